From an optimization exercise on the open Yosys and OpenROAD flow, aimed at small area; shortcuts taken in it are not production practice. In this exercise RTL edits were held to simulation tests only and were not proved equivalent to the original. The runs stand in the order in which they began. Some may have run side by side, so a run need not build on the results above it, and the first need not be the original design. The series may have gaps, and a smaller design here may also do less where the tests do not look. The clock cells of runs 2 to 9 come from the design's own scripts or RTL, not from TritonCTS. The flow treats the clock pin as an ideal source. Dropping or thinning the clock tree relies on that and would not hold on a real chip. No activity file was given, so power comes from the tool's default toggle rates.

[design/flow/design.v]
`timescale 1ns / 1ps
module Wlaz_kot(
input iCLK,
input iRST,
 output oSOUND
 );
 wire [30:0] mTIME [74:0];
 assign mTIME[0] = 6;
 assign mTIME[1] = 2;
 assign mTIME[2] = 6;
 assign mTIME[3] = 2;
 assign mTIME[4] = 6;
 assign mTIME[5] = 2;
 assign mTIME[6] = 6;
 assign mTIME[7] = 2;
 assign mTIME[8] = 6;
 assign mTIME[9] = 2;
 assign mTIME[10] = 6;
 assign mTIME[11] = 2;
 assign mTIME[12] = 6;
 assign mTIME[13] = 6;
 assign mTIME[14] = 2;
 assign mTIME[15] = 6;
 assign mTIME[16] = 2;
 assign mTIME[17] = 2;
 assign mTIME[18] = 6;
 assign mTIME[19] = 2;
 assign mTIME[20] = 6;
 assign mTIME[21] = 2;
 assign mTIME[22] = 6;
 assign mTIME[23] = 2;
 assign mTIME[24] = 6;
 assign mTIME[25] = 2;
 assign mTIME[26] = 6;
 assign mTIME[27] = 2;
 assign mTIME[28] = 6;
 assign mTIME[29] = 2;
 assign mTIME[30] = 6;
 assign mTIME[31] = 6;
 assign mTIME[32] = 2;
 assign mTIME[33] = 6;
 assign mTIME[34] = 2;
 assign mTIME[35] = 2;
 assign mTIME[36] = 2;
 assign mTIME[37] = 2;
 assign mTIME[38] = 2;
 assign mTIME[39] = 6;
 assign mTIME[40] = 2;
 assign mTIME[41] = 6;
 assign mTIME[42] = 2;
 assign mTIME[43] = 6;
 assign mTIME[44] = 2;
 assign mTIME[45] = 6;
 assign mTIME[46] = 2;
 assign mTIME[47] = 6;
 assign mTIME[48] = 2;
 assign mTIME[49] = 6;
 assign mTIME[50] = 2;
 assign mTIME[51] = 6;
 assign mTIME[52] = 6;
 assign mTIME[53] = 2;
 assign mTIME[54] = 6;
 assign mTIME[55] = 2;
 assign mTIME[56] = 2;
 assign mTIME[57] = 6;
 assign mTIME[58] = 2;
 assign mTIME[59] = 6;
 assign mTIME[60] = 2;
 assign mTIME[61] = 6;
 assign mTIME[62] = 2;
 assign mTIME[63] = 6;
 assign mTIME[64] = 2;
 assign mTIME[65] = 6;
 assign mTIME[66] = 2;
 assign mTIME[67] = 6;
 assign mTIME[68] = 2;
 assign mTIME[69] = 6;
 assign mTIME[70] = 6;
 assign mTIME[71] = 2;
 assign mTIME[72] = 6;
 assign mTIME[73] = 2;
 assign mTIME[74] = 2;
 wire [120:0] mFREQUENCY [74:0];
 assign mFREQUENCY[0] = 249;  
 assign mFREQUENCY[1] = 0;
 assign mFREQUENCY[2] = 296;  
 assign mFREQUENCY[3] = 0;
 assign mFREQUENCY[4] = 296;  
 assign mFREQUENCY[5] = 0;
 assign mFREQUENCY[6] = 280;  
 assign mFREQUENCY[7] = 0;
 assign mFREQUENCY[8] = 333;  
 assign mFREQUENCY[9] = 0;
 assign mFREQUENCY[10] = 333;  
 assign mFREQUENCY[11] = 0;
 assign mFREQUENCY[12] = 373;  
 assign mFREQUENCY[13] = 296;  
 assign mFREQUENCY[14] = 0;
 assign mFREQUENCY[15] = 249;  
 assign mFREQUENCY[16] = 0;
 assign mFREQUENCY[17] = 0;
 assign mFREQUENCY[18] = 249;  
 assign mFREQUENCY[19] = 0;
 assign mFREQUENCY[20] = 296;  
 assign mFREQUENCY[21] = 0;
 assign mFREQUENCY[22] = 296;  
 assign mFREQUENCY[23] = 0;
 assign mFREQUENCY[24] = 280;  
 assign mFREQUENCY[25] = 0;
 assign mFREQUENCY[26] = 333;  
 assign mFREQUENCY[27] = 0;
 assign mFREQUENCY[28] = 333;  
 assign mFREQUENCY[29] = 0;
 assign mFREQUENCY[30] = 373;  
 assign mFREQUENCY[31] = 296;  
 assign mFREQUENCY[32] = 0;
 assign mFREQUENCY[33] = 373;  
 assign mFREQUENCY[34] = 0;
 assign mFREQUENCY[35] = 0;
 assign mFREQUENCY[36] = 0;
 assign mFREQUENCY[37] = 0;
 assign mFREQUENCY[38] = 0;
 assign mFREQUENCY[39] = 373;  
 assign mFREQUENCY[40] = 0;
 assign mFREQUENCY[41] = 296;  
 assign mFREQUENCY[42] = 0;
 assign mFREQUENCY[43] = 296;  
 assign mFREQUENCY[44] = 0;
 assign mFREQUENCY[45] = 280;  
 assign mFREQUENCY[46] = 0;
 assign mFREQUENCY[47] = 333;  
 assign mFREQUENCY[48] = 0;
 assign mFREQUENCY[49] = 333;  
 assign mFREQUENCY[50] = 0;
 assign mFREQUENCY[51] = 373;  
 assign mFREQUENCY[52] = 296;  
 assign mFREQUENCY[53] = 0;
 assign mFREQUENCY[54] = 249;  
 assign mFREQUENCY[55] = 0;
 assign mFREQUENCY[56] = 0;
 assign mFREQUENCY[57] = 249;  
 assign mFREQUENCY[58] = 0;
 assign mFREQUENCY[59] = 296;  
 assign mFREQUENCY[60] = 0;
 assign mFREQUENCY[61] = 296;  
 assign mFREQUENCY[62] = 0;
 assign mFREQUENCY[63] = 280;  
 assign mFREQUENCY[64] = 0;
 assign mFREQUENCY[65] = 333;  
 assign mFREQUENCY[66] = 0;
 assign mFREQUENCY[67] = 333;  
 assign mFREQUENCY[68] = 0;
 assign mFREQUENCY[69] = 373;  
 assign mFREQUENCY[70] = 296;  
 assign mFREQUENCY[71] = 0;
 assign mFREQUENCY[72] = 373;  
 assign mFREQUENCY[73] = 0;
 assign mFREQUENCY[74] = 0;
reg rTYM;
reg [12:0] rCNT;
reg wTICK;
reg [12:0] wCNT;
always @(*) begin
wCNT = rCNT + 1;
wTICK = (wCNT == 6_250) && rTYM;
end
always @( posedge iCLK ) begin
if (iRST) begin
rCNT <= 0;
rTYM <= 0;
end else if (wCNT == 6_250) begin
rCNT <= 0;
rTYM <= !rTYM;
end else begin
rCNT <= wCNT;
end
end
reg [100:0] rNUMSTAN;
reg [100:0] rUCNT;
reg rSIG;
reg [100:0] vNUMSTAN;
reg [100:0] vUCNT;
reg vSIG;
always @(*) begin
vNUMSTAN = rNUMSTAN;
vUCNT = rUCNT;
vSIG = rSIG;
vUCNT = vUCNT + 1;
if (vUCNT >= mTIME[vNUMSTAN]) begin
vNUMSTAN=vNUMSTAN+1;
vUCNT=0;
vSIG=!vSIG;
if (vNUMSTAN>=74) vNUMSTAN=0;
end
end
always @( posedge iCLK ) begin
if (iRST) begin
rNUMSTAN <= 0;
rUCNT <= 2'b11;
rSIG <= 1;
end else if (wTICK) begin
rNUMSTAN <= vNUMSTAN;
rUCNT <= vUCNT;
rSIG <= vSIG;
end
end
reg [13:0] rCNT_S;
reg rSOUND;
reg [13:0] vCNT_S;
reg vSOUND;
always @(*) begin
vCNT_S = rCNT_S;
vSOUND = rSOUND;
if (rSIG==1) begin
vCNT_S=vCNT_S+1;
if (vCNT_S==mFREQUENCY[rNUMSTAN]) begin
vCNT_S=0;
vSOUND=!vSOUND;
end
end
if(rSIG == 0) begin
vSOUND = 0;
end
end
always @( posedge iCLK ) begin
if (iRST) begin
rCNT_S <= 0;
rSOUND <= 0;
end else begin
rCNT_S <= vCNT_S;
rSOUND <= vSOUND;
end
end
assign oSOUND=rSOUND;
endmodule
[design/flow/run.sh]
#!/bin/bash
# synth_recipe.tcl (not shown) runs the flow's synth.tcl, then flattens the netlist and writes it again
# the make line also repeats each setting of config.mk as NAME=value (left out here)
make -C /OpenROAD-flow-scripts/flow DESIGN_CONFIG=/design/flow/config.mk WORK_HOME=/design/flow/orfs CLKGATE_MAP_FILE= SYNTH_SCRIPT=/design/flow/synth_recipe.tcl finish
[design/flow/config.mk]
export PLATFORM = sky130hd
export DESIGN_NAME = Wlaz_kot
export DESIGN_NICKNAME = Wlaz_kot
export VERILOG_FILES = /design/flow/design.v
export SDC_FILE = /design/flow/constraint.sdc
export NUM_CORES = 4
export LEC_CHECK = 0
export CAP_MARGIN = 20
export CORE_MARGIN = 2
export CORE_UTILIZATION = 40
export PLACE_DENSITY = 0.6
export SLEW_MARGIN = 20
[design/flow/constraint.sdc]
create_clock -name core_clock -period 10.0 [get_ports {iCLK}]
set_input_delay 2.0000 -clock core_clock [delete_from_list [all_inputs] [get_ports {iCLK}]]
set_output_delay 2.0000 -clock core_clock [all_outputs]
set_load 0.01 [all_outputs]
==> reports/metrics.yaml, run 1 <==
synth-async-reset-ratio_pct: 0
n_antenna_cell: 0
cts_tree: "yes"
drive_above_1_share_pct: 5.20
min_period_over_period_pct: 51.3
cts_hold_buffers: 0
reg2reg_from: "rNUMSTAN[2]"
maxCapViolations: 0
post-cts-setup-buffers: 0
dieWidth_um: 185
tightest_slew_ns: 1.05
syn_to_final_growth_pct: 9.95
synthCells: 1611
core_area_um2: 32300
place_congestion: 0.885
synth.net_count: 1624
detail-route-antenna-nets: 0
dp_hpwl_mm: 22.4
ys_types: 73
rows: 66
outcome: "finished clean"
crit_start: "rNUMSTAN[2]"
arrival_ns: 5.56
path_max_fanout: 25
num_vias: 11382
endpoint_kind: "flip-flop"
grt_setup_unrepaired: "no"
tns_ns: 0
hold_path.class: "reg -> reg"
slew_violations: 0
fin_util_pct: 44.4
grt_use_total_pct: 18.9
drt_iter0_markers: 877
root_buffer: "clkbuf_16"
synthTopCellsByArea: "dfxtp_1 (36%), and2_1 (10%), xnor2_1 (5.4%), nand3_1 (4.1%), nand4_1 (3.8%)"
grt_pass1_vias: 10580
start_util_pct: 40.4
max_freq_ghz: 0.195
whs_ns: 0.483
cts-buffers-inserted: 27
setup_viol: 0
synth-main-ff-cell: "dfxtp_1"
cts_max_level: 1
finalClockSkew_ns: 0.0172
wl_per_cell_um: 15.7
clock_path_buffers: 3
cts_resized: 0
pin_count: 3
synth.yosys.warnings: 1
synth_top_area_cell: "dfxtp_1"
synth-edff-count: 0
required_ns: 10.43
slowest_delay_ns: 0.85
die_area_um2: 34100
maxSlewHeadroom_pct: 29.3
synth_seq_cells: 232
clock_insertion_delay_worst_skew_ns: 0.54
grt_max_degree: 99
period_minus_slack_ns: 5.13
firstDrtPassIters: 5
port_buffers: 2
grt_pass1_wl_mm: 54.0
path_cells: "nand3_1 > nor4_4 > nand4_1 > nor4_1 > xnor2_1 > a2111o_1 > nor4_1 > nand3_1 > nor4_4 > nand2b_1 > o31ai_1"
worst_setup_path_start_kind: "flip-flop"
synth.cell_area_um2: 13000
clkTransAtPathRegs_ns: 0.06
drc: 0
timing_worst_setup_path_type: "reg -> reg"
clock-sinks: 232
hold_violations: 0
vias_per_cell: 5.59
fp.dieH_um: 185
totalWireLength_mm: 32.1
antenna_found_initial: 0
avgSynthCellArea_um2: 8.10
yosys.area.top_type_share_pct: 35.6
min_from: "rCNT[0]"
nNetsFinal: 1590
overflow: 0
critical-path-top-delay-family: "simple AND/OR/NAND/NOR gates"
cp_slowest_cell: "dfxtp_1"
yosysSeqAreaShare_pct: 35.6
critPathBufInv: 0
==> area by class of cell <==
| cell class | count | area (um2) |
|---|---|---|
| clock inverter | 14 | 208 |
| timing repair buffer | 8 | 65.1 |
| multi-input combinational | 1279 | 8030 |
| inverter | 29 | 109 |
| tap | 442 | 553 |
| sequential | 232 | 4640 |
| fill | 3230 | 17900 |
| clock buffer | 33 | 738 |
==> worst register-to-register path, cell delays in order (launching register included) <==
cell,delay (ns)
dfxtp_1,0.85
nand3_1,0.47
nor4_4,0.54
nand4_1,0.61
nor4_1,0.51
xnor2_1,0.13
a2111o_1,0.36
nor4_1,0.26
nand3_1,0.18
nor4_4,0.57
nand2b_1,0.31
o31ai_1,0.24
==> layer usage <==
layer | vias up | track usage (%) | part of all wire (%)
li1 | 5768 | - | -
met1 | 5326 | 27.3 | 50
met2 | 246 | 29.5 | 44
met3 | 42 | 2.81 | 4.8
met4 | 0 | 4.48 | 1.5
met5 | - | 0 | 0
==> cells by family after synthesis <==
family                     after synthesis  synth area share [%]
AOI/OAI and AO/OA                      208                  10.9
muxes                                   11                 0.873
buffers and inverters                  100                  3.01
adders and majority gates               11                  1.05
xor gates and xnor gates               135                  9.06
and+or+nand+nor                        914                  39.5
DFF                                    232                  35.6
==> cells in the mapped netlist, types with 5 or more instances <==
master / count
dfxtp_1: 232
nand2_1: 119
xor2_1: 55
ha_1: 11
nand3_1: 108
a21oi_1: 39
o2111ai_1: 5
inv_1: 27
or4_1: 6
o31ai_1: 15
o21ai_0: 38
o211ai_1: 9
a31o_2: 5
nor2_1: 96
nand4_1: 80
or3_1: 20
and4_1: 17
a31oi_1: 24
and2_1: 210
mux2i_1: 8
or2_2: 11
nor4_1: 59
nor3_1: 74
o32ai_1: 8
nor3b_1: 8
clkbuf_1: 59
xnor2_1: 80
o31a_1: 7
a211oi_1: 11
nand2b_1: 21
and3_1: 49
nor2b_1: 7
buf_2: 7
==> registers in the layout (all words and copies together), names as in the netlist <==
name and flops:
rCNT 13, rCNT_S 14, rNUMSTAN 101, rSIG 1
rSOUND 1, rTYM 1, rUCNT 101
==> path summary, 6_finish.rpt <==
path                      end  slack, ns  cells past startpoint
setup / recovery  rNUMSTAN[0]       4.87                     11
hold / removal        rCNT[0]       0.48                      1
setup reg to reg  rNUMSTAN[0]       4.87                     11
hold reg to reg       rCNT[0]       0.48                      1
==> through the flow <==
step / instances / setup slack [ns] / cell area [um2]
floorplan: 1611 / 6.20 / 13000
global placement: 1990 / 4.90 / 13400
detailed placement: 1990 / 4.93 / 13400
CTS: 2037 / 4.88 / 14300
global route: 2037 / 4.32 / 14300
finish: 2037 / 4.87 / 14300
==> placed cells by master, fill, tap and decap left out, types with 15 or more instances in the layout <==
cell type | Yosys | routed
o31ai_1 | 15 | 15
o21ai_0 | 38 | 38
a31oi_1 | 24 | 24
clkbuf_16 | 0 | 27
xnor2_1 | 80 | 80
a21oi_1 | 39 | 38
nand4_1 | 80 | 80
nor3_1 | 74 | 74
nand2b_1 | 21 | 21
nand3_1 | 108 | 108
and4_1 | 17 | 17
dfxtp_1 | 232 | 232
or3_1 | 20 | 20
inv_1 | 27 | 27
and3_1 | 49 | 49
and2_1 | 210 | 210
nor2_1 | 96 | 96
nor4_1 | 59 | 59
nand2_1 | 119 | 119
xor2_1 | 55 | 55
Power of run 1 is not shown: the default activity estimate is doubtful for this run.
==> run 2: changes to the inputs <==
==> design/flow/design.v (replaced) <==
module Wlaz_kot(
  input iCLK,
  input iRST,
  output oSOUND
);
  reg [14:0] rT;
  wire dtick = (rT == 15'b010110101101000);
  wire fb = ~(rT[13] ^ rT[14]);
  always @(posedge iCLK)
    if (iRST) rT <= 15'b100001010010100;
    else if (dtick) rT <= 15'd0;
    else rT <= {~rT[13:0], fb};
  reg [1:0] ph;
  reg [3:0] g;
  reg [1:0] r;
  wire pend = g[3] & r[0] & ((ph == 2'd1) ? (g[0] & ~r[1]) : r[1]);
  always @(posedge iCLK)
    if (iRST) begin
      ph <= 0; g <= 0; r <= 2'd1;
    end else if (dtick) begin
      if (pend) begin
        ph <= ph + 2'd1; g <= 0; r <= 0;
      end else
        {g, r} <= {g, r} + 6'd1;
    end
  wire g_lt7 = ~g[3] & ~(g[2] & g[1] & g[0]);
  wire r3 = r[1] & r[0];
  wire r0 = ~r[1] & ~r[0];
  wire r2 = r[1] & ~r[0];
  wire en = ph[1] ? (g_lt7 ? r0 : ~r3)
                  : (g_lt7 ? ~r3 : (g[3] & g[0] ? r0 : r2));
  wire sA = ph[1] ? (g == 4'd8 & ~ph[0]) : (g == 4'd0);
  wire sB = ph[1] ? (g == 4'd7) : (g == 4'd1 | g == 4'd2);
  wire sC = ~ph[1] & (g == 4'd3);
  wire sD = ~ph[1] & (g == 4'd4 | g == 4'd5);
  wire sE = ph[1] ? (g == 4'd8 & ph[0]) : (g == 4'd6);
  wire sZ = ~(sA | sB | sC | sD | sE);
  reg [13:0] rC;
  reg rS;
  wire mA = rC[13:3] == 11'b00000011111;
  wire mB = ~rC[13] & ~rC[12] & rC[8] & rC[5] & rC[2] & rC[1] & rC[0];
  wire mC = rC == 14'd279;
  wire mD = rC[8] & rC[6] & rC[3] & rC[2];
  wire mE = rC[8] & rC[6] & rC[5] & rC[4] & rC[2];
  wire match = sA & mA | sB & mB | sC & mC | sD & mD | sE & mE | sZ & (&rC);
  always @(posedge iCLK)
    if (iRST) begin
      rC <= 0; rS <= 0;
    end else if (en) begin
      rC <= match ? 14'd0 : rC + 14'd1;
      rS <= rS ^ match;
    end else
      rS <= 0;
  assign oSOUND = rS;
endmodule
==> design/flow/flow/run.sh (new file) <==
#!/bin/bash
# Own flow: the standard layout (standard.sh's make command), with
#  - Yosys's ABC step given an area-oriented mapping script (flow/area.abc) in place of ORFS's,
#  - no separate half/full-adder mapping (ABC maps the adders with the rest of the logic),
#  - after clock tree synthesis, the tree replaced by ONEBUF_N clock buffers fed straight from
#    the clock port, each driving one cluster of flip-flops (flow/onebuf.tcl),
#  - port buffers of the smallest buffer cell.
# Each tool's output goes to the ORFS logs under orfs/logs; make's own output to flow.log.
set -euo pipefail
W=$(pwd)
export ONEBUF_CELL=sky130_fd_sc_hd__clkbuf_8
export ONEBUF_N=3
{
  head -n 1 synth_recipe.tcl
  echo "proc abc {args} { set i [lsearch -exact \$args -script]; if {\$i >= 0} { set args [lreplace \$args \$i [expr {\$i+1}] -script $W/flow/area.abc] }; yosys abc {*}\$args }"
  tail -n +2 synth_recipe.tcl
} > my_synth.tcl
sed -e "s|SYNTH_SCRIPT=[^ ]*|SYNTH_SCRIPT=$W/my_synth.tcl ADDER_MAP_FILE= 'CTS_ARGS=-sink_clustering_enable -repair_clock_nets -dont_use_dummy_load' POST_CTS_TCL=$W/flow/onebuf.tcl 'BUFFER_PORTS_ARGS=-buffer_cell sky130_fd_sc_hd__buf_1'|" standard.sh > my_standard.sh
bash my_standard.sh > flow.log 2>&1
==> design/flow/flow/area.abc (new file) <==
strash
&get -n
&deepsyn -T 20
&put
amap
topo
==> design/flow/flow/onebuf.tcl (new file) <==
# Replace the clock tree that CTS built with a single clock buffer driving every flip-flop.
# The clock port then drives only that buffer's input.
set cell $::env(ONEBUF_CELL)
set block [ord::get_db_block]
set db [ord::get_db]
set port [$block findBTerm iCLK]
set rootnet [$port getNet]
# the clock network: nets reached from the port through buffers
set bufs {}
set sinks {}
set todo [list $rootnet]
set nets {}
while {[llength $todo] > 0} {
  set n [lindex $todo 0]
  set todo [lrange $todo 1 end]
  lappend nets $n
  foreach it [$n getITerms] {
    if {![$it isInputSignal]} { continue }
    set inst [$it getInst]
    set m [[$inst getMaster] getName]
    if {[string match "*clkbuf*" $m] || [string match "*clkinv*" $m] || [string match "*_buf_*" $m]} {
      lappend bufs $inst
      foreach o [$inst getITerms] {
        if {[$o isOutputSignal] && [$o getNet] ne "NULL"} { lappend todo [$o getNet] }
      }
    } else {
      lappend sinks $it
    }
  }
}
puts "onebuf: [llength $bufs] clock buffers, [llength $sinks] sinks"
foreach it $sinks { $it disconnect }
foreach inst $bufs {
  foreach it [$inst getITerms] { if {[$it getNet] ne "NULL" && [$it getNet] ne $rootnet} { set nn [$it getNet]; $it disconnect; if {[llength [$nn getITerms]] == 0} { odb::dbNet_destroy $nn } } }
  odb::dbInst_destroy $inst
}
set master [$db findMaster $cell]
$rootnet setSigType CLOCK
# k-means on the sinks' positions, one buffer per cluster
set nclu $::env(ONEBUF_N)
set pts {}
foreach it $sinks { set bb [[$it getInst] getBBox]; lappend pts [list [expr {([$bb xMin] + [$bb xMax]) / 2.0}] [expr {([$bb yMin] + [$bb yMax]) / 2.0}]] }
set sorted [lsort -real -index 0 $pts]
set cent {}
for {set k 0} {$k < $nclu} {incr k} { lappend cent [lindex $sorted [expr {int(($k + 0.5) * [llength $sorted] / $nclu)}]] }
for {set iter 0} {$iter < 50} {incr iter} {
  set asg {}
  foreach p $pts {
    set best 0; set bd 1e30
    for {set k 0} {$k < $nclu} {incr k} {
      set c [lindex $cent $k]
      set d [expr {abs([lindex $p 0] - [lindex $c 0]) + abs([lindex $p 1] - [lindex $c 1])}]
      if {$d < $bd} { set bd $d; set best $k }
    }
    lappend asg $best
  }
  set nc {}
  for {set k 0} {$k < $nclu} {incr k} {
    set sx 0; set sy 0; set n 0
    foreach p $pts a $asg { if {$a == $k} { set sx [expr {$sx + [lindex $p 0]}]; set sy [expr {$sy + [lindex $p 1]}]; incr n } }
    if {$n > 0} { lappend nc [list [expr {$sx / $n}] [expr {$sy / $n}]] } else { lappend nc [lindex $cent $k] }
  }
  set cent $nc
}
for {set k 0} {$k < $nclu} {incr k} {
  set b [odb::dbInst_create $block $master clkbuf_leaf_$k]
  set cn [odb::dbNet_create $block clknet_leaf_$k]
  $cn setSigType CLOCK
  [$b findITerm A] connect $rootnet
  [$b findITerm X] connect $cn
  set n 0
  foreach it $sinks a $asg { if {$a == $k} { $it connect $cn; incr n } }
  set c [lindex $cent $k]
  $b setLocation [expr {int([lindex $c 0])}] [expr {int([lindex $c 1])}]
  $b setPlacementStatus PLACED
  puts "onebuf: leaf $k drives $n sinks"
}
detailed_placement
check_placement
estimate_parasitics -placement
==> design/flow/standard.sh (new file) <==
#!/bin/bash
# synth_recipe.tcl (not shown) runs the flow's synth.tcl, then flattens the netlist and writes it again
# the make line also repeats each setting of config.mk as NAME=value (left out here)
make -C /OpenROAD-flow-scripts/flow DESIGN_CONFIG=/design/flow/config.mk WORK_HOME=/design/flow/orfs CLKGATE_MAP_FILE= SYNTH_SCRIPT=/design/flow/synth_recipe.tcl "${@:-finish}"
--- a/design/flow/config.mk
+++ b/design/flow/config.mk
@@ -8,5 +8,5 @@
 export CAP_MARGIN = 20
-export CORE_MARGIN = 2
-export CORE_UTILIZATION = 40
-export PLACE_DENSITY = 0.6
+export CORE_AREA = 2.3 2.72 58.88 59.84
+export DIE_AREA = 0 0 61.18 62.56
+export PLACE_DENSITY = 0.8
 export SLEW_MARGIN = 20
removed: design/flow/run.sh
==> run 2 against run 1 <==
  * Still clean
  * Sequential share of layout area up 15 points
  * Utilization up 4.9 points
  * Global-route usage down 2.9 points
  * Critical path type unchanged
  * Critical endpoint is now rC[13]
  * Highest routed layer unchanged
==> reports/metrics.yaml, run 2 <==
clock_insertion_delay_worst_skew_ns: 0.14  # -0.40 ns
power_leakage_nw: 0.523
grt_max_degree: 14  # -86%
wl_per_cell_um: 11.1  # -29%
powerDensity_nw_per_um2: 141
drt_iter0_markers: 37  # -96%
tightest_slew_ns: 0.632  # -0.416 ns
yosysMostFrequentCell: "dfxtp_1"
totalWireLength_mm: 2.62  # -92%
core_area_um2: 3230  # -90%
worst_slack_ns: 6.85  # +1.98 ns
pin_count: 3  # unchanged
rows: 21  # -68%
ys_types: 24  # -67%
p_total_uw: 225
grt_pass1_vias: 1125  # -89%
synth.yosys.warnings: 1  # unchanged
fp.dieH_um: 62.6  # -66%
placed_cell_area_um2: 1550  # -88%
period_minus_slack_ns: 3.15  # -1.98 ns
synth_commonest_cells: "dfxtp_1 (38), nor2_1 (37), clkinv_1 (29)"
crit_top_cell: "nor2_1"
start_util_pct: 46.1  # +5.7 points
final_cell_mix: "dfxtp_1 (38), nor2_1 (37), clkinv_1 (29)"
synth-main-ff-cell: "dfxtp_1"
slew_violations: 0  # unchanged
maxSlewHeadroom_pct: 57.4  # +28 points
multi_input_area_um2: 619  # -92%
ir_worst_vdd_uv: 107
yosys.area.top_type_share_pct: 51.1  # +15 points
required_ns: 10.02  # -0.41 ns
largest_register_ffs: 15
slowest_delay_ns: 0.44  # -0.41 ns
register_area_um2: 761  # -84%
clock-sinks: 38  # -84%
final_area_um2: 1600  # -89%
synth.net_count: 186  # -89%
fillers: 307  # -90%
top_regs: "rT x15, rC x14, g x4"
die_area_um2: 3830  # -89%
dp_worst_setup_slack_ns: 6.78  # +1.86 ns
nNetsFinal: 193  # -88%
top_register: "rT"
drc: 0  # unchanged
synth_seq_cells: 38  # -84%
grt_setup_unrepaired: "no"
grt_use_total_pct: 16.0  # -2.9 points
firstDrtPassIters: 4  # -1
final_common_cell: "dfxtp_1"
place_congestion: 0.821  # -7.2%
setup_viol: 0  # unchanged
instances_no_fill: 235  # -88%
synth-edff-count: 0  # unchanged
place_inst: 232  # -88%
hold_path.class: "reg -> reg"
overflow: 0  # unchanged
min_period_over_period_pct: 31.5  # -20 points
clkTransAtPathRegs_ns: 0.08  # +0.02 ns
detail-route-antenna-nets: 0  # unchanged
timing_worst_setup_path_type: "reg -> reg"
outcome: "finished clean"
whs_ns: 0.387  # -0.0956 ns
maxCapViolations: 0  # unchanged
yosysSeqAreaShare_pct: 51.1  # +15 points
vias_per_cell: 5.31  # -5.0%
synth-async-reset-ratio_pct: 0  # unchanged
fin_util_pct: 49.4  # +4.9 points
finalClockSkew_ns: 0.0102  # -0.00703 ns
antenna_found_initial: 0  # unchanged
port_buffers: 2  # unchanged
hold_violations: 0  # unchanged
max_freq_ghz: 0.318  # +63%
synthTopCellsByArea: "dfxtp_1 (51%), nor2_1 (9.3%), clkinv_1 (7.3%), nand2_1 (4.8%), o21ai_0 (4.7%)"
dieWidth_um: 61.2  # -67%
drive_above_1_share_pct: 1.59  # -3.6 points
endpoint_kind: "flip-flop"
synthCells: 184  # -89%
path_max_fanout: 7  # -72%
tns_ns: 0  # unchanged
num_vias: 1248  # -89%
arrival_ns: 3.17  # -2.39 ns
path_cells: "nand2_1 > nor2_1 > o221ai_1 > o21ai_0 > o21ai_0 > clkinv_1 > nand2_1 > clkinv_1 > nand2_1 > nor2_1 > nand2_1 > nor2_1 > clkinv_1 > nor2_1 > clkinv_1 > nor2_1 > clkinv_1 > nor2_1 > nand2_1 > o21ai_0 > a21oi_1"
cp_slowest_cell: "dfxtp_1"
worst_setup_path_start_kind: "flip-flop"
synth.cell_area_um2: 1490  # -89%
n_antenna_cell: 0  # unchanged
grt_pass1_wl_mm: 4.73  # -91%
synth_top_area_cell: "dfxtp_1"
dp_hpwl_mm: 2.06  # -91%
syn_to_final_growth_pct: 7.14
avgSynthCellArea_um2: 8.09  # about the same
-- run 2: cell families after synthesis --
family,count (synthesis),share of synthesized area (%)
buffers and inverters,29,7.31
AOI/OAI and AO/OA,39,18.3
DFF,38,51.1
and+or+nand+nor,78,23.3
-- run 2: final cells by class --
| cell class | instances | area share, % |
|---|---|---|
| inverter | 29 | 6.82 |
| multi-input combinational | 117 | 38.8 |
| timing repair buffer | 2 | 0.471 |
| tap | 46 | 3.61 |
| buffer | 3 | 2.59 |
| sequential | 38 | 47.7 |
-- run 2: critical path: cells and delay by family (launching register included) --
family	cells	cell delay, ns
simple gates	11	1.55
flops	1	0.44
buf+inv	5	0.45
compound gates	5	0.57
-- run 2: where the power goes --
group | switching, mW | internal [mW]
Sequential | 0.00202 | 0.155
Clock | 0.0339 | 0.0274
Combinational | 0.00424 | 0.00186
-- run 2: worst paths after layout --
| check | start | endpoint | slack [ns] | cells after the start |
|---|---|---|---|---|
| max | g[1] | rC[13] | 6.85 | 21 |
| min | rT[6] | rT[7] | 0.39 | 1 |
| min reg2reg | rT[6] | rT[7] | 0.39 | 1 |
| max reg2reg | g[1] | rC[13] | 6.85 | 21 |
-- run 2: routing by layer --
| metal | track usage [%] | vias to the layer above | part of all wire [%] |
|---|---|---|---|
| met4 | 4.89 | 0 | 1.8 |
| met2 | 23.5 | 32 | 43 |
| met1 | 22.7 | 553 | 49 |
| met5 | 0 | - | 0 |
| met3 | 4.55 | 6 | 6.3 |
| li1 | - | 657 | - |
==> run 3: changes to the inputs <==
==> design/flow/flow/area.abc (replaced) <==
strash
&get -n
&deepsyn -T 20
&put
amap
strash
&get -n
&deepsyn -T 20
&put
amap
strash
&get -n
&deepsyn -T 20
&put
amap
strash
&get -n
&deepsyn -T 20
&put
amap
strash
&get -n
&deepsyn -T 20
&put
amap
topo
--- a/design/flow/config.mk
+++ b/design/flow/config.mk
@@ -8,4 +8,4 @@
 export CAP_MARGIN = 20
-export CORE_AREA = 2.3 2.72 58.88 59.84
-export DIE_AREA = 0 0 61.18 62.56
+export CORE_AREA = 2.3 2.72 57.5 59.84
+export DIE_AREA = 0 0 59.8 62.56
 export PLACE_DENSITY = 0.8
==> run 3 against run 2 <==
  * Largest cell class unchanged
  * Wire length fell by 3.6%
  * First-iteration DRC count rose by 5.4%
  * Fmax rose by 2.7%
  * Critical path type is now in -> reg
  * Die area fell by 2.3%
  * Cell count fell by 7.7%
  * Utilization fell by 0.39 points
  * Global-route usage fell by 0.30 points
  * Via count fell by 5.8%
==> reports/metrics.yaml, run 3 <==
outcome: "finished clean"
crit_start: "iRST"
clock_insertion_delay_worst_skew_ns: 0.15  # about the same
synth-simple-area-share_pct: 27.0  # +3.7 points
placed_cell_area_um2: 1500  # -3.3%
synth-edff-count: 0  # unchanged
firstDrtPassIters: 4  # unchanged
overflow: 0  # unchanged
synth_fa_ha_area_share_pct: 0  # unchanged
maxSlewHeadroom_pct: 60.2  # +2.8 points
nNetsFinal: 187  # -3.1%
drt_iter0_markers: 39  # +5.4%
whs_ns: 0.388  # +0.00119 ns
clock-sinks: 38  # unchanged
hold_path.class: "reg -> reg"
tightest_slew_ns: 0.596  # -0.0353 ns
setup_viol: 0  # unchanged
final_area_um2: 1540  # -3.2%
core_area_um2: 3150  # -2.4%
synth-async-reset-ratio_pct: 0  # unchanged
slew_violations: 0  # unchanged
synth-main-ff-cell: "dfxtp_1"
grt_pass1_wl_mm: 4.62  # -2.3%
wl_per_cell_um: 11.6  # +4.4%
required_ns: 10.05  # +0.03 ns
endpoint_kind: "flip-flop"
yosys.area.top_type_share_pct: 52.4  # +1.3 points
path_max_fanout: 11  # +4
totalWireLength_mm: 2.52  # -3.6%
synth.cell_area_um2: 1450  # -2.4%
fillers: 314  # +2.3%
hold_violations: 0  # unchanged
final_common_cell: "nor2_1"
worst_setup_path_start_kind: "input port"
worst_slack_ns: 6.93  # +0.0827 ns
min_from: "rT[3]"
synth_seq_cells: 38  # unchanged
dp_hpwl_mm: 1.93  # -6.6%
largest_register_ffs: 15  # unchanged
reg2reg_to: "rC[12]"
rows: 21  # unchanged
drive_above_1_share_pct: 1.64  # +0.052 points
max_freq_ghz: 0.326  # +2.7%
timing_worst_setup_path_type: "in -> reg"
synth_commonest_cells: "nor2_1 (42), dfxtp_1 (38), clkinv_1 (18)"
clkTransAtPathRegs_ns: 0.08  # about the same
grt_pass1_vias: 1101  # -2.1%
grt_setup_unrepaired: "no"
syn_to_final_growth_pct: 6.29
min_period_over_period_pct: 30.7  # -0.83 points
synthCells: 178  # -3.3%
top_regs: "rT x15, rC x14, g x4"
critPathCapture: "rC[12]"
regToRegSetupSlack_ns: 7.19  # +0.34 ns
antenna_found_initial: 0  # unchanged
p_total_uw: 227  # +0.97%
synth_xor_area_share_pct: 0  # unchanged
power_leakage_nw: 0.529  # +1.1%
instances_no_fill: 217  # -7.7%
fin_util_pct: 49.0  # -0.39 points
drc: 0  # unchanged
detail-route-antenna-nets: 0  # unchanged
place_congestion: 0.805  # -1.9%
port_buffers: 2  # unchanged
dp_worst_setup_slack_ns: 6.76  # -0.0208 ns
top_register: "rT"
fp.dieH_um: 62.6  # unchanged
reg2reg_from: "g[3]"
powerDensity_nw_per_um2: 147  # +4.3%
num_vias: 1176  # -5.8%
synth.area.mux_share_pct: 0  # unchanged
place_inst: 214  # -7.8%
tns_ns: 0  # unchanged
finalClockSkew_ns: 0.0182  # +0.00807 ns
maxCapViolations: 0  # unchanged
period_minus_slack_ns: 3.07  # -0.0827 ns
yosysMostFrequentCell: "nor2_1"
reg2regPathDepth: 11  # -48%
start_util_pct: 46.1  # about the same
synth.yosys.warnings: 1  # unchanged
synth.net_count: 180  # -3.2%
ys_types: 26  # +8.3%
dieWidth_um: 59.8  # -2.3%
grt_max_degree: 16  # +2
vias_per_cell: 5.42  # +2.0%
yosysSeqAreaShare_pct: 52.4  # +1.3 points
die_area_um2: 3740  # -2.3%
ir_worst_vdd_uv: 53.7  # -50%
synth_top_area_cell: "dfxtp_1"
avgSynthCellArea_um2: 8.16  # +0.85%
n_antenna_cell: 0  # unchanged
synthTopCellsByArea: "dfxtp_1 (52%), nor2_1 (11%), clkinv_1 (4.7%), a211oi_1 (4.1%), nand2_1 (4.1%)"
pin_count: 3  # unchanged
synth_top_family_by_area: "simple AND/OR/NAND/NOR gates"
grt_use_total_pct: 15.7  # -0.30 points
arrival_ns: 3.12  # -0.05 ns
synth_compound_area_share_pct: 16.0  # -2.3 points
final_cell_mix: "nor2_1 (42), dfxtp_1 (38), clkinv_1 (18)"
-- run 3: worst max-delay path, stage by stage --
cell and delay [ns]:
buf_1 0.17, a21oi_1 0.30, clkinv_1 0.34, a211oi_1 0.31
-- run 3: where the power goes --
| part | switching [mW] | internal [mW] |
|---|---|---|
| Combinational | 0.00457 | 0.00215 |
| Sequential | 0.00218 | 0.155 |
| Clock | 0.0353 | 0.0275 |
-- run 3: how the worst min path moves through the flow --
stage                 end  slack (ns)  cells past startpoint
floorplan           rT[9]        0.36                      1
global placement    rT[4]        0.37                      1
detailed placement  rT[4]        0.37                      1
global route        rT[9]        0.41                      1
finish              rT[4]        0.39                      1
-- run 3: cells by family after synthesis --
kind of cell	count (synthesis)
simple gates	86
flops	38
compound gates	36
buf+inv	18
-- run 3: metal layers --
metal | vias up | part of all wire [%] | track usage, %
met5 | - | 0 | 0
met4 | 0 | 1.5 | 5.00
met3 | 4 | 3.0 | 4.35
met2 | 11 | 46 | 25.1
met1 | 526 | 49 | 20.3
li1 | 635 | - | -
-- run 3: layout make-up --
type	count	area [um2]	area share, %
sequential	38	761	49.3
buffer	3	41.3	2.67
inverter	18	67.6	4.38
tap	34	42.5	2.76
multi-input combinational	122	624	40.4
timing repair buffer	2	7.51	0.486
==> run 4: changes to the inputs <==
==> design/flow/flow/run.sh (replaced) <==
#!/bin/bash
# Own flow: the standard layout (standard.sh's make command), with
#  - synthesis run NSYN times in parallel, each with Yosys's ABC step given an area-oriented
#    script (rounds of &deepsyn with a different seed, then amap) in place of ORFS's; the
#    synthesis with the smallest cell area is kept and the layout continues from it,
#  - no separate half/full-adder mapping (ABC maps the adders with the rest of the logic),
#  - after clock tree synthesis, the tree replaced by ONEBUF_N clock buffers fed straight from
#    the clock port, each driving one cluster of flip-flops (flow/onebuf.tcl),
#  - port buffers of the smallest buffer cell.
# Each synthesis logs to syn_K.log (and syn_K/logs), the layout to flow.log (and orfs/logs).
set -euo pipefail
W=$(pwd)
export ONEBUF_CELL=sky130_fd_sc_hd__clkbuf_8
export ONEBUF_N=3
NSYN=4
EXTRA="ADDER_MAP_FILE= 'CTS_ARGS=-sink_clustering_enable -repair_clock_nets -dont_use_dummy_load' POST_CTS_TCL=$W/flow/onebuf.tcl 'BUFFER_PORTS_ARGS=-buffer_cell sky130_fd_sc_hd__buf_1'"
for k in $(seq 1 $NSYN); do
  {
    for r in 0 1 2 3 4; do printf 'strash\n&get -n\n&deepsyn -T 20 -S %d\n&put\namap\n' $((k + 10 * r)); done
    echo topo
  } > area_$k.abc
  {
    head -n 1 synth_recipe.tcl
    echo "proc abc {args} { set i [lsearch -exact \$args -script]; if {\$i >= 0} { set args [lreplace \$args \$i [expr {\$i+1}] -script $W/area_$k.abc] }; yosys abc {*}\$args }"
    tail -n +2 synth_recipe.tcl
  } > my_synth_$k.tcl
  sed -e "s|SYNTH_SCRIPT=[^ ]*|SYNTH_SCRIPT=$W/my_synth_$k.tcl $EXTRA|" -e "s|WORK_HOME=[^ ]*|WORK_HOME=$W/syn_$k|" standard.sh > syn_$k.sh
  bash syn_$k.sh synth > syn_$k.log 2>&1 &
done
wait
best=0; bestarea=0
for k in $(seq 1 $NSYN); do
  f=syn_$k/reports/$FLOW_PLATFORM/Wlaz_kot/base/synth_stat.txt
  [[ -f $f ]] || continue
  a=$(grep -m1 "Chip area" $f | awk '{print $NF}')
  echo "synthesis $k: $a" >> synth_pick.log
  if [[ $best == 0 ]] || awk -v a="$a" -v b="$bestarea" 'BEGIN { exit !(a < b) }'; then best=$k; bestarea=$a; fi
done
echo "kept synthesis $best ($bestarea)" >> synth_pick.log
mkdir -p orfs
cp -a syn_$best/. orfs/
sed -e "s|SYNTH_SCRIPT=[^ ]*|SYNTH_SCRIPT=$W/my_synth_$best.tcl $EXTRA|" standard.sh > my_standard.sh
bash my_standard.sh > flow.log 2>&1
removed: design/flow/flow/area.abc
==> run 4 against run 3 <==
  * Wire length is 2.1% higher
  * Fmax shrank 22%
  * Still clean
  * Synthesized area up 1.9%
  * Global-route usage is 0.93 points lower
==> reports/metrics.yaml, run 4 <==
worst_setup_path_start_kind: "flip-flop"
min_from: "rT[6]"
port_buffers: 2  # unchanged
required_ns: 10.04  # about the same
clock_insertion_delay_worst_skew_ns: 0.15  # about the same
drc: 0  # unchanged
worstHoldEndpoint: "rT[7]"
yosys.area.top_type_share_pct: 51.4  # -0.97 points
syn_to_final_growth_pct: 6.17
outcome: "finished clean"
place_inst: 212  # -0.93%
synth-async-reset-ratio_pct: 0  # unchanged
totalWireLength_mm: 2.57  # +2.1%
regToRegSetupSlack_ns: 6.06  # -1.13 ns
dp_hpwl_mm: 1.94  # +0.76%
min_period_over_period_pct: 39.4  # +8.8 points
period_minus_slack_ns: 3.94  # +0.878 ns
yosysSeqAreaShare_pct: 51.4  # -0.97 points
n_antenna_cell: 0  # unchanged
reg2reg_to: "rC[12]"
die_area_um2: 3740  # unchanged
reg2reg_from: "g[0]"
grt_setup_unrepaired: "no"
placed_cell_area_um2: 1530  # +1.8%
synthCells: 176  # -1.1%
nNetsFinal: 185  # -1.1%
overflow: 0  # unchanged
clkTransAtPathRegs_ns: 0.10  # +0.02 ns
yosysMostFrequentCell: "dfxtp_1"
maxCapViolations: 0  # unchanged
vias_per_cell: 5.61  # +3.6%
wl_per_cell_um: 12.0  # +3.0%
synth.cell_area_um2: 1480  # +1.9%
tns_ns: 0  # unchanged
instances_no_fill: 215  # -0.92%
grt_pass1_vias: 1078  # -2.1%
finalClockSkew_ns: 0.0281  # +0.00991 ns
power_leakage_nw: 0.556  # +5.2%
synth.net_count: 178  # -1.1%
firstDrtPassIters: 6  # +2
path_max_fanout: 6  # -5
ir_worst_vdd_uv: 49.4  # -7.9%
setup_viol: 0  # unchanged
synth-main-ff-cell: "dfxtp_1"
avgSynthCellArea_um2: 8.41  # +3.1%
slew_violations: 0  # unchanged
final_cell_mix: "dfxtp_1 (38), nor2_1 (35), clkinv_1 (28)"
fp.dieH_um: 62.6  # unchanged
powerDensity_nw_per_um2: 145  # -1.4%
drive_above_1_share_pct: 1.66  # +0.018 points
core_area_um2: 3150  # unchanged
final_area_um2: 1570  # +1.8%
synth-edff-count: 0  # unchanged
top_regs: "rT x15, rC x14, g x4"
synth_commonest_cells: "dfxtp_1 (38), nor2_1 (35), clkinv_1 (28)"
maxSlewHeadroom_pct: 60.9  # +0.68 points
synth.yosys.warnings: 1  # unchanged
place_congestion: 0.838  # +4.1%
drt_iter0_markers: 73  # +87%
reg2regPathDepth: 23  # +12
num_vias: 1207  # +2.6%
max_freq_ghz: 0.254  # -22%
ys_types: 26  # unchanged
hold_path.class: "reg -> reg"
timing_worst_setup_path_type: "reg -> reg"
grt_pass1_wl_mm: 4.46  # -3.3%
tightest_slew_ns: 0.581  # -0.0156 ns
dieWidth_um: 59.8  # unchanged
synth_seq_cells: 38  # unchanged
largest_register_ffs: 15  # unchanged
grt_use_total_pct: 14.8  # -0.93 points
whs_ns: 0.393  # +0.00448 ns
start_util_pct: 46.9  # +0.87 points
pin_count: 3  # unchanged
endpoint_kind: "flip-flop"
antenna_found_initial: 0  # unchanged
detail-route-antenna-nets: 0  # unchanged
synth_top_area_cell: "dfxtp_1"
top_register: "rT"
final_common_cell: "dfxtp_1"
hold_violations: 0  # unchanged
worstHoldPathCells: 1  # unchanged
synthTopCellsByArea: "dfxtp_1 (51%), nor2_1 (8.9%), clkinv_1 (7.1%), a211oi_1 (5.1%), nand2_1 (3.3%)"
grt_max_degree: 19  # +3
clock-sinks: 38  # unchanged
arrival_ns: 3.98  # +0.86 ns
rows: 21  # unchanged
run 4: cell families (layout without fill, tap and decap cells):
kind of cell / Yosys count / count (layout) / share of synthesized area, %
AOI/OAI and AO/OA: 40 / 40 / 20.2
buffers and inverters: 28 / 33 / 7.10
and+or+nand+nor: 70 / 70 / 21.3
DFF: 38 / 38 / 51.4
run 4: where the power goes:
group	switching, mW	internal, mW	leakage (nW)
combinational	0.00486	0.00228	0.225
clock	0.0358	0.0275	0.0216
sequential	0.00191	0.155	0.310
run 4: how the worst max path moves through the flow:
| stage | from | end | slack, ns | depth (start not counted) |
|---|---|---|---|---|
| floorplan | g[1] | rC[12] | 6.68 | 23 |
| global placement | g[0] | rC[12] | 6.37 | 23 |
| detailed placement | g[0] | rC[12] | 6.14 | 23 |
| global route | g[0] | rC[12] | 5.55 | 23 |
| finish | g[0] | rC[12] | 6.06 | 23 |
run 4: layout make-up:
cell class | instances | area, um2
inverter | 28 | 105
timing repair buffer | 2 | 7.51
multi-input combinational | 110 | 614
fill | 305 | 1580
tap | 34 | 42.5
buffer | 3 | 41.3
sequential | 38 | 761
run 4: worst max-delay path, stage by stage (launching register included):
cell and delay (ns):
dfxtp_1 0.43, nand3_1 0.18, a22oi_1 0.21, nor2_1 0.07, nor2_1 0.12, o21ai_0 0.09
a31oi_1 0.20, clkinv_1 0.14, nor2_1 0.16, clkinv_1 0.12, nor2_1 0.23, nand2_1 0.13
nor2_1 0.19, nand2_1 0.11, nor2_1 0.14, clkinv_1 0.09, nor2_1 0.14, clkinv_1 0.10
nor2_1 0.14, clkinv_1 0.10, nor2_1 0.19, and3_1 0.24, nand2_1 0.08, a211oi_1 0.24
run 4: per-stage QoR:
stage | setup WS (ns) | utilization, % | power (mW)
finish | 6.06 | 49.8 | 0.227
floorplan | 6.68 | - | 0.165
global placement | 6.37 | 48.5 | 0.167
global route | 5.55 | 49.8 | 0.238
detailed placement | 6.14 | 48.5 | 0.168
run 4: metal layers:
layer,track usage [%],up-vias,share of wire (%)
li1,-,631,-
met1,19.1,554,49
met2,24.2,17,47
met3,3.11,5,2.6
met4,4.72,0,1.2
met5,0,-,0
==> run 5: changes to the inputs <==
==> design/flow/flow/run.sh (replaced) <==
#!/bin/bash
# Own flow: the standard layout (standard.sh's make command), with
#  - Yosys's ABC step given an area-oriented mapping script (flow/area.abc: rounds of &deepsyn
#    with fixed seeds and iteration limits, so the result is repeatable, then amap) in place of ORFS's,
#  - no separate half/full-adder mapping (ABC maps the adders with the rest of the logic),
#  - after clock tree synthesis, the tree replaced by ONEBUF_N clock buffers fed straight from
#    the clock port, each driving one cluster of flip-flops (flow/onebuf.tcl),
#  - port buffers of the smallest buffer cell.
# Each tool's output goes to the ORFS logs under orfs/logs; make's own output to flow.log.
set -euo pipefail
W=$(pwd)
export ONEBUF_CELL=sky130_fd_sc_hd__clkbuf_8
export ONEBUF_N=3
{
  head -n 1 synth_recipe.tcl
  echo "proc abc {args} { set i [lsearch -exact \$args -script]; if {\$i >= 0} { set args [lreplace \$args \$i [expr {\$i+1}] -script $W/flow/area.abc] }; yosys abc {*}\$args }"
  tail -n +2 synth_recipe.tcl
} > my_synth.tcl
sed -e "s|SYNTH_SCRIPT=[^ ]*|SYNTH_SCRIPT=$W/my_synth.tcl ADDER_MAP_FILE= 'CTS_ARGS=-sink_clustering_enable -repair_clock_nets -dont_use_dummy_load' POST_CTS_TCL=$W/flow/onebuf.tcl 'BUFFER_PORTS_ARGS=-buffer_cell sky130_fd_sc_hd__buf_1'|" standard.sh > my_standard.sh
bash my_standard.sh > flow.log 2>&1
==> design/flow/flow/area.abc (new file) <==
strash
&get -n
&deepsyn -J 200 -S 5
&put
amap
strash
&get -n
&deepsyn -J 200 -S 71
&put
amap
strash
&get -n
&deepsyn -J 200 -S 17
&put
amap
strash
&get -n
&deepsyn -J 200 -S 37
&put
amap
strash
&get -n
&deepsyn -J 200 -S 53
&put
amap
topo
==> run 5 against run 4 <==
  * Sequential share of layout area up 0.94 points
  * Worst hold slack better by 0.0059 ns
  * Critical path depth down 6
  * Via count down 3.8%
  * Largest power group unchanged
==> reports/metrics.yaml, run 5 <==
outcome: "finished clean"
rows: 21  # unchanged
pin_count: 3  # unchanged
grt_setup_unrepaired: "no"
period_minus_slack_ns: 3.24  # -0.704 ns
start_util_pct: 46.0  # -0.95 points
synthTopCellsByArea: "dfxtp_1 (52%), nor2_1 (10%), o21ai_0 (5.5%), clkinv_1 (4.9%), a211oi_1 (4.7%)"
nNetsFinal: 188  # +1.6%
synth.yosys.warnings: 1  # unchanged
setup_viol: 0  # unchanged
grt_util_met3_pct: 3.31  # +0.21 points
path_max_fanout: 5  # -1
synth_seq_cells: 38  # unchanged
powerDensity_nw_per_um2: 147  # +1.7%
path_cells: "clkinv_1 > nor2_1 > nor2_1 > a21oi_1 > clkinv_1 > o21ai_0 > o21ai_0 > nor2_1 > nand2_1 > nor2_1 > nand4_1 > nor2_1 > nand4_1 > or2_0 > nor2_1 > o21ai_0 > a21oi_1"
register_area_um2: 761  # unchanged
clock-sinks: 38  # unchanged
synth-async-reset-ratio_pct: 0  # unchanged
grt_use_total_pct: 14.4  # -0.38 points
fin_util_pct: 48.9  # -0.95 points
synth.cell_area_um2: 1450  # -2.0%
top_register: "rT"
clock_insertion_delay_worst_skew_ns: 0.16  # about the same
maxCapViolations: 0  # unchanged
multi_input_area_um2: 618  # +0.61%
tns_ns: 0  # unchanged
synth_top_area_cell: "dfxtp_1"
drive_above_1_share_pct: 1.63  # -0.027 points
ys_types: 24  # -7.7%
yosysSeqAreaShare_pct: 52.5  # +1.1 points
dp_hpwl_mm: 1.88  # -3.2%
slowest_delay_ns: 0.41  # -0.02 ns
place_congestion: 0.813  # -3.0%
fp.dieH_um: 62.6  # unchanged
ir_worst_vdd_uv: 91.7  # +86%
maxSlewHeadroom_pct: 64.0  # +3.1 points
fillers: 309  # +1.3%
hold_path.class: "reg -> reg"
synthCells: 179  # +1.7%
overflow: 0  # unchanged
dieWidth_um: 59.8  # unchanged
max_freq_ghz: 0.309  # +22%
synth.net_count: 181  # +1.7%
wl_per_cell_um: 11.1  # -7.1%
worst_slack_ns: 6.76  # +0.704 ns
synth-main-ff-cell: "dfxtp_1"
vias_per_cell: 5.33  # -5.1%
detail-route-antenna-nets: 0  # unchanged
synth-edff-count: 0  # unchanged
antenna_found_initial: 0  # unchanged
largest_register_ffs: 15  # unchanged
use_met2_pct: 20.9  # -3.3 points
grt_pass1_wl_mm: 4.25  # -4.8%
core_area_um2: 3150  # unchanged
clkTransAtPathRegs_ns: 0.11  # about the same
final_cell_mix: "nor2_1 (40), dfxtp_1 (38), clkinv_1 (19)"
drc: 0  # unchanged
synth_commonest_cells: "nor2_1 (40), dfxtp_1 (38), clkinv_1 (19)"
busiest_layer: "met2"
die_area_um2: 3740  # unchanged
slew_violations: 0  # unchanged
top_regs: "rT x15, rC x14, g x4"
drt_iter0_markers: 31  # -58%
dp_worst_setup_slack_ns: 6.77  # +0.628 ns
cp_slowest_cell: "dfxtp_1"
grt_pass1_vias: 1010  # -6.3%
power_leakage_nw: 0.523  # -6.0%
final_common_cell: "nor2_1"
yosysMostFrequentCell: "nor2_1"
avgSynthCellArea_um2: 8.10  # -3.7%
yosys.area.top_type_share_pct: 52.5  # +1.1 points
finalClockSkew_ns: 0.0363  # +0.00814 ns
arrival_ns: 3.30  # -0.68 ns
totalWireLength_mm: 2.43  # -5.8%
min_period_over_period_pct: 32.4  # -7.0 points
placed_cell_area_um2: 1500  # -2.0%
grt_max_degree: 20  # +1
instances_no_fill: 218  # +1.4%
crit_top_cell: "nor2_1"
worst_setup_path_start_kind: "flip-flop"
required_ns: 10.06  # +0.02 ns
num_vias: 1161  # -3.8%
endpoint_kind: "flip-flop"
firstDrtPassIters: 4  # -2
final_area_um2: 1540  # -1.9%
syn_to_final_growth_pct: 6.30
timing_worst_setup_path_type: "reg -> reg"
place_inst: 215  # +1.4%
hold_violations: 0  # unchanged
use_met1_pct: 19.9  # +0.77 points
tightest_slew_ns: 0.535  # -0.0458 ns
port_buffers: 2  # unchanged
n_antenna_cell: 0  # unchanged
## run 5: changes by cell type in the layout (fill, tap and decap cells not counted), sizes merged, moves of 2 or more
| cell | before | now |
|---|---|---|
| a21oi | 3 | 7 |
| clkinv | 28 | 19 |
| nand2 | 13 | 16 |
| nand3 | 8 | 3 |
| nand4 | 0 | 4 |
| nand4b | 3 | 1 |
| nor2 | 35 | 40 |
| o211a | 4 | 1 |
| o21ai | 6 | 16 |
| o221a | 3 | 0 |
| o22ai | 0 | 2 |
| o32ai | 2 | 0 |
| or2 | 1 | 3 |
## run 5: final timing paths
path | slack [ns] | start | depth (start not counted) | endpoint
setup reg to reg | 6.76 | g[2] | 17 | rC[13]
setup / recovery | 6.76 | g[2] | 17 | rC[13]
hold reg to reg | 0.40 | rT[6] | 1 | rT[7]
hold / removal | 0.40 | rT[6] | 1 | rT[7]
## run 5: where the power goes
group | switching (mW) | internal (mW) | leakage, nW
combinational | 0.00427 | 0.00210 | 0.191
sequential | 0.00201 | 0.155 | 0.310
clock | 0.0358 | 0.0275 | 0.0216
total | 0.0421 | 0.185 | 0.523
## run 5: logic make-up after synthesis
| family | Yosys count | synth area share [%] |
|---|---|---|
| AOI/OAI and AO/OA | 41 | 17.3 |
| buffers and inverters | 19 | 4.92 |
| DFF | 38 | 52.5 |
| and+or+nand+nor | 81 | 25.4 |
## run 5: area by class of cell
cell class | instances | area share (%)
Sequential cell | 38 | 49.4
Multi-Input combinational cell | 122 | 40.1
Inverter | 19 | 4.63
Tap cell | 34 | 2.76
Buffer | 3 | 2.68
Timing Repair Buffer | 2 | 0.487
## run 5: through the flow
stage / hold WS [ns] / power [mW]
2_1_floorplan: 0.358 / 0.165
3_3_place_gp: 0.369 / 0.167
3_5_place_dp: 0.375 / 0.167
5_1_grt: 0.411 / 0.236
6_report: 0.399 / 0.227
## run 5: metal layers
metal | vias up | wire [um]
li1 | 630 | -
met4 | 0 | 46
met5 | - | 0
met3 | 4 | 76
met2 | 11 | 1020
met1 | 516 | 1290
## run 5: worst max-delay path: cells and delay by family, from the launching register on
kind	cells	cell delay [ns]
DFF	1	0.41
buffers and inverters	2	0.18
and+or+nand+nor	10	1.79
AOI/OAI and AO/OA	5	0.78
==> run 6: changes to the inputs <==
--- a/design/flow/flow/run.sh
+++ b/design/flow/flow/run.sh
@@ -12,3 +12,3 @@
 export ONEBUF_CELL=sky130_fd_sc_hd__clkbuf_8
-export ONEBUF_N=3
+export ONEBUF_N=2
 {
--- a/design/flow/config.mk
+++ b/design/flow/config.mk
@@ -10,3 +10,3 @@
 export DIE_AREA = 0 0 59.8 62.56
-export PLACE_DENSITY = 0.8
+export PLACE_DENSITY = 0.95
 export SLEW_MARGIN = 20
==> run 6 against run 5 <==
  * Total power decreased by 4.6%
  * Via count grew 3.2%
  * Largest cell class unchanged
  * Worst setup slack got worse by 0.042 ns
  * Still clean on timing, DRC and antenna
  * Fmax down 1.3%
  * Highest routed layer unchanged
  * First-iteration DRC count increased to 2.9 times the previous value
  * Sequential power barely moved
  * Flip-flop and latch count stayed put
  * Critical endpoint unchanged
==> reports/metrics.yaml, run 6 <==
outcome: "finished clean"
dp_hpwl_mm: 1.86  # -1.1%
detail-route-antenna-nets: 0  # unchanged
synth_commonest_cells: "nor2_1 (40), dfxtp_1 (38), clkinv_1 (19)"
grt_pass1_vias: 1001  # -0.89%
grt_max_degree: 23  # +15%
n_antenna_cell: 0  # unchanged
final_common_cell: "nor2_1"
powerDensity_nw_per_um2: 142  # -3.8%
die_area_um2: 3740  # unchanged
worstHoldEndpoint: "rT[7]"
top_register: "rT"
synthCells: 179  # unchanged
start_util_pct: 46.0  # unchanged
totalWireLength_mm: 2.51  # +3.5%
place_inst: 215  # unchanged
arrival_ns: 3.37  # +0.07 ns
num_vias: 1198  # +3.2%
reg2reg_to: "rC[13]"
worst_setup_path_start_kind: "flip-flop"
largest_register_ffs: 15  # unchanged
synth.net_count: 181  # unchanged
setup_viol: 0  # unchanged
instances_no_fill: 217  # -0.46%
hold_violations: 0  # unchanged
whs_ns: 0.400  # +0.000790 ns
reg2regPathDepth: 17  # unchanged
synth-main-ff-cell: "dfxtp_1"
yosysMostFrequentCell: "nor2_1"
cp_slowest_cell: "dfxtp_1"
synthTopCellsByArea: "dfxtp_1 (52%), nor2_1 (10%), o21ai_0 (5.5%), clkinv_1 (4.9%), a211oi_1 (4.7%)"
maxCapViolations: 0  # unchanged
slowest_delay_ns: 0.42  # about the same
rows: 21  # unchanged
regToRegSetupSlack_ns: 6.72  # -0.04 ns
crit_top_cell: "nor2_1"
critPathBufInv: 2  # unchanged
multi_input_area_um2: 618  # unchanged
wl_per_cell_um: 11.6  # +3.9%
place_congestion: 0.894  # +9.9%
yosys.area.top_type_share_pct: 52.5  # unchanged
grt_setup_unrepaired: "no"
worst_slack_ns: 6.72  # -0.0423 ns
syn_to_final_growth_pct: 5.35
clock-sinks: 38  # unchanged
path_max_fanout: 5  # unchanged
top_regs: "rT x15, rC x14, g x4"
synth.yosys.warnings: 1  # unchanged
avgSynthCellArea_um2: 8.10  # unchanged
min_period_over_period_pct: 32.8  # +0.42 points
pin_count: 3  # unchanged
ys_types: 24  # unchanged
critical-path-top-delay-family: "simple AND/OR/NAND/NOR gates"
finalClockSkew_ns: 0.0186  # -0.0177 ns
worstHoldPathCells: 1  # unchanged
fp.dieH_um: 62.6  # unchanged
final_cell_mix: "nor2_1 (40), dfxtp_1 (38), clkinv_1 (19)"
register_area_um2: 761  # unchanged
maxSlewHeadroom_pct: 64.7  # +0.63 points
dieWidth_um: 59.8  # unchanged
drc: 0  # unchanged
port_buffers: 2  # unchanged
nNetsFinal: 187  # -0.53%
period_minus_slack_ns: 3.28  # +0.0423 ns
overflow: 0  # unchanged
synth-edff-count: 0  # unchanged
fillers: 296  # -4.2%
required_ns: 10.09  # +0.03 ns
hold_path.class: "reg -> reg"
min_from: "rT[6]"
tightest_slew_ns: 0.525  # -0.00979 ns
endpoint_kind: "flip-flop"
synth-async-reset-ratio_pct: 0  # unchanged
drt_iter0_markers: 90  # +190%
timing_worst_setup_path_type: "reg -> reg"
power_leakage_nw: 0.516  # -1.4%
drive_above_1_share_pct: 1.09  # -0.54 points
grt_use_total_pct: 13.9  # -0.52 points
max_freq_ghz: 0.305  # -1.3%
core_area_um2: 3150  # unchanged
grt_pass1_wl_mm: 4.07  # -4.2%
firstDrtPassIters: 4  # unchanged
vias_per_cell: 5.52  # +3.7%
tns_ns: 0  # unchanged
reg2reg_from: "g[2]"
clock_insertion_delay_worst_skew_ns: 0.17  # about the same
yosysSeqAreaShare_pct: 52.5  # unchanged
p_total_uw: 216  # -4.6%
antenna_found_initial: 0  # unchanged
slew_violations: 0  # unchanged
synth.cell_area_um2: 1450  # unchanged
clkTransAtPathRegs_ns: 0.11  # about the same
synth_seq_cells: 38  # unchanged
ir_worst_vdd_uv: 68.3  # -26%
synth_top_area_cell: "dfxtp_1"
path_cells: "clkinv_1 > nor2_1 > nor2_1 > a21oi_1 > clkinv_1 > o21ai_0 > o21ai_0 > nor2_1 > nand2_1 > nor2_1 > nand4_1 > nor2_1 > nand4_1 > or2_0 > nor2_1 > o21ai_0 > a21oi_1"
dp_worst_setup_slack_ns: 6.78  # +0.0130 ns
==> run 6: changes by cell type in the layout (fill, tap and decap cells not counted), sizes merged <==
cell,before,now
clkbuf,3,2
==> run 6: how the worst max path moves through the flow <==
stage / start / end / slack, ns / cells after the start
2_1_floorplan: iRST / rC[12] / 7.23 / 3
3_3_place_gp: iRST / rC[12] / 6.89 / 4
3_5_place_dp: iRST / rC[9] / 6.78 / 4
5_1_grt: g[2] / rC[13] / 6.38 / 17
6_report: g[2] / rC[13] / 6.72 / 17
==> run 6: stage by stage <==
step | area (um2) | util (%)
after floorplan | 1450 | -
after global placement | 1500 | 47.6
after detailed placement | 1500 | 47.6
after global routing | 1530 | 48.5
final | 1530 | 48.5
==> run 6: per-layer routing <==
metal	wire length, um	share of wire [%]	GRT usage [%]
met1	1250	50	18.8
met2	1100	44	20.8
met3	93	3.7	3.11
met4	57	2.3	6.39
met5	0	0	0
==> run 6: report_power, final <==
group	leakage, nW	internal [mW]	total (mW)	switching, mW
registers	0.310	0.155	0.157	0.00203
logic	0.191	0.00210	0.00653	0.00444
clock network	0.0144	0.0186	0.0526	0.0340
total	0.516	0.176	0.216	0.0404
==> run 6: area by class of cell <==
class,count,area share [%]
Timing Repair Buffer,2,0.491
Sequential cell,38,49.8
Inverter,19,4.67
Buffer,2,1.80
Multi-Input combinational cell,122,40.5
Tap cell,34,2.78
==> run 6: cell families after synthesis <==
logic type / after synthesis / synth area share, %
AOI/OAI and AO/OA: 41 / 17.3
buffers and inverters: 19 / 4.92
DFF: 38 / 52.5
and+or+nand+nor: 81 / 25.4
==> run 6: worst reg2reg max path: stages (launching register included) <==
cell	delay, ns
dfxtp_1	0.42
clkinv_1	0.10
nor2_1	0.15
nor2_1	0.07
a21oi_1	0.23
clkinv_1	0.09
o21ai_0	0.13
o21ai_0	0.17
nor2_1	0.25
nand2_1	0.13
nor2_1	0.21
nand4_1	0.17
nor2_1	0.25
nand4_1	0.18
or2_0	0.27
nor2_1	0.19
o21ai_0	0.10
a21oi_1	0.12
==> run 7: changes to the inputs <==
--- a/design/flow/design.v
+++ b/design/flow/design.v
@@ -39,7 +39,7 @@
   reg rS;
-  wire mA = rC[13:3] == 11'b00000011111;
-  wire mB = ~rC[13] & ~rC[12] & rC[8] & rC[5] & rC[2] & rC[1] & rC[0];
+  wire mA = rC[13:3] == 11'b00000011111;                                
+  wire mB = ~rC[13] & ~rC[12] & rC[8] & rC[5] & rC[2] & rC[1] & rC[0];   
   wire mC = rC == 14'd279;
-  wire mD = rC[8] & rC[6] & rC[3] & rC[2];
-  wire mE = rC[8] & rC[6] & rC[5] & rC[4] & rC[2];
+  wire mD = rC[8] & rC[6] & rC[3] & rC[2];                               
+  wire mE = rC[8] & rC[6] & rC[5] & rC[4] & rC[2];                       
   wire match = sA & mA | sB & mB | sC & mC | sD & mD | sE & mE | sZ & (&rC);
--- a/design/flow/flow/run.sh
+++ b/design/flow/flow/run.sh
@@ -3,6 +3,5 @@
 #  - Yosys's ABC step given an area-oriented mapping script (flow/area.abc: rounds of &deepsyn
-#    with fixed seeds and iteration limits, so the result is repeatable, then amap) in place of ORFS's,
+#    with fixed seeds and iteration limits, so the result is repeatable, each then mapped with
+#    amap; the seeds were picked by trying several on this design) in place of ORFS's,
 #  - no separate half/full-adder mapping (ABC maps the adders with the rest of the logic),
-#  - after clock tree synthesis, the tree replaced by ONEBUF_N clock buffers fed straight from
-#    the clock port, each driving one cluster of flip-flops (flow/onebuf.tcl),
 #  - port buffers of the smallest buffer cell.
--- a/design/flow/flow/onebuf.tcl
+++ b/design/flow/flow/onebuf.tcl
@@ -1,3 +1,5 @@
-# Replace the clock tree that CTS built with a single clock buffer driving every flip-flop.
-# The clock port then drives only that buffer's input.
+# Run after clock tree synthesis (POST_CTS_TCL): replace the tree that CTS built with ONEBUF_N
+# clock buffers (cell ONEBUF_CELL), fed straight from the clock port, each driving one cluster
+# of flip-flops found by k-means on their placed positions. Every flip-flop is one buffer away
+# from the port; the port drives only the buffers' inputs. The buffers are then legalized.
 set cell $::env(ONEBUF_CELL)
==> run 7 against run 6 <==
  * Utilization did not move
  * Wire length did not move
  * Cell count did not move
==> reports/metrics.yaml, run 7 <==
outcome: "finished clean"
syn_to_final_growth_pct: 5.35  # unchanged
top_register: "rT"
nNetsFinal: 187  # unchanged
powerDensity_nw_per_um2: 142  # unchanged
dieWidth_um: 59.8  # unchanged
arrival_ns: 3.37  # about the same
clkTransAtPathRegs_ns: 0.11  # about the same
wl_per_cell_um: 11.6  # unchanged
num_vias: 1198  # unchanged
firstDrtPassIters: 4  # unchanged
start_util_pct: 46.0  # unchanged
setup_viol: 0  # unchanged
crit_top_cell: "nor2_1"
ir_worst_vdd_uv: 68.3  # unchanged
slowest_delay_ns: 0.42  # about the same
rows: 21  # unchanged
worst_slack_ns: 6.72  # unchanged
n_antenna_cell: 0  # unchanged
grt_pass1_wl_mm: 4.07  # unchanged
timing_worst_setup_path_type: "reg -> reg"
pin_count: 3  # unchanged
synth_commonest_cells: "nor2_1 (40), dfxtp_1 (38), clkinv_1 (19)"
finalClockSkew_ns: 0.0186  # unchanged
yosysMostFrequentCell: "nor2_1"
critical-path-top-delay-family: "simple AND/OR/NAND/NOR gates"
port_buffers: 2  # unchanged
synth_top_area_cell: "dfxtp_1"
core_area_um2: 3150  # unchanged
clock_insertion_delay_worst_skew_ns: 0.17  # about the same
antenna_found_initial: 0  # unchanged
path_max_fanout: 5  # unchanged
totalWireLength_mm: 2.51  # unchanged
drc: 0  # unchanged
grt_use_total_pct: 13.9  # unchanged
ys_types: 24  # unchanged
place_inst: 215  # unchanged
yosysSeqAreaShare_pct: 52.5  # unchanged
final_common_cell: "nor2_1"
grt_max_degree: 23  # unchanged
instances_no_fill: 217  # unchanged
maxCapViolations: 0  # unchanged
synthCells: 179  # unchanged
detail-route-antenna-nets: 0  # unchanged
grt_setup_unrepaired: "no"
period_minus_slack_ns: 3.28  # unchanged
clock-sinks: 38  # unchanged
whs_ns: 0.400  # unchanged
synth.yosys.warnings: 1  # unchanged
power_leakage_nw: 0.516  # unchanged
worst_setup_path_start_kind: "flip-flop"
overflow: 0  # unchanged
cp_slowest_cell: "dfxtp_1"
yosys.area.top_type_share_pct: 52.5  # unchanged
dp_hpwl_mm: 1.86  # unchanged
endpoint_kind: "flip-flop"
tightest_slew_ns: 0.525  # unchanged
die_area_um2: 3740  # unchanged
dp_worst_setup_slack_ns: 6.78  # unchanged
final_cell_mix: "nor2_1 (40), dfxtp_1 (38), clkinv_1 (19)"
vias_per_cell: 5.52  # unchanged
synth_seq_cells: 38  # unchanged
avgSynthCellArea_um2: 8.10  # unchanged
hold_violations: 0  # unchanged
required_ns: 10.09  # about the same
maxSlewHeadroom_pct: 64.7  # unchanged
max_freq_ghz: 0.305  # unchanged
synth-main-ff-cell: "dfxtp_1"
grt_pass1_vias: 1001  # unchanged
critPathBufInv: 2  # unchanged
drt_iter0_markers: 90  # unchanged
min_period_over_period_pct: 32.8  # unchanged
hold_path.class: "reg -> reg"
drive_above_1_share_pct: 1.09  # unchanged
synth-edff-count: 0  # unchanged
synth-async-reset-ratio_pct: 0  # unchanged
synth.net_count: 181  # unchanged
largest_register_ffs: 15  # unchanged
fp.dieH_um: 62.6  # unchanged
p_total_uw: 216  # unchanged
tns_ns: 0  # unchanged
slew_violations: 0  # unchanged
synthTopCellsByArea: "dfxtp_1 (52%), nor2_1 (10%), o21ai_0 (5.5%), clkinv_1 (4.9%), a211oi_1 (4.7%)"
path_cells: "clkinv_1 > nor2_1 > nor2_1 > a21oi_1 > clkinv_1 > o21ai_0 > o21ai_0 > nor2_1 > nand2_1 > nor2_1 > nand4_1 > nor2_1 > nand4_1 > or2_0 > nor2_1 > o21ai_0 > a21oi_1"
synth.cell_area_um2: 1450  # unchanged
top_regs: "rT x15, rC x14, g x4"
place_congestion: 0.894  # unchanged
## run 7: cell counts in the layout (fill, tap and decap cells not counted)
No cell type changed its count.
## run 7: per-layer routing
layer	global-route usage [%]	share of wire, %	wire [um]	vias to the layer above
met1	18.8	50	1250	532
met4	6.39	2.3	57	0
met3	3.11	3.7	93	5
li1	-	-	-	635
met5	0	0	0	-
met2	20.8	44	1100	26
## run 7: report_power, final
part | internal, mW | leakage [nW] | switching, mW
sequential | 0.155 | 0.310 | 0.00203
combinational | 0.00210 | 0.191 | 0.00444
clock | 0.0186 | 0.0144 | 0.0340
total | 0.176 | 0.516 | 0.0404
## run 7: final timing paths
path	slack, ns	depth (start not counted)	from	to
max reg2reg	6.72	17	g[2]	rC[13]
max	6.72	17	g[2]	rC[13]
min	0.40	1	rT[6]	rT[7]
min reg2reg	0.40	1	rT[6]	rT[7]
## run 7: cell families (layout without fill, tap and decap cells)
| kind of cell | after synthesis | count (layout) | share of synthesized area (%) |
|---|---|---|---|
| AO/OA/AOI/OAI | 41 | 41 | 17.3 |
| buffers and inverters | 19 | 23 | 4.92 |
| flip-flops | 38 | 38 | 52.5 |
| AND/OR/NAND/NOR | 81 | 81 | 25.4 |
## run 7: worst reg2reg max path, cell delays in order (launching register included)
cell      delay (ns)
dfxtp_1         0.42
clkinv_1        0.10
nor2_1          0.15
nor2_1          0.07
a21oi_1         0.23
clkinv_1        0.09
o21ai_0         0.13
o21ai_0         0.17
nor2_1          0.25
nand2_1         0.13
nor2_1          0.21
nand4_1         0.17
nor2_1          0.25
nand4_1         0.18
or2_0           0.27
nor2_1          0.19
o21ai_0         0.10
a21oi_1         0.12
## run 7: layout make-up
class	instances	area, um2
multi-input combinational	122	618
inverter	19	71.3
fill	296	1630
sequential	38	761
tap	34	42.5
buffer	2	27.5
timing repair buffer	2	7.51
## run 7: per-stage QoR
stage,cell area [um2],util [%]
6_report,1530,48.5
3_5_place_dp,1500,47.6
5_1_grt,1530,48.5
3_3_place_gp,1500,47.6
2_1_floorplan,1450,-
==> run 8: changes to the inputs <==
--- a/design/flow/flow/run.sh
+++ b/design/flow/flow/run.sh
@@ -10,4 +10,4 @@
 W=$(pwd)
-export ONEBUF_CELL=sky130_fd_sc_hd__clkbuf_8
-export ONEBUF_N=2
+export ONEBUF_CELL=sky130_fd_sc_hd__clkbuf_16
+export ONEBUF_N=1
 {
==> run 8 against run 7 <==
  * Still clean on timing, DRC and antenna
  * Combinational power about the same
  * Wire length up 1.1%
  * Worst setup slack worse by 0.037 ns
  * Sequential power about the same
  * Global-route usage down 0.29 points
  * Die area unchanged
  * Clock skew down 0.0071 ns
  * Fmax down 1.1%
  * Critical endpoint unchanged
  * Largest cell class unchanged
  * Largest power group unchanged
==> reports/metrics.yaml, run 8 <==
outcome: "finished clean"
port_buffers: 2  # unchanged
overflow: 0  # unchanged
powerDensity_nw_per_um2: 143  # +0.80%
instances_no_fill: 216  # -0.46%
min_period_over_period_pct: 33.2  # +0.37 points
grt_max_degree: 39  # +70%
required_ns: 10.12  # +0.03 ns
yosysMostFrequentCell: "nor2_1"
nNetsFinal: 186  # -0.53%
slew_violations: 0  # unchanged
die_area_um2: 3740  # unchanged
synth.yosys.warnings: 1  # unchanged
synth-edff-count: 0  # unchanged
synth.cell_area_um2: 1450  # unchanged
totalWireLength_mm: 2.54  # +1.1%
grt_setup_unrepaired: "no"
grt_pass1_wl_mm: 4.09  # +0.49%
path_cells: "clkinv_1 > nor2_1 > nor2_1 > a21oi_1 > clkinv_1 > o21ai_0 > o21ai_0 > nor2_1 > nand2_1 > nor2_1 > nand4_1 > nor2_1 > nand4_1 > or2_0 > nor2_1 > o21ai_0 > a21oi_1"
drive_above_1_share_pct: 0.549  # -0.54 points
tns_ns: 0  # unchanged
place_inst: 215  # unchanged
syn_to_final_growth_pct: 5.18
pin_count: 3  # unchanged
tightest_slew_ns: 0.526  # +0.00105 ns
num_vias: 1197  # -0.083%
top_register: "rT"
synth_commonest_cells: "nor2_1 (40), dfxtp_1 (38), clkinv_1 (19)"
drt_iter0_markers: 108  # +20%
endpoint_kind: "flip-flop"
largest_register_ffs: 15  # unchanged
vias_per_cell: 5.54  # +0.38%
core_area_um2: 3150  # unchanged
critPathBufInv: 2  # unchanged
hold_path.class: "reg -> reg"
setup_viol: 0  # unchanged
drc: 0  # unchanged
synth-async-reset-ratio_pct: 0  # unchanged
wl_per_cell_um: 11.7  # +1.6%
maxSlewHeadroom_pct: 64.6  # -0.071 points
synth_top_area_cell: "dfxtp_1"
slowest_delay_ns: 0.43  # about the same
final_cell_mix: "nor2_1 (40), dfxtp_1 (38), clkinv_1 (19)"
max_freq_ghz: 0.301  # -1.1%
fp.dieH_um: 62.6  # unchanged
rows: 21  # unchanged
worst_setup_path_start_kind: "flip-flop"
grt_use_total_pct: 13.6  # -0.29 points
cp_slowest_cell: "dfxtp_1"
avgSynthCellArea_um2: 8.10  # unchanged
synthTopCellsByArea: "dfxtp_1 (52%), nor2_1 (10%), o21ai_0 (5.5%), clkinv_1 (4.9%), a211oi_1 (4.7%)"
synthCells: 179  # unchanged
n_antenna_cell: 0  # unchanged
ir_worst_vdd_uv: 87.3  # +28%
final_common_cell: "nor2_1"
path_max_fanout: 5  # unchanged
yosysSeqAreaShare_pct: 52.5  # unchanged
maxCapViolations: 0  # unchanged
clock_insertion_delay_worst_skew_ns: 0.18  # about the same
firstDrtPassIters: 4  # unchanged
timing_worst_setup_path_type: "reg -> reg"
min_from: "rT[6]"
grt_pass1_vias: 1013  # +1.2%
reg2reg_from: "g[2]"
clock-sinks: 38  # unchanged
critical-path-top-delay-family: "simple AND/OR/NAND/NOR gates"
crit_top_cell: "nor2_1"
clkTransAtPathRegs_ns: 0.12  # about the same
start_util_pct: 46.0  # unchanged
hold_violations: 0  # unchanged
synth.net_count: 181  # unchanged
antenna_found_initial: 0  # unchanged
finalClockSkew_ns: 0.0115  # -0.00710 ns
arrival_ns: 3.44  # +0.07 ns
detail-route-antenna-nets: 0  # unchanged
top_regs: "rT x15, rC x14, g x4"
place_congestion: 0.894  # unchanged
synth-main-ff-cell: "dfxtp_1"
yosys.area.top_type_share_pct: 52.5  # unchanged
dieWidth_um: 59.8  # unchanged
ys_types: 24  # unchanged
crit_start: "g[2]"
dp_hpwl_mm: 1.86  # unchanged
power_leakage_nw: 0.514  # -0.40%
whs_ns: 0.401  # +0.00138 ns
period_minus_slack_ns: 3.32  # +0.0367 ns
synth_seq_cells: 38  # unchanged
[run 8: cell count changes in the layout (fill, tap and decap cells not counted), sizes merged]
cell    previous run  this run
clkbuf             2         1
[run 8: cell families after synthesis]
kind of cell | share of synthesized area (%)
AND/OR/NAND/NOR | 25.4
buffers and inverters | 4.92
AO/OA/AOI/OAI | 17.3
flip-flops | 52.5
[run 8: per-stage QoR]
stage | power [mW] | cell area, um2 | worst slack [ns] | utilization [%]
2_1_floorplan | 0.165 | 1450 | 7.23 | -
3_3_place_gp | 0.167 | 1500 | 6.89 | 47.6
3_5_place_dp | 0.167 | 1500 | 6.78 | 47.6
5_1_grt | 0.227 | 1530 | 6.37 | 48.4
6_report | 0.218 | 1530 | 6.68 | 48.4
[run 8: final timing paths]
check             endpoint  cells past startpoint  slack (ns)
setup / recovery    rC[13]                     17        6.68
hold / removal       rT[7]                      1        0.40
setup reg to reg    rC[13]                     17        6.68
hold reg to reg      rT[7]                      1        0.40
[run 8: area by class of cell]
| cell class | count | area, um2 |
|---|---|---|
| Buffer | 1 | 25.0 |
| Fill cell | 289 | 1630 |
| Inverter | 19 | 71.3 |
| Multi-Input combinational cell | 122 | 618 |
| Sequential cell | 38 | 761 |
| Tap cell | 34 | 42.5 |
| Timing Repair Buffer | 2 | 7.51 |
[run 8: worst register-to-register path: cells and delay by family, from the launching register on]
family / cells / cell delay, ns
AO/OA/AOI/OAI: 5 / 0.77
flip-flops: 1 / 0.43
AND/OR/NAND/NOR: 10 / 1.87
buffers and inverters: 2 / 0.19
[run 8: power by group]
group          switching [mW]  internal (mW)
clock network          0.0350         0.0188
logic                 0.00442        0.00210
registers             0.00204          0.155
[run 8: layer usage]
metal  GRT usage (%)  vias up  wire, um
met2            22.1       22      1160
li1                -      636         -
met4            3.06        0        31
met1            18.1      535      1240
met5               0        -         0
met3            3.11        4       102
==> run 9: changes to the inputs <==
--- a/design/flow/design.v
+++ b/design/flow/design.v
@@ -6,3 +6,3 @@
   reg [14:0] rT;
-  wire dtick = (rT == 15'b010110101101000);
+  wire dtick = (rT[14:6] == 9'b010110101) && (rT[3:0] == 4'b1000);
   wire fb = ~(rT[13] ^ rT[14]);
--- a/design/flow/flow/run.sh
+++ b/design/flow/flow/run.sh
@@ -10,4 +10,4 @@
 W=$(pwd)
-export ONEBUF_CELL=sky130_fd_sc_hd__clkbuf_16
-export ONEBUF_N=1
+export ONEBUF_CELL=sky130_fd_sc_hd__clkbuf_8
+export ONEBUF_N=2
 {
==> design/flow/flow/area.abc (replaced) <==
strash
&get -n
&deepsyn -J 200 -S 27
&put
amap
strash
&get -n
&deepsyn -J 200 -S 52
&put
amap
strash
&get -n
&deepsyn -J 200 -S 7
&put
amap
strash
&get -n
&deepsyn -J 200 -S 98
&put
amap
strash
&get -n
&deepsyn -J 200 -S 44
&put
amap
topo
==> run 9 against run 8 <==
  * Die area did not move
  * Worst setup slack worse by 0.33 ns
  * Cell count shrank 0.93%
  * Clock power increased by 2%
  * Clock skew is 0.0021 ns higher
  * Combinational power grew 0.6%
  * Synthesized area is essentially flat
  * Worst hold slack worse by 0.0068 ns
  * Register-to-register slack worse by 0.33 ns
  * Global-route usage rose by 2.1 points
  * Cell area about the same
  * Utilization about the same
==> reports/metrics.yaml, run 9 <==
outcome: "finished clean"
clock_insertion_delay_worst_skew_ns: 0.17  # about the same
wl_per_cell_um: 12.6  # +6.9%
synthCells: 176  # -1.7%
final_cell_mix: "dfxtp_1 (38), nor2_1 (36), clkinv_1 (25)"
powerDensity_nw_per_um2: 143  # +0.37%
synth_fa_ha_area_share_pct: 0  # unchanged
power_leakage_nw: 0.505  # -1.8%
tightest_slew_ns: 0.591  # +0.0651 ns
instances_no_fill: 214  # -0.93%
worst_slack_ns: 6.35  # -0.331 ns
synth.net_count: 178  # -1.7%
overflow: 0  # unchanged
min_from: "rT[6]"
synthTopCellsByArea: "dfxtp_1 (53%), nor2_1 (9.3%), clkinv_1 (6.5%), a211oi_1 (5.7%), nand2_1 (4.1%)"
maxCapViolations: 0  # unchanged
synth_xor_area_share_pct: 0  # unchanged
drc: 0  # unchanged
dieWidth_um: 59.8  # unchanged
synth_top_area_cell: "dfxtp_1"
totalWireLength_mm: 2.69  # +5.9%
port_buffers: 2  # unchanged
slew_violations: 0  # unchanged
synth-async-reset-ratio_pct: 0  # unchanged
die_area_um2: 3740  # unchanged
start_util_pct: 46.0  # about the same
path_cells: "clkinv_1 > nor4_1 > nor2_1 > a222oi_1 > nand2_1 > nor2_1 > nand2_1 > nor2_1 > nand2_1 > nor2_1 > clkinv_1 > nor2_1 > clkinv_1 > nor2_1 > nand2_1 > nor2_1 > clkinv_1 > nor2_1 > o21ai_0 > a21oi_1"
syn_to_final_growth_pct: 5.35
cp_slowest_cell: "dfxtp_1"
pin_count: 3  # unchanged
synth-edff-count: 0  # unchanged
synth.area.mux_share_pct: 0  # unchanged
vias_per_cell: 5.59  # +0.93%
fin_util_pct: 48.4  # about the same
top_regs: "rT x15, rC x14, g x4"
worst_setup_path_start_kind: "flip-flop"
crit_top_cell: "nor2_1"
hold_path.class: "reg -> reg"
place_inst: 212  # -1.4%
setup_viol: 0  # unchanged
n_antenna_cell: 0  # unchanged
synth.cell_area_um2: 1450  # about the same
timing_worst_setup_path_type: "reg -> reg"
synth.yosys.warnings: 1  # unchanged
grt_pass1_vias: 1129  # +11%
slowest_delay_ns: 0.41  # -0.02 ns
synth_top_family_by_area: "simple AND/OR/NAND/NOR gates"
avgSynthCellArea_um2: 8.23  # +1.6%
yosys.area.top_type_share_pct: 52.5  # about the same
endpoint_kind: "flip-flop"
yosysMostFrequentCell: "dfxtp_1"
firstDrtPassIters: 4  # unchanged
ir_worst_vdd_uv: 123  # +41%
arrival_ns: 3.75  # +0.31 ns
min_period_over_period_pct: 36.5  # +3.3 points
dp_worst_setup_slack_ns: 6.42  # -0.361 ns
clkTransAtPathRegs_ns: 0.11  # about the same
tns_ns: 0  # unchanged
yosysSeqAreaShare_pct: 52.5  # about the same
core_area_um2: 3150  # unchanged
drive_above_1_share_pct: 1.11  # +0.56 points
grt_use_total_pct: 15.8  # +2.1 points
period_minus_slack_ns: 3.65  # +0.331 ns
place_congestion: 0.863  # -3.4%
synth_seq_cells: 38  # unchanged
hold_violations: 0  # unchanged
antenna_found_initial: 0  # unchanged
reg2reg_from: "g[0]"
max_freq_ghz: 0.274  # -9.1%
nNetsFinal: 184  # -1.1%
maxSlewHeadroom_pct: 60.2  # -4.4 points
synth-main-ff-cell: "dfxtp_1"
required_ns: 10.10  # -0.02 ns
num_vias: 1197  # unchanged
largest_register_ffs: 15  # unchanged
synth_commonest_cells: "dfxtp_1 (38), nor2_1 (36), clkinv_1 (25)"
p_total_uw: 219  # +0.45%
path_max_fanout: 5  # unchanged
crit_start: "g[0]"
clock-sinks: 38  # unchanged
detail-route-antenna-nets: 0  # unchanged
dp_hpwl_mm: 1.97  # +5.9%
synth-simple-area-share_pct: 22.0  # -3.3 points
grt_max_degree: 22  # -44%
fp.dieH_um: 62.6  # unchanged
rows: 21  # unchanged
synth_compound_area_share_pct: 19.0  # +1.7 points
ys_types: 25  # +4.2%
top_register: "rT"
drt_iter0_markers: 41  # -62%
finalClockSkew_ns: 0.0136  # +0.00206 ns
grt_setup_unrepaired: "no"
final_common_cell: "dfxtp_1"
grt_pass1_wl_mm: 4.69  # +15%
-- run 9: changes by cell type after synthesis, moves of 2 or more --
cell,delta
clkinv_1,+6
o21ai_0,-6
nor2_1,-4
nand4_1,-3
o32ai_1,+3
a211oi_1,+2
a21oi_1,+2
a31oi_1,-2
nor3_1,-2
nor4_1,+2
o211ai_1,+2
or2_0,-2
-- run 9: through the flow --
step | cell area [um2] | hold WS, ns
finish | 1530 | 0.394
global route | 1530 | 0.415
detailed placement | 1500 | 0.369
global placement | 1500 | 0.361
floorplan | 1450 | 0.353
-- run 9: kinds of logic after synthesis --
group | count (synthesis)
simple gates | 71
buf+inv | 25
compound gates | 42
flops | 38
-- run 9: metal layers --
layer / wire length, um / up-vias / share of wire, % / GRT usage [%]
li1: - / 615 / - / -
met1: 1260 / 553 / 47 / 20.3
met2: 1290 / 27 / 48 / 26.1
met3: 91 / 2 / 3.4 / 2.69
met4: 38 / 0 / 1.4 / 5.28
met5: 0 / - / 0 / 0
-- run 9: worst paths after layout --
path                  to  slack (ns)  cells after the start
setup / recovery  rC[13]        6.35                     20
hold / removal     rT[7]        0.39                      1
setup reg to reg  rC[13]        6.35                     20
hold reg to reg    rT[7]        0.39                      1
-- run 9: layout make-up --
class                           count  area [um2]
Inverter                           25        93.8
Tap cell                           34        42.5
Buffer                              2        27.5
Sequential cell                    38         761
Fill cell                         293        1630
Multi-Input combinational cell    113         594
Timing Repair Buffer                2        7.51
-- run 9: power breakdown --
part / switching [mW] / internal, mW / total [mW]
registers: 0.00205 / 0.155 / 0.157
clock network: 0.0362 / 0.0187 / 0.0549
logic: 0.00447 / 0.00209 / 0.00656
-- run 9: worst max-delay path: cells and delay by family, from the launching register on --
family	cells	cell delay [ns]
flip-flops	1	0.41
AND/OR/NAND/NOR	13	2.10
buffers and inverters	4	0.46
AO/OA/AOI/OAI	3	0.63

==> port drivers added, routing unchanged <==
Ports are ideal in the flow. The routed layouts listed here were re-timed in OpenROAD. Step 1 assumes that a clkbuf_16 drives the clock port and a buf_2 every other input. Step 2, shift: input delay + t, output delay - t, t = (earliest + latest rising clock arrival at the registers) / 2. This alone moves slack from input paths to output paths. a / b / c = ideal ports / drivers / drivers and shift; a / b = the first two.
run | shift t [ns] | slack for setup (ns) | worst data-port slew with drivers (ns) | pins driven straight from the clock port
run 1 | 0.579 | 4.873 / 4.873 / 4.873 | 0.03 | 1
run 2 | 0.178 | 6.851 / 6.851 / 6.791 | 0.03 | 3
run 3 | 0.182 | 6.934 / 6.958 / 6.776 | 0.03 | 3
run 4 | 0.183 | 6.056 / 6.056 / 6.056 | 0.03 | 3
run 5 | 0.189 | 6.760 / 6.760 / 6.760 | 0.03 | 3
run 6 | 0.194 | 6.718 / 6.718 / 6.718 | 0.03 | 2
run 7 | 0.194 | 6.718 / 6.718 / 6.718 | 0.03 | 2
run 8 | 0.210 | 6.681 / 6.681 / 6.681 | 0.03 | 1
run 9 | 0.198 | 6.350 / 6.350 / 6.350 | 0.03 | 2
After both steps every run listed still meets setup and hold. The setup slack of run 3, which loses most, moves by +0.024 ns with the drivers and by -0.158 ns with both steps.
